This is an optimization exercise on Yosys and OpenROAD, whose aim is small area, not a production implementation. Only simulation tests tie the RTL to the original design; equivalence was not proved. Runs are listed by start time; runs that overlapped did not see each other's results, and the first one shown may already differ from the original design. The series may have gaps, and a smaller design here may also do less where the tests do not look. Power is estimated from default activity; no workload was simulated.

`design/flow/run.sh`:
```
#!/bin/bash
# synth_recipe.tcl (not shown) runs the flow's synth.tcl, then flattens the netlist and writes it again
# the make line also repeats each setting of config.mk as NAME=value (left out here)
make -C /OpenROAD-flow-scripts/flow DESIGN_CONFIG=/design/flow/config.mk WORK_HOME=/design/flow/orfs CLKGATE_MAP_FILE= SYNTH_SCRIPT=/design/flow/synth_recipe.tcl finish
```
`design/flow/constraint.sdc`:
```
create_clock -name core_clock -period 18.0 [get_ports {clk}]
set_input_delay 3.6000 -clock core_clock [delete_from_list [all_inputs] [get_ports {clk}]]
set_output_delay 3.6000 -clock core_clock [all_outputs]
set_load 0.01 [all_outputs]
```
`design/flow/config.mk`:
```
export PLATFORM = sky130hd
export DESIGN_NAME = Num24
export DESIGN_NICKNAME = Num24
export VERILOG_FILES = /design/flow/design.v
export SDC_FILE = /design/flow/constraint.sdc
export NUM_CORES = 4
export LEC_CHECK = 0
export CAP_MARGIN = 20
export CORE_MARGIN = 2
export CORE_UTILIZATION = 40
export SLEW_MARGIN = 20
```
`design/flow/design.v`:
```
`timescale 1ns / 1ps
module clock_gen(
        clk_in,
        rst,
        clk_debounce
    );
    input clk_in;
    input rst;
    output clk_debounce;  
    reg clk_div;
    localparam debounce = 32'd99_999;
    reg [31:0] counter_debounce;
    assign clk_debounce = (counter_debounce == debounce) && !clk_div;
    always @(posedge clk_in) begin
        if (rst) begin
            counter_debounce <= 0;
            clk_div <= 1'b0;
        end
        else if (counter_debounce == debounce) begin
            counter_debounce <= 0;
            clk_div <= ~clk_div;
        end
        else
            counter_debounce <= counter_debounce + 1'b1;
    end
endmodule
module clock_gen_display(clk, rst, clk_pix);
    input clk;
    input rst;
    output clk_pix;  
    reg clk_display;
    reg [1:0] counter;
    always @(posedge clk) begin
        if (rst) begin
            counter <= 0;
            clk_display <= 1'b0;
        end else begin
            counter <= counter + 1;
            if (counter == 1) begin
                counter <= 0;
                clk_display <= ~clk_display;
            end
        end
    end
    assign clk_pix = (counter == 1) && !clk_display;
endmodule
module debouncer(clk_in, rst, en, but, but_out);
    input wire clk_in;
    input wire rst;
    input wire en;
    input wire but;
    output wire but_out;
    reg but_ff;
    always @ (posedge clk_in) begin
        if (rst)
            but_ff <= 0;
        else if (!en) begin
        end
        else if (but == 0)
            but_ff <= 0;
        else
            but_ff <= 1;
    end
    assign but_out = but_ff;
endmodule
`timescale 1ns / 1ps
module Decoder(
        clk,
        rst,
        Row,
        Col,
        DecodeOut
    );
    input clk;						 
    input rst;
    input [3:0] Row;				 
    output [3:0] Col;			 
    output [3:0] DecodeOut;	 
    reg [3:0] Col;
    reg [3:0] DecodeOut;
    reg [19:0] sclk;
    always @(posedge clk) begin
        if (rst) begin
            Col <= 4'b1111;
            DecodeOut <= 4'b0000;
            sclk <= 20'b00000000000000000000;
        end
        else if (sclk == 20'b00011000011010100000) begin
            Col <= 4'b0111;
            sclk <= sclk + 1'b1;
        end
        else if(sclk == 20'b00011000011010101000) begin
            if (Row == 4'b0111) begin
                DecodeOut <= 4'b0001;		 
            end
            else if(Row == 4'b1011) begin
                DecodeOut <= 4'b0100; 		 
            end
            else if(Row == 4'b1101) begin
                DecodeOut <= 4'b0111; 		 
            end
            else if(Row == 4'b1110) begin
                DecodeOut <= 4'b0000; 		 
            end
            sclk <= sclk + 1'b1;
        end
        else if(sclk == 20'b00110000110101000000) begin
            Col<= 4'b1011;
            sclk <= sclk + 1'b1;
        end
        else if(sclk == 20'b00110000110101001000) begin
            if (Row == 4'b0111) begin
                DecodeOut <= 4'b0010; 		 
            end
            else if(Row == 4'b1011) begin
                DecodeOut <= 4'b0101; 		 
            end
            else if(Row == 4'b1101) begin
                DecodeOut <= 4'b1000; 		 
            end
            else if(Row == 4'b1110) begin
                DecodeOut <= 4'b1111; 		 
            end
            sclk <= sclk + 1'b1;
        end
        else if(sclk == 20'b01001001001111100000) begin
            Col<= 4'b1101;
            sclk <= sclk + 1'b1;
        end
        else if(sclk == 20'b01001001001111101000) begin
            if(Row == 4'b0111) begin
                DecodeOut <= 4'b0011; 		 
            end
            else if(Row == 4'b1011) begin
                DecodeOut <= 4'b0110; 		 
            end
            else if(Row == 4'b1101) begin
                DecodeOut <= 4'b1001; 		 
            end
            else if(Row == 4'b1110) begin
                DecodeOut <= 4'b1110; 		 
            end
            sclk <= sclk + 1'b1;
        end
        else if(sclk == 20'b01100001101010000000) begin
            Col<= 4'b1110;
            sclk <= sclk + 1'b1;
        end
        else if(sclk == 20'b01100001101010001000) begin
            if(Row == 4'b0111) begin
                DecodeOut <= 4'b1010;  
            end
            else if(Row == 4'b1011) begin
                DecodeOut <= 4'b1011;  
            end
            else if(Row == 4'b1101) begin
                DecodeOut <= 4'b1100;  
            end
            else if(Row == 4'b1110) begin
                DecodeOut <= 4'b1101;  
            end
            sclk <= 20'b00000000000000000000;
        end
        else begin
            sclk <= sclk + 1'b1;
        end
    end
endmodule
`timescale 1ns / 1ps
module PmodKYPD( clk, rst, JA_row, JA_col, Decode);
    input clk;					 
    input rst;
    input [3:0] JA_row;			 
    output [3:0] JA_col;		 
    output wire [3:0] Decode;
    Decoder C0(
                .clk(clk),
                .rst(rst),
                .Row(JA_row),
                .Col(JA_col),
                .DecodeOut(Decode)
            );
endmodule
`timescale 1ns / 1ps
module psuedo_rand(clk, rst, enable, out);
    input clk, rst;
    input enable;
    output [3:0] out;
    reg enabled;
    reg [3:0] register;
    assign out=register;
    always @(posedge clk) begin
        if (rst) begin
            register <= 4'b1010;
            enabled <= 1'b0;
        end
        if (enable && !enabled) begin  
            register <= {register[2:0], ~(register[3] ^ register[2])};
            enabled <= 1'b1;
        end else if (enable == 0) begin
            enabled <= 1'b0;
        end else begin
        end
    end
endmodule
`timescale 1ns / 1ps
module valid_sets(index, num1, num2, num3, num4);
    input wire [3:0] index;
    output reg [9:0] num1;
    output reg [9:0]	num2;
    output reg [9:0] num3;
    output reg [9:0] num4;
    always @(index) begin
        case(index)
            4'b0000: begin
                num1 = 2; num2 = 4; num3 = 8; num4 = 10;
            end
            4'b0001: begin
                num1 = 2; num2 = 6; num3 = 12; num4 = 13;
            end
            4'b0010: begin
                num1 = 3; num2 = 5; num3 = 7; num4 = 13;
            end
            4'b0011: begin
                num1 = 3; num2 = 6; num3 = 6; num4 = 11;
            end
            4'b0100: begin
                num1 = 1; num2 = 3; num3 = 7; num4 = 12;
            end
            4'b0101: begin
                num1 = 7; num2 = 8; num3 = 9; num4 = 10;
            end
            4'b0110: begin
                num1 = 2; num2 = 6; num3 = 11; num4 = 12;
            end
            4'b0111: begin
                num1 = 3; num2 = 4; num3 = 8; num4 = 13;
            end
            4'b1000: begin
                num1 = 3; num2 = 6; num3 = 10; num4 = 10;
            end
            4'b1001: begin
                num1 = 4; num2 = 4; num3 = 9; num4 = 12;
            end
            4'b1010: begin
                num1 = 4; num2 = 6; num3 = 7; num4 = 9;
            end
            4'b1011: begin
                num1 = 5; num2 = 6; num3 = 11; num4 = 13;
            end
            4'b1100: begin
                num1 = 8; num2 = 8; num3 = 11; num4 = 12;
            end
            4'b1101: begin
                num1 = 11; num2 = 12; num3 = 12; num4 = 13;
            end
            4'b1111: begin
                num1 = 7; num2 = 8; num3 = 10; num4 = 13;
            end
            default: begin  
                num1 = 7; num2 = 8; num3 = 10; num4 = 13;
            end
        endcase
    end
endmodule
module FSM(clk, rst, START, RESTART, decode, m1, m2, m3, m4, num1, num2, num3, num4, valid_output, s1, s2, win, lose);
    input clk, START, RESTART;  
    input rst;	 
    input [3:0] decode;
    input [9:0] m1, m2, m3, m4;
    output [9:0] num1, num2, num3, num4;
    output [3:0] valid_output;
    output [2:0] s1, s2;
    assign s1 = {valid[select_1] && state[2] == 1, select_1};
    assign s2 = {valid[select_2] && state[1] == 1, select_2};
    wire [3:0] index;
    reg [9:0] num[0:3];
    reg [3:0] valid;
    reg [9:0] num1_old, num2_old, num3_old, num4_old;
    wire [5:0] signal;
    reg [5:0] last_signal;
    reg [2:0] state;
    reg [3:0] last_state;
    reg [1:0] select_1;  
    reg [1:0] select_2;
    wire [1:0] select_smaller;
    wire [1:0] select_larger;
    reg [1:0] op;
    wire [9:0] cal_num1, cal_num2;
    wire [9:0] result_add, result_sub, result_mul, result_div;
    wire [9:0] result;
    output wire win;
    output wire lose;
    assign win = (valid == 4'b0001 && num[0] == 24) ? 1 : 0;
    assign lose = (valid == 4'b0001 && num[0] != 24) ? 1 : 0;
    assign num1=num[0];
    assign num2=num[1];
    assign num3=num[2];
    assign num4=num[3];
    assign valid_output=valid;
    assign signal={START, RESTART, decode};
    assign select_smaller = select_1 < select_2 ? select_1 : select_2;
    assign select_larger = select_1 > select_2 ? select_1 : select_2;
    assign cal_num1 = num[select_1];
    assign cal_num2 = num[select_2];
    assign result_add=cal_num1+cal_num2;
    assign result_sub=cal_num1-cal_num2;
    assign result_mul=cal_num1*cal_num2;
    assign result_div=(cal_num2 == 10'd0) ? 10'h3FF : cal_num1/cal_num2;
    assign result=(op==2'b00 ? result_add : (op==2'b01 ? result_sub : (op==2'b10 ? result_mul : result_div)));
    always @(posedge clk) begin
        last_signal<=signal;
        if(rst) begin
            state <= 3'b000;
            num[0] <= 10'd0;
            num[1] <= 10'd0;
            num[2] <= 10'd0;
            num[3] <= 10'd0;
            num1_old <= 10'd0;
            num2_old <= 10'd0;
            num3_old <= 10'd0;
            num4_old <= 10'd0;
            valid <= 4'b1111;
            select_1 <= 2'b00;
            select_2 <= 2'b00;
            op <= 2'b00;
            last_signal <= 6'd0;
        end else
        if(last_signal==signal) begin
        end else
        begin
            if(START==1) begin
                state <= 3'b000;
                num[0] <= m1;
                num[1] <= m2;
                num[2] <= m3;
                num[3] <= m4;
                num1_old[9:0] <= m1[9:0];
                num2_old[9:0] <= m2[9:0];
                num3_old[9:0] <= m3[9:0];
                num4_old[9:0] <= m4[9:0];
                valid <= 4'b1111;
            end else
            begin
                if(RESTART==1) begin  
                    state <= 3'b000;
                    num[0][9:0] <= num1_old[9:0];
                    num[1][9:0] <= num2_old[9:0];
                    num[2][9:0] <= num3_old[9:0];
                    num[3][9:0] <= num4_old[9:0];
                    valid <= 4'b1111;
                end else begin
                    case(state)  
                        3'b000: begin
                            if (decode>=4'b0001 && decode<=4'b0100 && (valid[decode - 1] == 1'b1)) begin
                                select_1 <= decode - 1;
                                state<=3'b100;
                            end else begin
                                if(decode >= 4'b1010&& decode <= 4'b1101) begin
                                    op <= decode - 4'b1010;
                                    state<=3'b001;
                                end else begin
                                end
                            end
                        end
                        3'b001: begin
                            if(decode>=4'b0001 && decode<=4'b0100 && (valid[decode - 1] == 1'b1)) begin
                                select_1 <= decode - 1;
                                state<=3'b101;
                            end else begin if(decode>=4'b1010&& decode<=4'b1101) begin
                                    op <= decode - 4'b1010;
                                    state<=3'b001;
                                end else begin
                                end
                            end
                        end
                        3'b100: begin
                            if(decode>=4'b0001 && decode<=4'b0100 && (valid[decode - 1] == 1'b1)) begin
                                select_2 <= decode - 1;
                                state<=3'b110;
                            end else begin if(decode>=4'b1010&& decode<=4'b1101) begin
                                    op <= decode - 4'b1010;
                                    state<=3'b101;
                                end else begin
                                end
                            end
                        end
                        3'b101: begin
                            if(decode>=4'b0001 && decode<=4'b0100 && (valid[decode - 1] == 1'b1)) begin
                                select_2 <= decode - 1;
                                state<=3'b111;
                            end else begin
                                if(decode>=4'b1010&& decode<=4'b1101) begin  
                                    op <= decode - 4'b1010;
                                    state<=3'b101;
                                end else begin
                                end
                            end
                        end
                        3'b110: begin
                            if(decode>=4'b0001 && decode<=4'b0100 && (valid[decode - 1] == 1'b1)) begin  
                                select_1 <= decode - 1;
                                state<=3'b100;
                            end else begin if(decode>=4'b1010&& decode<=4'b1101) begin
                                    op <= decode - 4'b1010;
                                    state<=3'b111;
                                end else begin
                                end
                            end
                        end
                        3'b111: begin  
                            num[select_smaller] <= result;
                            valid[select_larger] <= 1'b0;
                            state <= 3'b000;
                        end
                        default: begin  
                            state <= 3'b000;
                        end
                    endcase
                end
            end
        end
    end
endmodule
`timescale 1ns / 1ps
module number_converter(num1, num2, num3, num4, valid, numbers);
    input [9:0] num1; input [9:0] num2; input [9:0] num3; input [9:0] num4;
    input [3:0] valid;
    output wire [47:0] numbers;
    wire [3:0] num1_d1;		 
    wire [3:0] num1_d2;
    wire [3:0] num1_d3;
    wire [3:0] num1_d4;
    wire [3:0] num2_d1;
    wire [3:0] num2_d2;
    wire [3:0] num2_d3;
    wire [3:0] num2_d4;
    wire [3:0] num3_d1;
    wire [3:0] num3_d2;
    wire [3:0] num3_d3;
    wire [3:0] num3_d4;
    wire [3:0] num4_d1;
    wire [3:0] num4_d2;
    wire [3:0] num4_d3;
    wire [3:0] num4_d4;
    assign num1_d1 = num1/100;	 
    assign num1_d2 = (num1/10)%10;
    assign num1_d3 = (num1)%10;
    assign num2_d1 = num2/100;
    assign num2_d2 = (num2/10)%10;
    assign num2_d3 = (num2)%10;
    assign num3_d1 = num3/100;
    assign num3_d2 = (num3/10)%10;
    assign num3_d3 = (num3)%10;
    assign num4_d1 = num4/100;
    assign num4_d2 = (num4/10)%10;
    assign num4_d3 = (num4)%10;
    assign numbers[47:36] = (valid[0] == 1) ?
           {num1_d1, num1_d2, num1_d3}
           : {12{1'b1}};
    assign numbers[35:24] = (valid[1] == 1) ?
           {num2_d1, num2_d2, num2_d3}
           : {12{1'b1}};
    assign numbers[23:12] = (valid[2] == 1) ?
           {num3_d1, num3_d2, num3_d3}
           : {12{1'b1}};
    assign numbers[11:0] = (valid[3] == 1) ?
           {num4_d1, num4_d2, num4_d3}
           : {12{1'b1}};
endmodule
module seven_segment_sim(sx_offset, sy_offset, number, if_display);
    input [9:0] sx_offset, sy_offset;
    input [3:0] number;
    output if_display;
    wire if_a, if_b, if_c, if_d, if_e, if_f, if_g;
    assign if_a = (sx_offset >= 0 && sx_offset < 80 && sy_offset >= 0 && sy_offset < 20);
    assign if_b = {sx_offset >= 60 && sx_offset < 80 && sy_offset >= 0 && sy_offset < 80};
    assign if_c = {sx_offset >= 60 && sx_offset < 80 && sy_offset >= 60 && sy_offset < 140};
    assign if_d = {sx_offset >= 0 && sx_offset < 80 && sy_offset >= 120 && sy_offset < 140};
    assign if_e = {sx_offset >= 0 && sx_offset < 20 && sy_offset >= 60 && sy_offset < 140};
    assign if_f = {sx_offset >= 0 && sx_offset < 20 && sy_offset >= 0 && sy_offset < 80};
    assign if_g = {sx_offset >= 0 && sx_offset < 80 && sy_offset >= 60 && sy_offset < 80};
    wire if_FAIL, if_SUCCESS;
    wire if_0, if_1, if_2, if_3, if_4, if_5, if_6, if_7, if_8, if_9;
    assign if_0 = if_a || if_b || if_c || if_d || if_e || if_f;
    assign if_1 = if_b || if_c;
    assign if_2 = if_a || if_b || if_g || if_e || if_d;
    assign if_3 = if_a || if_b || if_g || if_c || if_d;
    assign if_4 = if_f || if_g || if_b || if_c;
    assign if_5 = if_a || if_f || if_g || if_c || if_d;
    assign if_6 = if_a || if_f || if_g || if_c || if_d || if_e;
    assign if_7 = if_a || if_b || if_c;
    assign if_8 = if_a || if_b || if_c || if_d || if_e || if_f || if_g;
    assign if_9 = if_a || if_b || if_c || if_d || if_f || if_g;
    assign if_FAIL = if_a || if_f || if_g || if_e;
    assign if_SUCCESS = if_5;
    assign if_display = (number == 0 && if_0) || (number == 1 && if_1) || (number == 2 && if_2)
           || (number == 3 && if_3) || (number == 4 && if_4) || (number == 5 && if_5)
           || (number == 6 && if_6) || (number == 7 && if_7) || (number == 8 && if_8)
           || (number == 9 && if_9)
           || (number == 10 && if_FAIL) || (number == 11 && if_SUCCESS);
endmodule
module screen(sx, sy, numbers_concat, vga_r, vga_g, vga_b, s1, s2, win, lose);  
    input [9:0] sx, sy;
    input [2:0] s1, s2;
    input win , lose;
    input [47:0] numbers_concat;  
    output [2:0] vga_r;   
    output [2:0] vga_g;   
    output [1:0] vga_b;    
    wire [3:0] number;
    wire [1:0] num_pos;  
    wire [9:0] sx_offset, sy_offset;
    number_to_display number_to_display_INS(.numbers_concat(numbers_concat), .sx(sx), .sy(sy), .number(number), .sx_offset(sx_offset), .sy_offset(sy_offset), .num_pos(num_pos)
                                            , .win(win), .lose(lose));
    wire if_display;
    seven_segment_sim seven_segment_sim_INS(.sx_offset(sx_offset), .sy_offset(sy_offset), .number(number), .if_display(if_display));
    assign vga_r = if_display ? (((num_pos == s1[1:0] && s1[2] == 1) || (num_pos==s2[1:0] && s2[2] == 1)) ? 3'b111 :3'b111) : 3'b0;
    assign vga_g = if_display ? (((num_pos == s1[1:0] && s1[2] == 1) || (num_pos==s2[1:0] && s2[2] == 1)) ? 3'b000 :3'b111) : 3'b0;
    assign vga_b = if_display ? (((num_pos == s1[1:0] && s1[2] == 1) || (num_pos==s2[1:0] && s2[2] == 1)) ? 2'b00 : 2'b11) : 2'b0;
endmodule
module number_to_display(numbers_concat, sx, sy, number, sx_offset, sy_offset, num_pos, win, lose);
    input [47:0] numbers_concat;  
    input [9:0] sx, sy;
    input win , lose;
    output [9:0] sx_offset, sy_offset;
    output [3:0] number;
    reg [3:0] the_number;  
    output reg [1:0] num_pos;  
    reg [9:0] sx_offset_reg, sy_offset_reg;
    always @(*) begin
        case (1)
            (sx>=20 && sx<100 && sy>=20 && sy<160) : begin
                the_number[3:0] <= numbers_concat[47:44];
                sx_offset_reg <= sx - 20;
                sy_offset_reg <= sy - 20;
                num_pos <= 3'b000;
            end
            (sx>=120 && sx<200 && sy>=20 && sy<160) : begin
                the_number[3:0] <= numbers_concat[43:40];
                sx_offset_reg <= sx - 120;
                sy_offset_reg <= sy - 20;
                num_pos <= 3'b000;
            end
            (sx>=220 && sx<300 && sy>=20 && sy<160) : begin
                the_number[3:0] <= numbers_concat[39:36];
                sx_offset_reg <= sx - 220;
                sy_offset_reg <= sy - 20;
                num_pos <= 3'b000;
            end
            (sx>=340 && sx<420 && sy>=20 && sy<160) : begin
                the_number[3:0] <= numbers_concat[35:32];
                sx_offset_reg <= sx - 340;
                sy_offset_reg <= sy - 20;
                num_pos <= 3'b001;
            end
            (sx>=440 && sx<520 && sy>=20 && sy<160) : begin
                the_number[3:0] <= numbers_concat[31:28];
                sx_offset_reg <= sx - 440;
                sy_offset_reg <= sy - 20;
                num_pos <= 3'b001;
            end
            (sx>=540 && sx<620 && sy>=20 && sy<160) : begin
                the_number[3:0] <= numbers_concat[27:24];
                sx_offset_reg <= sx - 540;
                sy_offset_reg <= sy - 20;
                num_pos <= 3'b001;
            end
            (sx>=20 && sx<100 && sy>=200 && sy<340) : begin
                the_number[3:0] <= numbers_concat[23:20];
                sx_offset_reg <= sx - 20;
                sy_offset_reg <= sy - 200;
                num_pos <= 3'b010;
            end
            (sx>=120 && sx<200 && sy>=200 && sy<340) : begin
                the_number[3:0] <= numbers_concat[19:16];
                sx_offset_reg <= sx - 120;
                sy_offset_reg <= sy - 200;
                num_pos <= 3'b010;
            end
            (sx>=220 && sx<300 && sy>=200 && sy<340) : begin
                the_number[3:0] <= numbers_concat[15:12];
                sx_offset_reg <= sx - 220;
                sy_offset_reg <= sy - 200;
                num_pos <= 3'b010;
            end
            (sx>=340 && sx<420 && sy>=200 && sy<340) : begin
                the_number[3:0] <= numbers_concat[11:8];
                sx_offset_reg <= sx - 340;
                sy_offset_reg <= sy - 200;
                num_pos <= 3'b011;
            end
            (sx>=440 && sx<520 && sy>=200 && sy<340) : begin
                the_number[3:0] <= numbers_concat[7:4];
                sx_offset_reg <= sx - 440;
                sy_offset_reg <= sy - 200;
                num_pos <= 3'b011;
            end
            (sx>=540 && sx<620 && sy>=200 && sy<340) : begin
                the_number[3:0] <= numbers_concat[3:0];
                sx_offset_reg <= sx - 540;
                sy_offset_reg <= sy - 200;
                num_pos <= 3'b011;
            end
            (sx>=120 && sx<200 && sy >= 340 && sy < 480) : begin
                the_number[3:0] <= (win) ? 11 : ((lose) ? 10 : 15);
                sx_offset_reg <= sx - 120;
                sy_offset_reg <= sy - 340;
                num_pos <= 3'b100;
            end
            default : begin
                the_number[3:0] <= 4'b1111;   
                sx_offset_reg <= 0;
                sy_offset_reg <= 0;
                num_pos <= 3'b000;
            end
        endcase
    end
    assign number = the_number;
    assign sx_offset = sx_offset_reg;
    assign sy_offset = sy_offset_reg;
endmodule
module simple_480p (clk, clk_pix, rst, sx, sy, hsync, vsync, de);
    input  clk;        
    input  clk_pix;    
    input  rst;        
    output [9:0] sx;   
    output [9:0] sy;   
    output hsync;      
    output vsync;      
    output de;          
    reg [9:0] sx_cnt;
    reg [9:0] sy_cnt;
    localparam HA_END = 639;            
    localparam HS_STA = HA_END + 16;    
    localparam HS_END = HS_STA + 96;    
    localparam LINE   = 799;            
    localparam VA_END = 479;            
    localparam VS_STA = VA_END + 10;    
    localparam VS_END = VS_STA + 2;     
    localparam SCREEN = 524;            
    assign hsync = ~(sx >= HS_STA && sx < HS_END);   
    assign vsync = ~(sy >= VS_STA && sy < VS_END);   
    assign de = (sx <= HA_END && sy <= VA_END);
    always @(posedge clk) begin
        if(rst) begin
            sx_cnt <= 10'b0;
            sy_cnt <= 10'b0;
        end else if (clk_pix) begin
            if (sx_cnt == LINE) begin   
                sx_cnt <= 10'b0;
                sy_cnt <= (sy_cnt == SCREEN) ? 10'b0 : sy_cnt + 1'b1;   
            end else begin
                sx_cnt <= sx_cnt + 1'b1;
            end
        end
    end
    assign sx=sx_cnt;
    assign sy=sy_cnt;
endmodule
module vga (clk_100m, rst, numbers_concat, vga_hsync, vga_vsync, vga_r, vga_g, vga_b, s1, s2, win, lose);
    input  clk_100m;      
    input  rst;       
    input [47:0] numbers_concat;
    input [2:0] s1, s2;
    input win, lose;  
    output reg vga_hsync;     
    output reg vga_vsync;     
    output reg [2:0] vga_r;   
    output reg [2:0] vga_g;   
    output reg [1:0] vga_b;   
    wire clk_pix;
    clock_gen_display clock_pix_inst (
                          .clk(clk_100m),
                          .rst(rst),
                          .clk_pix(clk_pix)
                      );
    wire [9:0] sx, sy;
    wire hsync, vsync, de;
    simple_480p display_inst (
                    .clk(clk_100m),
                    .clk_pix(clk_pix),
                    .rst(rst),   
                    .sx(sx),
                    .sy(sy),
                    .hsync(hsync),
                    .vsync(vsync),
                    .de(de)
                );
    wire [2:0] vga_r_wire;
    wire [2:0] vga_g_wire;
    wire [1:0] vga_b_wire;
    screen screen_INS(.sx(sx), .sy(sy), .numbers_concat(numbers_concat), .vga_r(vga_r_wire), .vga_g(vga_g_wire), .vga_b(vga_b_wire), .s1(s1), .s2(s2)
                      , .win(win), .lose(lose));
    always @(posedge clk_100m) begin
        if (rst) begin
            vga_hsync <= 1'b1;
            vga_vsync <= 1'b1;
            vga_r <= 3'b0;
            vga_g <= 3'b0;
            vga_b <= 2'b0;
        end else if (clk_pix) begin
        vga_hsync <= hsync;
        vga_vsync <= vsync;
        vga_r <= vga_r_wire;
        vga_g <= vga_g_wire;
        vga_b <= vga_b_wire;
        end
    end
endmodule
`timescale 1ns / 1ps
module Num24(clk, rst, JA_row, JA_col, START, RESTART, red, green, blue, hsync, vsync);
    input clk;
    input rst;
    input [3:0] JA_row;   
    output [3:0] JA_col;  
    input START, RESTART;
    output [2:0] red;
    output [2:0] green;
    output [1:0] blue;
    output hsync, vsync;
    wire clk_debounce;
    clock_gen clock_gen_INS(
                  .clk_in(clk),
                  .rst(rst),
                  .clk_debounce(clk_debounce)
              );
    wire [3:0] decode;  
    PmodKYPD num_pad(.clk(clk), .rst(rst), .JA_row(JA_row), .JA_col(JA_col), .Decode(decode));
    wire START_d;
    debouncer debounce_START(.clk_in(clk), .rst(rst), .en(clk_debounce), .but(START),
                             .but_out(START_d));
    wire RESTART_d;
    debouncer debounce_RESTART(.clk_in(clk), .rst(rst), .en(clk_debounce), .but(RESTART),
                               .but_out(RESTART_d));
    wire enable;
    assign enable = START_d;
    wire [3:0] index;
    wire [9:0] m1, m2, m3, m4;
    psuedo_rand rand_index(.clk(clk), .rst(rst), .enable(enable), .out(index));
    valid_sets valid_set(.index(index), .num1(m1), .num2(m2), .num3(m3), .num4(m4));
    wire [9:0] num1, num2, num3, num4;
    wire [3:0] valid;
    wire [2:0] sel1;
    wire [2:0] sel2;
    wire w, l;
    FSM FSM_INS(.clk(clk), .rst(rst), .START(START_d), .RESTART(RESTART_d), .decode(decode), .m1(m1), .m2(m2), .m3(m3), .m4(m4), .num1(num1), .num2(num2), .num3(num3), .num4(num4), .valid_output(valid)
                , .s1(sel1), .s2(sel2), .win(w), .lose(l));
    wire [47:0] numbers;
    number_converter number_converter_INS(.num1(num1), .num2(num2), .num3(num3), .num4(num4), .valid(valid), .numbers(numbers));
    vga vga_INS(.clk_100m(clk), .rst(rst), .numbers_concat(numbers), .vga_hsync(hsync), .vga_vsync(vsync), .vga_r(red), .vga_g(green), .vga_b(blue)
                , .s1(sel1), .s2(sel2), .win(w), .lose(l));
endmodule
```
==> out/qor.yml, run 1 <==
num_vias: 26500
synth_compound_area_share_pct: 29.0
hold_viol: 0
yosys.area.top_type: "dfxtp_1"
ys_seq_elements: 189
antenna_found_initial: 0
cts_hold_repair.buffers: 0
max_freq_mhz: 59.6
h-tree-depth: 4
ios: 22
tns_ns: 0
synth-xor-area-share_pct: 6.07
tightest_slew_ns: 1.05
required_ns: 18.16
status: "no timing/DRC/antenna violations"
drv_slew: 0
drt-initial-drc-count: 2330
netlist_area_um2: 26100
worstSetupEndpointType: "flip-flop"
ys_seq_area_share_pct: 16.2
ys_top_cells_by_area: "dfxtp_1 (11%), ha_1 (8.6%), nor2_1 (5.8%)"
clock_latency_ns: 0.46
drtAntennaViolNets: 0
dr.pass1.iters: 8
r2r_cells: 89
r2r_end: "FSM_INS.num[3][0]$_DFFE_PP_"
ir_worst_vdd_uv: 70.4
min_period_ns: 16.79
period_share_pct: 93.3
critPathMostFrequentCell: "o21a_1"
setup_viol: 0
synth_fa_ha_area_share_pct: 10.8
vias_per_cell: 6.11
synth_simple_gate_area_share_pct: 26.4
grt_pass1_vias: 23900
start_kind: "flip-flop"
io_buffers: 21
grtUsageTotal_pct: 23.0
fp.coreArea_um2: 64500
die_area_um2: 67300
synth_top_area_share_pct: 11.1
diodes: 0
cp_max_fo: 16
r2r_slack_ns: 1.21
syn_nets: 3795
cts_buffers: 17
worstSetupPathType: "flip-flop to flip-flop"
arrival_ns: 16.95
p_per_area_nw_per_um2: 53.5
seq_area_um2: 4230
yosysMostFrequentCell: "nor2_1"
synth_top_family_by_area: "compound AO/OA/AOI/OAI gates"
num_rows: 93
clock_skew_ns: 0.0187
synthMuxAreaShare_pct: 5.09
numClockSinks: 189
avgRoutedWirePerCell_um: 18.3
clockBufferDepth: 2
grt_remaining_overflow: 0
synth_edf_count: 44
syn_inst: 3584
synth_flop_cell: "dfxtp_1"
path_clk_slew_ns: 0.08
crit_end: "FSM_INS.num[3][0]$_DFFE_PP_"
dp_hpwl_um: 60400
grt_pass1_wl_um: 129000
max_slew_margin_pct: 29.6
drcViolationCount: 0
syn_to_final_growth_pct: 5.75
die_w_um: 259
gp_congestion: 0.933
cts_tree: "built"
ys_types: 134
wl_um: 79600
power_mw: 1.48
async_reset_ff_share_pct: 0
synth_warnings: 10
grt_max_degree: 41
die_y_um: 259
hp-class: "flip-flop to flip-flop"
multi_input_area_um2: 20300
fillers: 6769
cts-root-buf: "clkbuf_16"
cap_violations: 0
fin_nets: 3683
start_util_pct: 40.5
drive_gt1_share_pct: 7.80
synth_commonest_cells: "nor2_1 (402), nand2_1 (373), a21oi_1 (234)"
avgSynthCellArea_um2: 7.28
slowest_delay_ns: 0.57
p_leak_nw: 10.2
crit_path_top_delay_cell: "mux4_2"
worst min path at each step:
stage	end	cells past startpoint	slack, ns	start
final	vga_INS.clock_pix_inst.counter[0]$_SDFF_PP0_	1	0.44	vga_INS.clock_pix_inst.counter[0]$_SDFF_PP0_
after global routing	FSM_INS.num4_old[2]$_SDFFE_PP0P_	2	0.46	FSM_INS.num4_old[2]$_SDFFE_PP0P_
after CTS	vga_INS.clock_pix_inst.counter[0]$_SDFF_PP0_	1	0.44	vga_INS.clock_pix_inst.counter[0]$_SDFF_PP0_
after detailed placement	vga_INS.clock_pix_inst.counter[0]$_SDFF_PP0_	1	0.42	vga_INS.clock_pix_inst.counter[0]$_SDFF_PP0_
after global placement	vga_INS.clock_pix_inst.counter[0]$_SDFF_PP0_	1	0.42	vga_INS.clock_pix_inst.counter[0]$_SDFF_PP0_
after floorplan	vga_INS.clock_pix_inst.counter[0]$_SDFF_PP0_	1	0.40	vga_INS.clock_pix_inst.counter[0]$_SDFF_PP0_
layout make-up:
type | count | area share [%]
Inverter | 185 | 2.55
Timing Repair Buffer | 84 | 2.47
Tap cell | 855 | 3.88
Clock buffer | 18 | 1.63
Sequential cell | 189 | 15.3
Clock inverter | 14 | 0.730
Multi-Input combinational cell | 2995 | 73.4
where the power goes:
group | switching, mW | internal, mW | total [mW]
Sequential | 0.00684 | 0.440 | 0.447
Clock | 0.215 | 0.203 | 0.418
Combinational | 0.375 | 0.236 | 0.611
Total | 0.597 | 0.879 | 1.48
per-layer routing:
metal / vias up / GRT usage (%) / wire, µm
met1: 12500 / 33.0 / 37600
met3: 107 / 2.27 / 4810
met2: 928 / 37.1 / 35800
met4: 0 / 5.36 / 1510
met5: - / 0 / 0
li1: 13000 / - / -
registers in the layout, summed over array words and instances, names as in the netlist, 6 cells and up, named ones only:
| name | flops |
|---|---|
| FSM_INS.last_signal | 6 |
| clock_gen_INS.counter_debounce | 32 |
| vga_INS.display_inst.sx_cnt | 10 |
| num_pad.C0.sclk | 20 |
| FSM_INS.num | 40 |
| vga_INS.display_inst.sy_cnt | 10 |
critical path, delay by kind of cell (launching register included):
family,cells,cell delay (ns)
compound gates,58,9.88
buf+inv,4,0.69
fa+ha+maj,9,2.56
simple gates,14,1.71
flops,1,0.40
mux,4,1.27
cells in the final DEF (no fill, tap or decap), types with 49 or more instances in the layout:
cell	netlist	final
nand3_1	103	103
o211ai_1	49	49
buf_4	14	62
dfxtp_1	145	144
xor2_1	61	61
o21ai_0	209	205
nor2_1	402	400
o21a_1	51	51
nor3_1	138	137
inv_1	169	169
xnor2_1	118	118
a31oi_1	56	56
nand2_1	373	373
a21oi_1	234	231
ha_1	179	179
repair_timing:
action / 4_1_cts / 5_1_grt
endpoints found under the hold margin: 0 / 0
setup endpoints to repair: 0 / 4
setup buffers: 0 / 7
resized for setup: 0 / 21
kinds of logic after synthesis:
group	Yosys count
buffers and inverters	400
multiplexers	95
AO/OA/AOI/OAI	1091
XOR/XNOR	180
adder cells (fa/ha/maj)	212
flip-flops	189
AND/OR/NAND/NOR	1417
through the flow:
step	cells	utilization (%)	instance area (µm²)	hold slack (ns)	setup WS [ns]
final	4340	42.8	27600	0.438	1.21
after global placement	4301	41.6	26800	0.417	0.512
after detailed placement	4301	41.6	26800	0.424	0.206
after CTS	4333	42.6	27500	0.437	0.143
after floorplan	3584	-	26100	0.404	0.834
after global routing	4340	42.8	27600	0.460	-0.0417
==> inputs of run 2 (changes only) <==
==> design/flow/design.v (replaced) <==
module Num24(clk, rst, JA_row, JA_col, START, RESTART, red, green, blue, hsync, vsync);
    input clk;
    input rst;
    input [3:0] JA_row;
    output [3:0] JA_col;
    input START, RESTART;
    output [2:0] red;
    output [2:0] green;
    output [1:0] blue;
    output hsync, vsync;
    reg [1:0] ph;
    reg [4:0] rx;
    reg [5:0] cx;
    reg [4:0] ry;
    reg [4:0] cy;
    reg [6:0] ln;
    wire pix = (ph == 2'd1);
    wire rx_end = (rx == 5'd19);
    wire x_end = rx_end && (cx == 6'd39);
    always @(posedge clk) begin
        if (rst) begin
            ph <= 2'd0;
            rx <= 5'd0;
            cx <= 6'd0;
            ry <= 5'd0;
            cy <= 5'd0;
            ln <= 7'd0;
        end else begin
            ph <= ph + 2'd1;
            if (pix) begin
                if (rx_end) begin
                    rx <= 5'd0;
                    cx <= (cx == 6'd39) ? 6'd0 : cx + 6'd1;
                end else
                    rx <= rx + 5'd1;
                if (x_end) begin
                    ln <= (ln == 7'd124) ? 7'd0 : ln + 7'd1;
                    if (cy == 5'd26 && ry == 5'd4) begin
                        ry <= 5'd0;
                        cy <= 5'd0;
                    end else if (ry == 5'd19) begin
                        ry <= 5'd0;
                        cy <= cy + 5'd1;
                    end else
                        ry <= ry + 5'd1;
                end
            end
        end
    end
    wire en = (ph == 2'd3) && (rx == 5'd0) &&
         ((ln == 7'd31 && cx == 6'd10) || (ln == 7'd93 && cx == 6'd30));
    reg [16:0] kr;
    reg [1:0] kc;
    reg kfirst;
    reg [3:0] dk;
    wire kwrap = (kc == 2'd3) ? (kr == 17'd100008) : (kr == 17'd99999);
    wire ksamp = (kr == 17'd7);
    reg khit;
    reg [3:0] kkey;
    always @(*) begin
        khit = 1'b1;
        kkey = 4'd0;
        case (JA_row)
            4'b0111: case (kc) 2'd0: kkey = 4'h1; 2'd1: kkey = 4'h2; 2'd2: kkey = 4'h3; default: kkey = 4'hA; endcase
            4'b1011: case (kc) 2'd0: kkey = 4'h4; 2'd1: kkey = 4'h5; 2'd2: kkey = 4'h6; default: kkey = 4'hB; endcase
            4'b1101: case (kc) 2'd0: kkey = 4'h7; 2'd1: kkey = 4'h8; 2'd2: kkey = 4'h9; default: kkey = 4'hC; endcase
            4'b1110: case (kc) 2'd0: kkey = 4'h0; 2'd1: kkey = 4'hF; 2'd2: kkey = 4'hE; default: kkey = 4'hD; endcase
            default: khit = 1'b0;
        endcase
    end
    wire [3:0] dk_next = (ksamp && khit) ? kkey : dk;
    always @(posedge clk) begin
        if (rst) begin
            kr <= 17'd8;
            kc <= 2'd3;
            kfirst <= 1'b1;
            dk <= 4'd0;
        end else begin
            if (kwrap) begin
                kr <= 17'd0;
                kc <= kc + 2'd1;
                kfirst <= 1'b0;
            end else
                kr <= kr + 17'd1;
            dk <= dk_next;
        end
    end
    assign JA_col = kfirst ? 4'b1111 : ~(4'b1000 >> kc);
    reg sd, rd;
    always @(posedge clk) begin
        if (rst) begin
            sd <= 1'b0;
            rd <= 1'b0;
        end else if (en) begin
            sd <= START;
            rd <= RESTART;
        end
    end
    reg enabled;
    reg [3:0] lfsr;
    always @(posedge clk) begin
        if (sd && !enabled) begin
            lfsr <= {lfsr[2:0], ~(lfsr[3] ^ lfsr[2])};
            enabled <= 1'b1;
        end else if (rst) begin
            lfsr <= 4'b1010;
            enabled <= 1'b0;
        end else if (!sd)
            enabled <= 1'b0;
    end
    reg chg;
    always @(posedge clk)
        chg <= !rst && ((en && ((START ^ sd) || (RESTART ^ rd))) || (dk_next != dk));
    reg [9:0] n0, n1, n2, n3;
    reg [3:0] valid;
    reg [2:0] st;
    reg [1:0] s1r, s2r, op;
    reg [3:0] oidx;    
    wire [3:0] ri = sd ? lfsr : oidx;
    reg [15:0] rom;
    always @(*) begin
        case (ri)
            4'd0:  rom = {4'd2, 4'd4, 4'd8, 4'd10};
            4'd1:  rom = {4'd2, 4'd6, 4'd12, 4'd13};
            4'd2:  rom = {4'd3, 4'd5, 4'd7, 4'd13};
            4'd3:  rom = {4'd3, 4'd6, 4'd6, 4'd11};
            4'd4:  rom = {4'd1, 4'd3, 4'd7, 4'd12};
            4'd5:  rom = {4'd7, 4'd8, 4'd9, 4'd10};
            4'd6:  rom = {4'd2, 4'd6, 4'd11, 4'd12};
            4'd7:  rom = {4'd3, 4'd4, 4'd8, 4'd13};
            4'd8:  rom = {4'd3, 4'd6, 4'd10, 4'd10};
            4'd9:  rom = {4'd4, 4'd4, 4'd9, 4'd12};
            4'd10: rom = {4'd4, 4'd6, 4'd7, 4'd9};
            4'd11: rom = {4'd5, 4'd6, 4'd11, 4'd13};
            4'd12: rom = {4'd8, 4'd8, 4'd11, 4'd12};
            4'd13: rom = {4'd11, 4'd12, 4'd12, 4'd13};
            4'd14: rom = {4'd7, 4'd8, 4'd10, 4'd13};
            default: rom = sd ? {4'd7, 4'd8, 4'd10, 4'd13} : 16'd0;
        endcase
    end
    wire dnum = (dk >= 4'd1) && (dk <= 4'd4);
    wire [1:0] dsel = dk[1:0] - 2'd1;
    wire isnum = dnum && valid[dsel];
    wire isop = (dk >= 4'd10) && (dk <= 4'd13);
    wire [1:0] dop = dk[1:0] - 2'd2;
    reg [9:0] a, b;
    always @(*) begin
        case (s1r) 2'd0: a = n0; 2'd1: a = n1; 2'd2: a = n2; default: a = n3; endcase
        case (s2r) 2'd0: b = n0; 2'd1: b = n1; 2'd2: b = n2; default: b = n3; endcase
    end
    wire [9:0] r_add = a + b;
    wire [9:0] r_sub = a - b;
    wire [9:0] r_mul = a * b;
    wire [9:0] r_div = (b == 10'd0) ? 10'h3FF : a / b;
    reg [9:0] res;
    always @(*) begin
        case (op) 2'd0: res = r_add; 2'd1: res = r_sub; 2'd2: res = r_mul; default: res = r_div; endcase
    end
    wire [1:0] ssm = (s1r < s2r) ? s1r : s2r;
    wire [1:0] slg = (s1r > s2r) ? s1r : s2r;
    always @(posedge clk) begin
        if (rst) begin
            st <= 3'd0;
            n0 <= 10'd0;
            n1 <= 10'd0;
            n2 <= 10'd0;
            n3 <= 10'd0;
            valid <= 4'hF;
            oidx <= 4'hF;
        end else if (chg) begin
            if (sd || rd) begin
                st <= 3'd0;
                n0 <= {6'd0, rom[15:12]};
                n1 <= {6'd0, rom[11:8]};
                n2 <= {6'd0, rom[7:4]};
                n3 <= {6'd0, rom[3:0]};
                valid <= 4'hF;
                if (sd)
                    oidx <= (lfsr == 4'hF) ? 4'hE : lfsr;
            end else begin
                case (st)
                    3'b000, 3'b001: begin
                        if (isnum) begin
                            s1r <= dsel;
                            st <= {1'b1, 1'b0, st[0]};
                        end else if (isop) begin
                            op <= dop;
                            st <= 3'b001;
                        end
                    end
                    3'b100, 3'b101: begin
                        if (isnum) begin
                            s2r <= dsel;
                            st <= {2'b11, st[0]};
                        end else if (isop) begin
                            op <= dop;
                            st <= 3'b101;
                        end
                    end
                    3'b110: begin
                        if (isnum) begin
                            s1r <= dsel;
                            st <= 3'b100;
                        end else if (isop) begin
                            op <= dop;
                            st <= 3'b111;
                        end
                    end
                    3'b111: begin
                        case (ssm)
                            2'd0: n0 <= res;
                            2'd1: n1 <= res;
                            2'd2: n2 <= res;
                            default: n3 <= res;
                        endcase
                        valid[slg] <= 1'b0;
                        st <= 3'b000;
                    end
                    default: st <= 3'b000;
                endcase
            end
        end
    end
    wire one_left = (valid == 4'b0001);
    wire is24 = (n0 == 10'd24);
    wire win = one_left && is24;
    wire lose = one_left && !is24;
    wire hl1 = valid[s1r] && st[2];
    wire hl2 = valid[s2r] && st[1];
    reg xin;           
    reg xright;        
    reg [1:0] xdig;    
    reg [1:0] ix;
    always @(*) begin
        xin = 1'b1;
        xright = 1'b0;
        xdig = 2'd0;
        ix = 2'd0;
        if (cx >= 6'd1 && cx <= 6'd4) begin xdig = 2'd0; ix = cx - 6'd1; end
        else if (cx >= 6'd6 && cx <= 6'd9) begin xdig = 2'd1; ix = cx - 6'd6; end
        else if (cx >= 6'd11 && cx <= 6'd14) begin xdig = 2'd2; ix = cx - 6'd11; end
        else if (cx >= 6'd17 && cx <= 6'd20) begin xright = 1'b1; xdig = 2'd0; ix = cx - 6'd17; end
        else if (cx >= 6'd22 && cx <= 6'd25) begin xright = 1'b1; xdig = 2'd1; ix = cx - 6'd22; end
        else if (cx >= 6'd27 && cx <= 6'd30) begin xright = 1'b1; xdig = 2'd2; ix = cx - 6'd27; end
        else xin = 1'b0;
    end
    reg yrow0, yrow1, ybox;
    reg [2:0] iy;
    always @(*) begin
        yrow0 = 1'b0;
        yrow1 = 1'b0;
        ybox = 1'b0;
        iy = 3'd0;
        if (cy >= 5'd1 && cy <= 5'd7) begin yrow0 = 1'b1; iy = cy - 5'd1; end
        else if (cy >= 5'd10 && cy <= 5'd16) begin yrow1 = 1'b1; iy = cy - 5'd10; end
        else if (cy >= 5'd17 && cy <= 5'd23) begin ybox = 1'b1; iy = cy - 5'd17; end
    end
    wire innum = xin && (yrow0 || yrow1);
    wire inbox = ybox && (cx >= 6'd6) && (cx <= 6'd9);
    wire [1:0] pos = innum ? {yrow1, xright} : 2'd0;
    reg [9:0] nsel;
    always @(*) begin
        case (pos) 2'd0: nsel = n0; 2'd1: nsel = n1; 2'd2: nsel = n2; default: nsel = n3; endcase
    end
    wire [3:0] d_h = nsel / 10'd100;
    wire [3:0] d_t = (nsel / 10'd10) % 10'd10;
    wire [3:0] d_o = nsel % 10'd10;
    reg [3:0] code;
    always @(*) begin
        code = 4'hF;
        if (innum) begin
            if (valid[pos])
                case (xdig) 2'd0: code = d_h; 2'd1: code = d_t; default: code = d_o; endcase
        end else if (inbox)
            code = win ? 4'd11 : (lose ? 4'd10 : 4'd15);
    end
    wire ix0 = (ix == 2'd0);
    wire ix3 = (ix == 2'd3);
    wire sa = (iy == 3'd0);
    wire sb = ix3 && (iy <= 3'd3);
    wire sc = ix3 && (iy >= 3'd3);
    wire sd_ = (iy == 3'd6);
    wire se = ix0 && (iy >= 3'd3);
    wire sf = ix0 && (iy <= 3'd3);
    wire sg = (iy == 3'd3);
    reg disp;
    always @(*) begin
        case (code)
            4'd0: disp = sa | sb | sc | sd_ | se | sf;
            4'd1: disp = sb | sc;
            4'd2: disp = sa | sb | sg | se | sd_;
            4'd3: disp = sa | sb | sg | sc | sd_;
            4'd4: disp = sf | sg | sb | sc;
            4'd5, 4'd11: disp = sa | sf | sg | sc | sd_;
            4'd6: disp = sa | sf | sg | sc | sd_ | se;
            4'd7: disp = sa | sb | sc;
            4'd8: disp = sa | sb | sc | sd_ | se | sf | sg;
            4'd9: disp = sa | sb | sc | sd_ | sf | sg;
            4'd10: disp = sa | sf | sg | se;
            default: disp = 1'b0;
        endcase
    end
    wire hl = (hl1 && pos == s1r) || (hl2 && pos == s2r);
    reg px_r, px_gb;
    always @(posedge clk) begin
        if (rst) begin
            px_r <= 1'b0;
            px_gb <= 1'b0;
        end else if (pix) begin
            px_r <= disp;
            px_gb <= disp && !hl;
        end
    end
    assign red = {3{px_r}};
    assign green = {3{px_gb}};
    assign blue = {2{px_gb}};
    assign hsync = !((cx == 6'd32 && rx >= 5'd16) || (cx >= 6'd33 && cx <= 6'd36) ||
                     (cx == 6'd37 && rx <= 5'd11));
    wire sx0 = (cx == 6'd0) && (rx == 5'd0);
    assign vsync = !((cy == 5'd24) && (sx0 ? (ry == 5'd10 || ry == 5'd11) : (ry == 5'd9 || ry == 5'd10)));
endmodule
--- a/design/flow/config.mk
+++ b/design/flow/config.mk
@@ -5,6 +5,7 @@
 export SDC_FILE = /design/flow/constraint.sdc
 export NUM_CORES = 4
 export LEC_CHECK = 0
+export ABC_AREA = 1
 export CAP_MARGIN = 20
 export CORE_MARGIN = 2
 export CORE_UTILIZATION = 40
==> run 2 against run 1 <==
Net effect: still clean on timing, DRC and antenna; register-to-register slack improved by 0.27 ns; sequential share of layout area increased by 1.4 points; hold slack got worse by 0.0090 ns.
==> out/qor.yml, run 2 <==
antenna_found_initial: 0  # unchanged
clock_latency_ns: 0.43  # -0.03 ns
cts_buffers: 17  # unchanged
clock_skew_ns: 0.00823  # -0.0105 ns
setup_viol: 0  # unchanged
layout_common_cells: "nand2_1 (375), inv_1 (314), nor2_1 (231)"
synth_commonest_cells: "nand2_1 (378), inv_1 (315), nor2_1 (231)"
ios: 22  # unchanged
fp.coreArea_um2: 33400  # -48%
cts_hold_repair.buffers: 0  # unchanged
critPathMostFrequentCell: "nand2_1"
worstSetupPathType: "flip-flop to flip-flop"
yosysMostFrequentCell: "nand2_1"
ys_types: 63  # -53%
largest_register_ffs: 17  # -57%
netlist_area_um2: 13500  # -48%
slowest_delay_ns: 0.50  # -0.07 ns
regMostFlops: "kr"
grtUsageTotal_pct: 22.5  # -0.53 points
cts-root-buf: "clkbuf_16"
layout_commonest_cell: "nand2_1"
syn_to_final_growth_pct: 11.1
drtAntennaViolNets: 0  # unchanged
wl_um: 39100  # -51%
ys_top_cells_by_area: "dfxtp_1 (16%), ha_1 (12%), nand2_1 (10%)"
grt_max_degree: 56  # +37%
fillers: 3507  # -48%
start_kind: "flip-flop"
multi_input_area_um2: 9590  # -53%
fin_nets: 2288  # -38%
synth_edf_count: 10  # -77%
syn_nets: 2247  # -41%
grt_remaining_overflow: 0  # unchanged
status: "no timing/DRC/antenna violations"
arrival_ns: 16.80  # -0.15 ns
drcViolationCount: 0  # unchanged
drt-initial-drc-count: 913  # -61%
ys_seq_area_share_pct: 18.6  # +2.4 points
grt_pass1_wl_um: 65000  # -50%
path_clk_slew_ns: 0.06  # -0.02 ns
async_reset_ff_share_pct: 0  # unchanged
cts_tree: "built"
synth_flop_cell: "dfxtp_1"
min_period_ns: 16.51  # -0.271 ns
grt_pass1_vias: 13100  # -45%
avgSynthCellArea_um2: 6.50  # -11%
max_freq_mhz: 60.6  # +1.6%
avgRoutedWirePerCell_um: 15.1  # -17%
hp-class: "flip-flop to flip-flop"
io_buffers: 21  # unchanged
die_area_um2: 35300  # -47%
required_ns: 18.29  # +0.13 ns
cap_violations: 0  # unchanged
start_util_pct: 40.5  # about the same
yosys.area.top_type: "dfxtp_1"
h-tree-depth: 4  # unchanged
syn_inst: 2083  # -42%
synth_warnings: 1  # -9
hold_viol: 0  # unchanged
clockBufferDepth: 2  # unchanged
dr.pass1.iters: 8  # unchanged
numClockSinks: 121  # -36%
tightest_slew_ns: 0.862  # -0.189 ns
drive_gt1_share_pct: 8.75  # +0.95 points
max_slew_margin_pct: 42.0  # +12 points
ys_seq_elements: 121  # -36%
die_y_um: 188  # -28%
cp_max_fo: 12  # -4
num_rows: 67  # -28%
worstSetupEndpointType: "flip-flop"
crit_path_top_delay_cell: "edfxtp_1"
vias_per_cell: 5.35  # -12%
num_vias: 13800  # -48%
drv_slew: 0  # unchanged
diodes: 0  # unchanged
fin_util_pct: 45.0  # +2.2 points
period_share_pct: 91.7  # -1.5 points
synth_top_area_share_pct: 16.4  # +5.3 points
seq_area_um2: 2520  # -40%
gp_congestion: 0.934  # about the same
die_w_um: 188  # -28%
dp_hpwl_um: 30700  # -49%
==> run 2: changes by cell type after synthesis, sizes merged, moves of 48 or more <==
| cell | delta |
|---|---|
| a21oi | -106 |
| nor3 | -109 |
| inv | +153 |
| nor2 | -164 |
| mux2i | -48 |
| xnor2 | -88 |
| clkbuf | -129 |
| buf | -48 |
==> run 2: final timing paths <==
check                                          start                   end  slack [ns]  cells past startpoint
worst max-delay path                s2r[1]$_DFFE_PP_    n1[0]$_SDFFE_PP0P_        1.49                    106
worst min-delay path            enabled$_SDFFE_PP1P_  enabled$_SDFFE_PP1P_        0.43                      1
worst max register to register      s2r[1]$_DFFE_PP_    n1[0]$_SDFFE_PP0P_        1.49                    106
worst min register to register  enabled$_SDFFE_PP1P_  enabled$_SDFFE_PP1P_        0.43                      1
==> run 2: cell families after synthesis <==
| logic type | after synthesis | synth area share, % |
|---|---|---|
| simple gates | 869 | 28.8 |
| mux | 2 | 0.157 |
| compound gates | 477 | 20.5 |
| flops | 121 | 18.6 |
| buf+inv | 375 | 10.8 |
| xor+xnor | 83 | 5.43 |
| fa+ha+maj | 156 | 15.7 |
==> run 2: metrics by stage <==
step	cell area, µm²	setup WS [ns]	cells	TNS (ns)	hold slack (ns)
after floorplan	13500	0.825	2083	0	0.409
after global placement	14300	0.449	2541	0	0.418
after detailed placement	14300	-0.220	2541	-0.857	0.424
after CTS	14900	0.133	2573	0	0.431
after global routing	15000	-0.0739	2585	-0.208	0.469
final	15000	1.49	2585	0	0.429
==> run 2: repair_timing <==
item | 4_1_cts | 5_1_grt
setup buffers | 0 | 12
cloned | 0 | 0
gates resized for setup | 3 | 15
pin swaps | 0 | 1
setup endpoints to repair | 4 | 8
==> run 2: cell type report <==
class | count | area share [%]
clock inverters | 14 | 1.14
well taps | 448 | 3.73
clock buffers | 18 | 2.85
repair buffers | 60 | 3.33
inverters | 337 | 8.42
multi-input cells | 1587 | 63.8
flip-flops and latches | 121 | 16.8
==> run 2: worst max-delay path, delay by kind of cell (launching register included) <==
family / cells / cell delay (ns)
AO/OA/AOI/OAI: 52 / 7.69
AND/OR/NAND/NOR: 27 / 3.52
adder cells (fa/ha/maj): 9 / 2.58
buffers and inverters: 17 / 1.69
flip-flops: 1 / 0.50
multiplexers: 1 / 0.36
==> run 2: per-layer routing <==
layer  GRT usage (%)  share of wire [%]
met1            29.7                 46
met2            37.5                 46
met3            3.31                5.7
met4            7.51                2.7
met5               0                  0
Power of run 2 is not shown: the default activity estimate is doubtful for this run.
==> inputs of run 3 (changes only) <==
--- a/design/flow/design.v
+++ b/design/flow/design.v
@@ -1,60 +1,141 @@
-module Num24(clk, rst, JA_row, JA_col, START, RESTART, red, green, blue, hsync, vsync);
-    input clk;
-    input rst;
-    input [3:0] JA_row;
-    output [3:0] JA_col;
-    input START, RESTART;
-    output [2:0] red;
-    output [2:0] green;
-    output [1:0] blue;
+module timebase(clk, rst, pix, en, rx, cx, ry, cy, hsync, vsync);
+    input clk, rst;
+    output pix, en;
+    output reg [4:0] rx;
+    output reg [5:0] cx;
+    output reg [4:0] ry;
+    output reg [4:0] cy;
     output hsync, vsync;
+    localparam [5:0] CX_0 = 6'b000100;
+    localparam [5:0] CX_10 = 6'b010100;
+    localparam [5:0] CX_30 = 6'b110011;
+    localparam [5:0] CX_32 = 6'b111001;
+    localparam [5:0] CX_37 = 6'b111110;
+    localparam [5:0] CX_39 = 6'b011000;
+    localparam [4:0] CY_0 = 5'b11011;
+    localparam [4:0] CY_24 = 5'b11000;
+    localparam [4:0] CY_26 = 5'b11010;
+    localparam [6:0] L_0 = 7'h01;
+    localparam [6:0] L_31 = 7'h0B;
+    localparam [6:0] L_93 = 7'h69;
+    localparam [6:0] L_124 = 7'h70;
     reg [1:0] ph;
-    reg [4:0] rx;
-    reg [5:0] cx;
-    reg [4:0] ry;
-    reg [4:0] cy;
     reg [6:0] ln;
-    wire pix = (ph == 2'd1);
+    function [4:0] inc5;
+        input [4:0] x;
+        integer i;
+        reg c;
+        begin
+            c = 1'b1;
+            for (i = 0; i < 5; i = i + 1) begin
+                inc5[i] = x[i] ^ c;
+                c = c & x[i];
+            end
+        end
+    endfunction
+    wire [1:0] cxd = cx[4:3];
+    wire [1:0] cxk = cx[1:0];
+    wire [1:0] cxk_inc = {cxk[1] ^ cxk[0], ~cxk[0]};
+    wire [1:0] cxd_inc = {cxd[0], ~cxd[1] & ~cxd[0]};    
+    reg [5:0] cx_inc;
+    always @(*) begin
+        if (cxd == 2'd3) begin
+            if (!cx[5])
+                cx_inc = CX_0;
+            else if (cx[2:0] == 3'd7)
+                cx_inc = CX_39;
+            else
+                cx_inc = {3'b111, cx[2] ^ (cx[1] & cx[0]), cxk_inc};
+        end else if (!cx[2]) begin
+            if (cxk != 2'd3)
+                cx_inc = {cx[5:2], cxk_inc};
+            else if (cxd == 2'd2)
+                cx_inc = cx[5] ? {3'b111, 3'b000} : 6'b100100;
+            else
+                cx_inc = {cx[5], cxd_inc, 3'b100};
+        end else begin
+            if (cx[5] && cxd == 2'd0 && cxk == 2'd0)
+                cx_inc = 6'b100101;
+            else
+                cx_inc = {cx[5:3], 3'b000};
+        end
+    end
+    wire [2:0] cyi = cy[2:0];
+    wire [2:0] cyi_inc = {cyi[2] ^ (cyi[1] & cyi[0]), cyi[1] ^ cyi[0], ~cyi[0]};
+    reg [4:0] cy_inc;
+    always @(*) begin
+        if (cy[4:3] == 2'd3) begin
+            if (cyi == 3'd3)
+                cy_inc = 5'b00000;
+            else if (cyi == 3'd5)
+                cy_inc = 5'b01000;
+            else
+                cy_inc = {2'b11, cyi_inc};
+        end else if (cyi == 3'd6) begin
+            case (cy[4:3])
+                2'd0: cy_inc = 5'b11100;
+                2'd1: cy_inc = 5'b10000;
+                default: cy_inc = 5'b11000;
+            endcase
+        end else
+            cy_inc = {cy[4:3], cyi_inc};
+    end
+    assign pix = (ph == 2'd1);
     wire rx_end = (rx == 5'd19);
-    wire x_end = rx_end && (cx == 6'd39);
+    wire x_end = rx_end && (cx == CX_39);
+    wire y_step = (ry == 5'd19) || (cy == CY_26 && ry == 5'd4);
     always @(posedge clk) begin
         if (rst) begin
             ph <= 2'd0;
             rx <= 5'd0;
-            cx <= 6'd0;
+            cx <= CX_0;
             ry <= 5'd0;
-            cy <= 5'd0;
-            ln <= 7'd0;
+            cy <= CY_0;
+            ln <= L_0;
         end else begin
-            ph <= ph + 2'd1;
+            ph <= {ph[1] ^ ph[0], ~ph[0]};
             if (pix) begin
                 if (rx_end) begin
                     rx <= 5'd0;
-                    cx <= (cx == 6'd39) ? 6'd0 : cx + 6'd1;
+                    cx <= cx_inc;
                 end else
-                    rx <= rx + 5'd1;
+                    rx <= inc5(rx);
                 if (x_end) begin
-                    ln <= (ln == 7'd124) ? 7'd0 : ln + 7'd1;
-                    if (cy == 5'd26 && ry == 5'd4) begin
-                        ry <= 5'd0;
-                        cy <= 5'd0;
-                    end else if (ry == 5'd19) begin
+                    ln <= (ln == L_124) ? L_0 : {ln[5:0], ln[6] ^ ln[5]};
+                    if (y_step) begin
                         ry <= 5'd0;
-                        cy <= cy + 5'd1;
+                        cy <= cy_inc;
                     end else
-                        ry <= ry + 5'd1;
+                        ry <= inc5(ry);
                 end
             end
         end
     end
-    wire en = (ph == 2'd3) && (rx == 5'd0) &&
-         ((ln == 7'd31 && cx == 6'd10) || (ln == 7'd93 && cx == 6'd30));
+    assign en = (ph == 2'd3) && (rx == 5'd0) &&
+         ((ln == L_31 && cx == CX_10) || (ln == L_93 && cx == CX_30));
+    wire hs_lo = (cx == CX_32 && rx[4]) ||                           
+                 (cx[5:3] == 3'b111 && (cx[2] ^ cx[1])) ||            
+                 (cx == CX_37 && !(rx[4] || (rx[3] && rx[2])));       
+    assign hsync = !hs_lo;
+    wire sx0 = (cx == CX_0) && (rx == 5'd0);
+    assign vsync = !((cy == CY_24) && (sx0 ? (ry == 5'd10 || ry == 5'd11) : (ry == 5'd9 || ry == 5'd10)));
+endmodule
+module keypad(clk, rst, JA_row, JA_col, dk, dk_chg);
+    input clk, rst;
+    input [3:0] JA_row;
+    output [3:0] JA_col;
+    output reg [3:0] dk;
+    output dk_chg;       
     reg [16:0] kr;
     reg [1:0] kc;
     reg kfirst;
-    reg [3:0] dk;
-    wire kwrap = (kc == 2'd3) ? (kr == 17'd100008) : (kr == 17'd99999);
-    wire ksamp = (kr == 17'd7);
+    localparam [16:0] S_0 = 17'h00001;
+    localparam [16:0] S_7 = 17'h00080;
+    localparam [16:0] S_8 = 17'h00100;
+    localparam [16:0] S_99999 = 17'h0FCBC;
+    localparam [16:0] S_100008 = 17'h17919;
+    wire kwrap = (kc == 2'd3) ? (kr == S_100008) : (kr == S_99999);
+    wire ksamp = (kr == S_7);
     reg khit;
     reg [3:0] kkey;
     always @(*) begin
@@ -68,24 +149,35 @@
             default: khit = 1'b0;
         endcase
     end
-    wire [3:0] dk_next = (ksamp && khit) ? kkey : dk;
+    wire load = ksamp && khit;
+    assign dk_chg = load && (kkey != dk);
     always @(posedge clk) begin
         if (rst) begin
-            kr <= 17'd8;
+            kr <= S_8;
             kc <= 2'd3;
             kfirst <= 1'b1;
             dk <= 4'd0;
         end else begin
             if (kwrap) begin
-                kr <= 17'd0;
-                kc <= kc + 2'd1;
+                kr <= S_0;
+                kc <= {kc[1] ^ kc[0], ~kc[0]};
                 kfirst <= 1'b0;
             end else
-                kr <= kr + 17'd1;
-            dk <= dk_next;
+                kr <= {kr[15:0], kr[16] ^ kr[13]};
+            if (load)
+                dk <= kkey;
         end
     end
     assign JA_col = kfirst ? 4'b1111 : ~(4'b1000 >> kc);
+endmodule
+module game(clk, rst, en, START, RESTART, dk, dk_chg, n0, n1, n2, n3, valid, st, s1r, s2r);
+    input clk, rst, en, START, RESTART;
+    input [3:0] dk;
+    input dk_chg;
+    output reg [9:0] n0, n1, n2, n3;
+    output reg [3:0] valid;
+    output reg [2:0] st;
+    output reg [1:0] s1r, s2r;
     reg sd, rd;
     always @(posedge clk) begin
         if (rst) begin
@@ -110,11 +202,8 @@
     end
     reg chg;
     always @(posedge clk)
-        chg <= !rst && ((en && ((START ^ sd) || (RESTART ^ rd))) || (dk_next != dk));
-    reg [9:0] n0, n1, n2, n3;
-    reg [3:0] valid;
-    reg [2:0] st;
-    reg [1:0] s1r, s2r, op;
+        chg <= !rst && ((en && ((START ^ sd) || (RESTART ^ rd))) || dk_chg);
+    reg [1:0] op;
     reg [3:0] oidx;    
     wire [3:0] ri = sd ? lfsr : oidx;
     reg [15:0] rom;
@@ -148,14 +237,8 @@
         case (s1r) 2'd0: a = n0; 2'd1: a = n1; 2'd2: a = n2; default: a = n3; endcase
         case (s2r) 2'd0: b = n0; 2'd1: b = n1; 2'd2: b = n2; default: b = n3; endcase
     end
-    wire [9:0] r_add = a + b;
-    wire [9:0] r_sub = a - b;
-    wire [9:0] r_mul = a * b;
-    wire [9:0] r_div = (b == 10'd0) ? 10'h3FF : a / b;
-    reg [9:0] res;
-    always @(*) begin
-        case (op) 2'd0: res = r_add; 2'd1: res = r_sub; 2'd2: res = r_mul; default: res = r_div; endcase
-    end
+    wire [9:0] res;
+    alu alu_i(.a(a), .b(b), .op(op), .y(res));
     wire [1:0] ssm = (s1r < s2r) ? s1r : s2r;
     wire [1:0] slg = (s1r > s2r) ? s1r : s2r;
     always @(posedge clk) begin
@@ -221,50 +304,130 @@
             end
         end
     end
+endmodule
+module alu(a, b, op, y);
+    input [9:0] a, b;
+    input [1:0] op;
+    output reg [9:0] y;
+    wire sub = op[0];
+    wire [10:0] ac;
+    wire [9:0] as;
+    assign ac[0] = sub;
+    genvar i, j, k;
+    generate
+        for (j = 0; j < 10; j = j + 1) begin : g_add
+            wire bb = b[j] ^ sub;
+            assign as[j] = a[j] ^ bb ^ ac[j];
+            assign ac[j+1] = (a[j] & bb) | (a[j] & ac[j]) | (bb & ac[j]);
+        end
+    endgenerate
+    wire [9:0] ms [0:9];
+    wire [9:0] mc [0:9];
+    wire [9:0] mp;
+    generate
+        for (j = 0; j < 10; j = j + 1) begin : g_m0
+            assign ms[0][j] = a[j] & b[0];
+            assign mc[0][j] = 1'b0;
+        end
+        for (i = 1; i < 10; i = i + 1) begin : g_mr
+            for (j = 0; j < 10; j = j + 1) begin : g_mc
+                if (j < i) begin : g_pass
+                    assign ms[i][j] = ms[i-1][j];
+                    assign mc[i][j] = 1'b0;
+                end else begin : g_fa
+                    wire pp = a[j-i] & b[i];
+                    wire x = ms[i-1][j];
+                    wire ci = (j > 0) ? mc[i-1][j-1] : 1'b0;
+                    assign ms[i][j] = x ^ pp ^ ci;
+                    assign mc[i][j] = (x & pp) | (x & ci) | (pp & ci);
+                end
+            end
+        end
+    endgenerate
+    wire [10:0] mr;
+    assign mr[0] = 1'b0;
+    generate
+        for (j = 0; j < 10; j = j + 1) begin : g_mf
+            wire cc = (j > 0) ? mc[9][j-1] : 1'b0;
+            assign mp[j] = ms[9][j] ^ cc ^ mr[j];
+            assign mr[j+1] = (ms[9][j] & cc) | (ms[9][j] & mr[j]) | (cc & mr[j]);
+        end
+    endgenerate
+    wire [9:0] dq = (b == 10'd0) ? 10'h3FF : a / b;
+    always @(*) begin
+        case (op)
+            2'd0, 2'd1: y = as;
+            2'd2: y = mp;
+            default: y = dq;
+        endcase
+    end
+endmodule
+module bin2dec(n, h, t, o);
+    input [9:0] n;
+    output [3:0] h, t, o;
+    function [3:0] a3;
+        input [3:0] x;
+        case (x)
+            4'd0: a3 = 4'd0;
+            4'd1: a3 = 4'd1;
+            4'd2: a3 = 4'd2;
+            4'd3: a3 = 4'd3;
+            4'd4: a3 = 4'd4;
+            4'd5: a3 = 4'd8;
+            4'd6: a3 = 4'd9;
+            4'd7: a3 = 4'd10;
+            4'd8: a3 = 4'd11;
+            4'd9: a3 = 4'd12;
+            default: a3 = 4'bxxxx;
+        endcase
+    endfunction
+    integer i;
+    reg [25:0] s;
+    always @(*) begin
+        s = {16'd0, n};
+        for (i = 0; i < 10; i = i + 1) begin
+            s[13:10] = a3(s[13:10]);
+            s[17:14] = a3(s[17:14]);
+            s[21:18] = a3(s[21:18]);
+            s = s << 1;
+        end
+    end
+    assign h = s[22] ? 4'd10 : s[21:18];
+    assign t = s[17:14];
+    assign o = s[13:10];
+endmodule
+module display(clk, rst, pix, cx, cy, n0, n1, n2, n3, valid, st, s1r, s2r, px_r, px_gb);
+    input clk, rst, pix;
+    input [5:0] cx;
+    input [4:0] cy;
+    input [9:0] n0, n1, n2, n3;
+    input [3:0] valid;
+    input [2:0] st;
+    input [1:0] s1r, s2r;
+    output reg px_r, px_gb;
     wire one_left = (valid == 4'b0001);
     wire is24 = (n0 == 10'd24);
     wire win = one_left && is24;
     wire lose = one_left && !is24;
     wire hl1 = valid[s1r] && st[2];
     wire hl2 = valid[s2r] && st[1];
-    reg xin;           
-    reg xright;        
-    reg [1:0] xdig;    
-    reg [1:0] ix;
-    always @(*) begin
-        xin = 1'b1;
-        xright = 1'b0;
-        xdig = 2'd0;
-        ix = 2'd0;
-        if (cx >= 6'd1 && cx <= 6'd4) begin xdig = 2'd0; ix = cx - 6'd1; end
-        else if (cx >= 6'd6 && cx <= 6'd9) begin xdig = 2'd1; ix = cx - 6'd6; end
-        else if (cx >= 6'd11 && cx <= 6'd14) begin xdig = 2'd2; ix = cx - 6'd11; end
-        else if (cx >= 6'd17 && cx <= 6'd20) begin xright = 1'b1; xdig = 2'd0; ix = cx - 6'd17; end
-        else if (cx >= 6'd22 && cx <= 6'd25) begin xright = 1'b1; xdig = 2'd1; ix = cx - 6'd22; end
-        else if (cx >= 6'd27 && cx <= 6'd30) begin xright = 1'b1; xdig = 2'd2; ix = cx - 6'd27; end
-        else xin = 1'b0;
-    end
-    reg yrow0, yrow1, ybox;
-    reg [2:0] iy;
-    always @(*) begin
-        yrow0 = 1'b0;
-        yrow1 = 1'b0;
-        ybox = 1'b0;
-        iy = 3'd0;
-        if (cy >= 5'd1 && cy <= 5'd7) begin yrow0 = 1'b1; iy = cy - 5'd1; end
-        else if (cy >= 5'd10 && cy <= 5'd16) begin yrow1 = 1'b1; iy = cy - 5'd10; end
-        else if (cy >= 5'd17 && cy <= 5'd23) begin ybox = 1'b1; iy = cy - 5'd17; end
-    end
+    wire xin = !cx[2] && (cx[4:3] != 2'd3);    
+    wire xright = cx[5];                       
+    wire [1:0] xdig = cx[4:3];                 
+    wire [1:0] ix = cx[1:0];
+    wire yrow0 = (cy[4:3] == 2'd0);
+    wire yrow1 = (cy[4:3] == 2'd1);
+    wire ybox = (cy[4:3] == 2'd2);
+    wire [2:0] iy = cy[2:0];
     wire innum = xin && (yrow0 || yrow1);
-    wire inbox = ybox && (cx >= 6'd6) && (cx <= 6'd9);
+    wire inbox = ybox && (cx[5:2] == 4'b0010);    
     wire [1:0] pos = innum ? {yrow1, xright} : 2'd0;
     reg [9:0] nsel;
     always @(*) begin
         case (pos) 2'd0: nsel = n0; 2'd1: nsel = n1; 2'd2: nsel = n2; default: nsel = n3; endcase
     end
-    wire [3:0] d_h = nsel / 10'd100;
-    wire [3:0] d_t = (nsel / 10'd10) % 10'd10;
-    wire [3:0] d_o = nsel % 10'd10;
+    wire [3:0] d_h, d_t, d_o;
+    bin2dec bin2dec_i(.n(nsel), .h(d_h), .t(d_t), .o(d_o));
     reg [3:0] code;
     always @(*) begin
         code = 4'hF;
@@ -277,11 +440,13 @@
     wire ix0 = (ix == 2'd0);
     wire ix3 = (ix == 2'd3);
     wire sa = (iy == 3'd0);
-    wire sb = ix3 && (iy <= 3'd3);
-    wire sc = ix3 && (iy >= 3'd3);
+    wire iy_le3 = !iy[2];
+    wire iy_ge3 = iy[2] || (iy[1] && iy[0]);
+    wire sb = ix3 && iy_le3;
+    wire sc = ix3 && iy_ge3;
     wire sd_ = (iy == 3'd6);
-    wire se = ix0 && (iy >= 3'd3);
-    wire sf = ix0 && (iy <= 3'd3);
+    wire se = ix0 && iy_ge3;
+    wire sf = ix0 && iy_le3;
     wire sg = (iy == 3'd3);
     reg disp;
     always @(*) begin
@@ -301,7 +466,6 @@
         endcase
     end
     wire hl = (hl1 && pos == s1r) || (hl2 && pos == s2r);
-    reg px_r, px_gb;
     always @(posedge clk) begin
         if (rst) begin
             px_r <= 1'b0;
@@ -311,11 +475,35 @@
             px_gb <= disp && !hl;
         end
     end
+endmodule
+module Num24(clk, rst, JA_row, JA_col, START, RESTART, red, green, blue, hsync, vsync);
+    input clk;
+    input rst;
+    input [3:0] JA_row;   
+    output [3:0] JA_col;  
+    input START, RESTART;
+    output [2:0] red;
+    output [2:0] green;
+    output [1:0] blue;
+    output hsync, vsync;
+    wire pix, en;
+    wire [4:0] rx, ry, cy;
+    wire [5:0] cx;
+    timebase timebase_i(.clk(clk), .rst(rst), .pix(pix), .en(en), .rx(rx), .cx(cx), .ry(ry), .cy(cy),
+                        .hsync(hsync), .vsync(vsync));
+    wire [3:0] dk;
+    wire dk_chg;
+    keypad keypad_i(.clk(clk), .rst(rst), .JA_row(JA_row), .JA_col(JA_col), .dk(dk), .dk_chg(dk_chg));
+    wire [9:0] n0, n1, n2, n3;
+    wire [3:0] valid;
+    wire [2:0] st;
+    wire [1:0] s1r, s2r;
+    game game_i(.clk(clk), .rst(rst), .en(en), .START(START), .RESTART(RESTART), .dk(dk), .dk_chg(dk_chg),
+                .n0(n0), .n1(n1), .n2(n2), .n3(n3), .valid(valid), .st(st), .s1r(s1r), .s2r(s2r));
+    wire px_r, px_gb;
+    display display_i(.clk(clk), .rst(rst), .pix(pix), .cx(cx), .cy(cy), .n0(n0), .n1(n1), .n2(n2), .n3(n3),
+                      .valid(valid), .st(st), .s1r(s1r), .s2r(s2r), .px_r(px_r), .px_gb(px_gb));
     assign red = {3{px_r}};
     assign green = {3{px_gb}};
     assign blue = {2{px_gb}};
-    assign hsync = !((cx == 6'd32 && rx >= 5'd16) || (cx >= 6'd33 && cx <= 6'd36) ||
-                     (cx == 6'd37 && rx <= 5'd11));
-    wire sx0 = (cx == 6'd0) && (rx == 5'd0);
-    assign vsync = !((cy == 5'd24) && (sx0 ? (ry == 5'd10 || ry == 5'd11) : (ry == 5'd9 || ry == 5'd10)));
 endmodule
--- a/design/flow/config.mk
+++ b/design/flow/config.mk
@@ -8,5 +8,6 @@
 export ABC_AREA = 1
 export CAP_MARGIN = 20
 export CORE_MARGIN = 2
-export CORE_UTILIZATION = 40
+export CORE_UTILIZATION = 70
+export CTS_BUF_LIST = sky130_fd_sc_hd__clkbuf_8
 export SLEW_MARGIN = 20
==> run 3 against run 2 <==
Net effect: cell count fell by 23%; sequential share of layout area rose by 2.8 points; still clean on timing, DRC and antenna; critical path type unchanged; highest routed layer unchanged; synthesized cell count fell by 17%; synthesized area fell by 12%; count of clock-buffer cells in the layout did not move.
==> out/qor.yml, run 3 <==
fin_nets: 1905  # -17%
period_share_pct: 94.0  # +2.2 points
arrival_ns: 17.22  # +0.42 ns
cp_max_fo: 14  # +2
layout_common_cells: "nand2_1 (304), inv_1 (225), nor2_1 (180)"
avgSynthCellArea_um2: 6.86  # +5.5%
drv_slew: 0  # unchanged
synth_top_area_share_pct: 18.7  # +2.3 points
max_freq_mhz: 59.1  # -2.4%
avgRoutedWirePerCell_um: 16.2  # +6.9%
grt_pass1_vias: 10900  # -16%
place_ws_ns: -0.152  # +0.0687 ns
clockBufferDepth: 2  # unchanged
dr.pass1.iters: 7  # -1
numClockSinks: 121  # unchanged
die_w_um: 134  # -29%
grt_pass1_wl_um: 51700  # -20%
die_area_um2: 18000  # -49%
critPathMostFrequentCell: "nand2_1"
worstSetupPathType: "flip-flop to flip-flop"
ys_top_cells_by_area: "dfxtp_1 (19%), ha_1 (10%), nand2_1 (9.7%)"
slowest_delay_ns: 0.50  # about the same
largest_register_ffs: 17  # unchanged
tns_ns: 0  # unchanged
hp-class: "flip-flop to flip-flop"
layout_commonest_cell: "nand2_1"
dp_hpwl_um: 24300  # -21%
drive_gt1_share_pct: 10.1  # +1.4 points
ys_seq_elements: 121  # unchanged
ys_types: 62  # -1.6%
syn_nets: 1876  # -17%
drtAntennaViolNets: 0  # unchanged
die_y_um: 134  # -29%
setup_viol: 0  # unchanged
fillers: 1299  # -63%
ios: 22  # unchanged
grtUsageTotal_pct: 35.3  # +13 points
syn_to_final_growth_pct: 8.67
grt_remaining_overflow: 0  # unchanged
tightest_slew_ns: 1.10  # +0.240 ns
h-tree-depth: 4  # unchanged
stdcell_count: 1994  # -23%
wl_um: 32300  # -18%
async_reset_ff_share_pct: 0  # unchanged
synth_edf_count: 10  # unchanged
clock_skew_ns: 0.0146  # +0.00634 ns
r2r_start: "game_i.s2r[0]$_DFFE_PP_"
cts_tree: "built"
io_buffers: 21  # unchanged
crit_path_top_delay_cell: "edfxtp_1"
cts_buffers: 17  # unchanged
hp-start: "keypad_i.kr[14]$_SDFF_PP0_"
start_util_pct: 71.6  # +31 points
yosys.area.top_type: "dfxtp_1"
dp.cells: 1941  # -24%
syn_inst: 1733  # -17%
cts-root-buf: "clkbuf_8"
cap_violations: 0  # unchanged
cts_hold_repair.buffers: 0  # unchanged
required_ns: 18.30  # about the same
max_slew_margin_pct: 26.3  # -16 points
place_area_um2: 12300  # -14%
synth_warnings: 6  # +5
num_rows: 47  # -30%
drcViolationCount: 0  # unchanged
gp_congestion: 0.989  # +5.9%
fin_ws_ns: 1.08  # -0.405 ns
antenna_found_initial: 0  # unchanged
start_kind: "flip-flop"
yosysMostFrequentCell: "nand2_1"
synth_commonest_cells: "nand2_1 (306), inv_1 (230), nor2_1 (183)"
vias_per_cell: 6.05  # +13%
regMostFlops: "keypad_i.kr"
clock_latency_ns: 0.45  # +0.02 ns
grt_max_degree: 59  # +5.4%
num_vias: 12100  # -13%
status: "no timing/DRC/antenna violations"
fin_area_um2: 12900  # -14%
diodes: 0  # unchanged
worstSetupStartpoint: "game_i.s2r[0]$_DFFE_PP_"
synth_flop_cell: "dfxtp_1"
drt-initial-drc-count: 1045  # +14%
fp.coreArea_um2: 16600  # -50%
netlist_area_um2: 11900  # -12%
path_clk_slew_ns: 0.08  # +0.02 ns
ys_seq_area_share_pct: 21.2  # +2.6 points
worstSetupEndpointType: "flip-flop"
min_period_ns: 16.92  # +0.405 ns
hold_viol: 0  # unchanged
## run 3: changes by cell type after synthesis, sizes merged, moves of 27 or more
cell,before,now
a21oi,131,104
ha,133,99
inv,330,249
nand2,416,327
nand3,120,82
nor2,241,194
o21ai,209,177
## run 3: final timing paths
kind	end	slack, ns	depth (start not counted)
max	game_i.n3[0]$_SDFFE_PP0P_	1.08	105
min	keypad_i.kr[15]$_SDFF_PP0_	0.45	2
max reg2reg	game_i.n3[0]$_SDFFE_PP0P_	1.08	105
min reg2reg	keypad_i.kr[15]$_SDFF_PP0_	0.45	2
## run 3: what timing repair did
| action | in CTS | in global routing |
|---|---|---|
| pin swaps | 0 | 6 |
| setup buffers | 0 | 22 |
| endpoints found under the setup margin | 4 | 8 |
| resized for setup | 2 | 27 |
## run 3: cell families after synthesis
family	Yosys count	synth area share [%]
DFF	121	21.2
xor gates and xnor gates	68	5.01
buffers and inverters	305	10.1
and+or+nand+nor	673	25.5
adders and majority gates	135	16.5
muxes	1	0.0948
AOI/OAI and AO/OA	430	21.7
## run 3: layout make-up
type | instances | area [µm²] | share of cell area [%]
Clock buffer | 18 | 248 | 1.92
Tap cell | 220 | 275 | 2.13
Multi-Input combinational cell | 1307 | 8250 | 63.9
Timing Repair Buffer | 60 | 515 | 3.99
Inverter | 255 | 966 | 7.48
Clock inverter | 13 | 130 | 1.01
Sequential cell | 121 | 2520 | 19.5
## run 3: per-stage QoR
step / hold WS, ns / util, %
3_3_place_gp: 0.431 / 74.0
5_1_grt: 0.472 / 77.9
3_5_place_dp: 0.439 / 74.0
4_1_cts: 0.450 / 76.3
2_1_floorplan: 0.421 / -
6_report: 0.452 / 77.9
## run 3: critical path, delay by kind of cell, from the launching register on
family,cells,cell delay [ns]
flops,1,0.50
buf+inv,12,1.24
simple gates,30,3.92
mux,1,0.34
compound gates,53,8.02
fa+ha+maj,9,2.77
## run 3: per-layer routing
layer	vias up	part of all wire [%]	GRT usage [%]
met4	0	1.8	10.1
met5	-	0	0
met1	5572	43	47.9
met3	62	9.5	8.35
met2	551	45	56.2
li1	5871	-	-
Power of run 3 is not shown: the default activity estimate is doubtful for this run.
==> run 4: too many edits to list; what changed since run 3 <==
design/flow/design.v: 509 -> 4658 lines; modules unchanged: 0
  Num24: edited, 31 -> 4658 lines, shown in part
  removed: timebase, keypad, game, alu, bin2dec, display
==> module Num24, changes in run 4, first 57 of 4688 lines <==
@@ -1,31 +1,4658 @@
 module Num24(clk, rst, JA_row, JA_col, START, RESTART, red, green, blue, hsync, vsync);
-    input clk;
-    input rst;
-    input [3:0] JA_row;   
-    output [3:0] JA_col;  
-    input START, RESTART;
-    output [2:0] red;
-    output [2:0] green;
-    output [1:0] blue;
-    output hsync, vsync;
-    wire pix, en;
-    wire [4:0] rx, ry, cy;
-    wire [5:0] cx;
-    timebase timebase_i(.clk(clk), .rst(rst), .pix(pix), .en(en), .rx(rx), .cx(cx), .ry(ry), .cy(cy),
-                        .hsync(hsync), .vsync(vsync));
-    wire [3:0] dk;
-    wire dk_chg;
-    keypad keypad_i(.clk(clk), .rst(rst), .JA_row(JA_row), .JA_col(JA_col), .dk(dk), .dk_chg(dk_chg));
-    wire [9:0] n0, n1, n2, n3;
-    wire [3:0] valid;
-    wire [2:0] st;
-    wire [1:0] s1r, s2r;
-    game game_i(.clk(clk), .rst(rst), .en(en), .START(START), .RESTART(RESTART), .dk(dk), .dk_chg(dk_chg),
-                .n0(n0), .n1(n1), .n2(n2), .n3(n3), .valid(valid), .st(st), .s1r(s1r), .s2r(s2r));
-    wire px_r, px_gb;
-    display display_i(.clk(clk), .rst(rst), .pix(pix), .cx(cx), .cy(cy), .n0(n0), .n1(n1), .n2(n2), .n3(n3),
-                      .valid(valid), .st(st), .s1r(s1r), .s2r(s2r), .px_r(px_r), .px_gb(px_gb));
-    assign red = {3{px_r}};
-    assign green = {3{px_gb}};
-    assign blue = {2{px_gb}};
+  input clk;
+  wire clk;
+  input rst;
+  wire rst;
+  input [3:0] JA_row;
+  wire [3:0] JA_row;
+  output [3:0] JA_col;
+  wire [3:0] JA_col;
+  input START;
+  wire START;
+  input RESTART;
+  wire RESTART;
+  output [2:0] red;
+  wire [2:0] red;
+  output [2:0] green;
+  wire [2:0] green;
+  output [1:0] blue;
+  wire [1:0] blue;
+  output hsync;
+  wire hsync;
+  output vsync;
+  wire vsync;
+  wire _0000_;
+  wire _0001_;
+  wire _0002_;
+  wire _0003_;
==> run 4 against run 3 <==
Net effect: still clean on timing, DRC and antenna; clock skew up 0.0075 ns; sequential share of layout area up 0.56 points; routed wire length up 3.7%; global-route usage up 3.9 points; synthesized cell count down 1.0%; count of clock-buffer cells in the layout up 2; critical endpoint is now display_i_n3[0]$_SDFF_PN0_; largest cell class unchanged.
==> out/qor.yml, run 4 <==
syn_inst: 1715  # -1.0%
layout_common_cells: "inv_1 (297), nand2_1 (295), nor2_1 (184)"
io_buffers: 21  # unchanged
hp-class: "flip-flop to flip-flop"
ys_seq_area_share_pct: 21.6  # +0.34 points
setup_viol: 0  # unchanged
start_kind: "flip-flop"
fin_nets: 1832  # -3.8%
grt_pass1_vias: 10800  # -0.80%
clock_skew_ns: 0.0221  # +0.00754 ns
num_rows: 46  # -2.1%
cts_buffers: 17  # unchanged
cp_max_fo: 18  # +4
ys_types: 66  # +6.5%
clock_latency_ns: 0.45  # about the same
synth_flop_cell: "dfxtp_1"
fillers: 1315  # +1.2%
die_area_um2: 17100  # -5.3%
avgRoutedWirePerCell_um: 17.1  # +5.9%
max_slew_margin_pct: 33.8  # +7.5 points
path_delay_family: "compound AO/OA/AOI/OAI gates"
period_share_pct: 90.9  # -3.1 points
synth_warnings: 1  # -5
num_vias: 11800  # -1.8%
fin_util_pct: 76.5  # -1.3 points
netlist_area_um2: 11200  # -5.5%
syn_nets: 1822  # -2.9%
tightest_slew_ns: 0.989  # -0.112 ns
gp_congestion: 1.05  # +6.1%
grtUsageTotal_pct: 39.2  # +3.9 points
numClockSinks: 121  # unchanged
cap_violations: 0  # unchanged
path_clk_slew_ns: 0.08  # about the same
dp_hpwl_um: 25000  # +2.9%
slowest_delay_ns: 0.61  # +0.11 ns
drv_slew: 0  # unchanged
die_w_um: 131  # -2.7%
avgSynthCellArea_um2: 6.55  # -4.5%
worstSetupPathType: "flip-flop to flip-flop"
largest_register_ffs: 17  # unchanged
critical_path_buf_inv_count: 26  # +14
status: "no timing/DRC/antenna violations"
worstSetupEndpointType: "flip-flop"
drt-initial-drc-count: 1381  # +32%
use_met2_pct: 63.6  # +7.4 points
regMostFlops: "keypad_i_kr"
diodes: 0  # unchanged
ys_seq_elements: 121  # unchanged
hold_viol: 0  # unchanged
wl_um: 33500  # +3.7%
start_util_pct: 71.2  # -0.42 points
drtAntennaViolNets: 0  # unchanged
use_met1_pct: 48.3  # +0.36 points
drcViolationCount: 0  # unchanged
drive_gt1_share_pct: 8.69  # -1.5 points
yosysMostFrequentCell: "inv_1"
max_freq_mhz: 61.1  # +3.4%
min_period_ns: 16.37  # -0.551 ns
syn_to_final_growth_pct: 7.47
async_reset_ff_share_pct: 0  # unchanged
crit_path_top_delay_cell: "dfxtp_2"
layout_commonest_cell: "inv_1"
clockBufferDepth: 2  # unchanged
met3_usage_pct: 8.47  # +0.12 points
synth_commonest_cells: "inv_1 (298), nand2_1 (296), nor2_1 (184)"
yosys.area.top_type: "dfxtp_1"
dr.pass1.iters: 7  # unchanged
synth_edf_count: 0  # -10
critPathMostFrequentCell: "nand2_1"
die_y_um: 131  # -2.7%
arrival_ns: 16.74  # -0.48 ns
grt_remaining_overflow: 0  # unchanged
grt_max_degree: 54  # -8.5%
required_ns: 18.37  # +0.07 ns
cts_tree: "built"
ios: 22  # unchanged
ys_top_cells_by_area: "dfxtp_1 (22%), inv_1 (10%), nand2_1 (9.9%)"
grt_pass1_wl_um: 52800  # +2.1%
fp.coreArea_um2: 15800  # -4.9%
synth_top_area_share_pct: 21.6  # +2.9 points
vias_per_cell: 6.06  # +0.21%
h-tree-depth: 4  # unchanged
cts-root-buf: "clkbuf_8"
busiest_layer: "met2"
antenna_found_initial: 0  # unchanged
==> run 4: cell count changes after synthesis, moves of 10 or more <==
cell      before  now
xnor2_1       29   17
nand2_1      306  296
nand4_1       18   34
a21o_1        14    1
inv_1        230  298
edfxtp_1      10    0
ha_1          99   71
dfxtp_1      111  121
o221ai_1       5   20
a31oi_1       17    7
==> run 4: final timing paths <==
| check | startpoint | end | slack (ns) | depth (start not counted) |
|---|---|---|---|---|
| setup / recovery | display_i_s2r[0]$_SDFFE_PP1P_ | display_i_n3[0]$_SDFF_PN0_ | 1.63 | 122 |
| hold / removal | keypad_i_kr[6]$_SDFF_PN0_ | keypad_i_kr[7]$_SDFF_PN0_ | 0.43 | 2 |
| setup reg to reg | display_i_s2r[0]$_SDFFE_PP1P_ | display_i_n3[0]$_SDFF_PN0_ | 1.63 | 122 |
| hold reg to reg | keypad_i_kr[6]$_SDFF_PN0_ | keypad_i_kr[7]$_SDFF_PN0_ | 0.43 | 2 |
==> run 4: worst reg2reg max path, delay by kind of cell, from the launching register on <==
kind,cells,cell delay [ns]
compound gates,27,4.63
simple gates,45,4.50
flops,1,0.61
buf+inv,26,2.08
fa+ha+maj,19,3.65
xor+xnor,5,0.84
==> run 4: cell families (layout without fill, tap and decap cells) <==
group	after synthesis	in the layout	share of synthesized area (%)
buf+inv	374	397	13.2
mux	1	1	0.0891
simple gates	672	672	27.0
flops	121	121	21.6
fa+ha+maj	99	99	12.9
xor+xnor	61	61	4.76
compound gates	387	387	20.5
==> run 4: per-stage QoR <==
stage	hold WS, ns	area, µm²	setup TNS, ns	instances	setup slack, ns
after floorplan	0.406	11200	0	1715	4.11
after global placement	0.416	11500	0	1908	1.95
after detailed placement	0.423	11500	0	1908	1.13
after CTS	0.436	11900	0	1940	1.07
after global routing	0.455	12100	-0.147	1954	-0.0578
final	0.433	12100	0	1954	1.63
==> run 4: layout make-up <==
class	count	area, µm²	share of cell area (%)
tap	216	270	2.24
sequential	121	2430	20.1
inverter	323	1220	10.1
clock buffer	20	275	2.28
multi-input combinational	1220	7350	60.9
clock inverter	12	161	1.34
timing repair buffer	42	368	3.05
==> run 4: repair_timing <==
item / 4_1_cts / 5_1_grt
hold buffers: 0 / 0
setup endpoints to repair: 0 / 8
resized for setup: 0 / 12
buffers inserted: 0 / 14
==> run 4: metal layers <==
layer / wire length, µm / vias up
met3: 3550 / 173
met5: 0 / -
met1: 13100 / 5320
li1: - / 5623
met2: 14900 / 723
met4: 1920 / 0
Power of run 4 is not shown: the default activity estimate is doubtful for this run.
==> inputs of run 5 (changes only) <==
==> design/flow/design.v: back to that of run 3 <==
--- a/design/flow/config.mk
+++ b/design/flow/config.mk
@@ -10,4 +10,6 @@
 export CORE_MARGIN = 2
 export CORE_UTILIZATION = 70
 export CTS_BUF_LIST = sky130_fd_sc_hd__clkbuf_8
+export CTS_CLUSTER_DIAMETER = 100
+export CTS_CLUSTER_SIZE = 30
 export SLEW_MARGIN = 20
==> run 5 against run 4 <==
Net effect: global-route usage down 3.9 points; still clean; non-clock buffer count up 18; routed wire length down 3.6%; final area up 7.0%; highest routed layer unchanged; register-to-register slack worse by 0.55 ns; fmax down 3.3%; synthesized area up 5.8%; synthesized cell count up 1.0%; critical path type unchanged; setup slack worse by 0.55 ns; count of clock-buffer cells in the layout down 2; largest cell class unchanged; cell count up 2.0%.
==> out/qor.yml, run 5 <==
r2r_cells: 105  # -14%
setup_viol: 0  # unchanged
wl_um: 32300  # -3.6%
arrival_ns: 17.22  # +0.48 ns
grt_pass1_wl_um: 51700  # -2.1%
die_w_um: 134  # +2.8%
regMostFlops: "keypad_i.kr"
syn_to_final_growth_pct: 8.67
num_vias: 12100  # +1.8%
clock_skew_ns: 0.0146  # -0.00754 ns
min_period_ns: 16.92  # +0.551 ns
largest_register_ffs: 17  # unchanged
r2r_end: "game_i.n3[0]$_SDFFE_PP0P_"
synth_edf_count: 10  # +10
seq_area_um2: 2520  # +4.0%
vias_per_cell: 6.05  # -0.21%
ios: 22  # unchanged
synth_warnings: 6  # +5
tns_ns: 0  # unchanged
stdcell_count: 1994  # +2.0%
start_util_pct: 71.6  # +0.42 points
path_clk_slew_ns: 0.08  # about the same
grt_max_degree: 59  # +9.3%
multi_input_area_um2: 8250  # +12%
cap_violations: 0  # unchanged
hp-class: "flip-flop to flip-flop"
avgRoutedWirePerCell_um: 16.2  # -5.5%
dr.pass1.iters: 7  # unchanged
gp_congestion: 0.989  # -5.7%
max_freq_mhz: 59.1  # -3.3%
required_ns: 18.30  # -0.07 ns
grt_pass1_vias: 10900  # +0.81%
ys_seq_elements: 121  # unchanged
fillers: 1299  # -1.2%
syn_nets: 1876  # +3.0%
slowest_delay_ns: 0.50  # -0.11 ns
antenna_found_initial: 0  # unchanged
cts_hold_repair.buffers: 0  # unchanged
diodes: 0  # unchanged
ys_top_cells_by_area: "dfxtp_1 (19%), ha_1 (10%), nand2_1 (9.7%)"
syn_inst: 1733  # +1.0%
h-tree-depth: 4  # unchanged
r2r_start: "game_i.s2r[0]$_DFFE_PP_"
worstSetupEndpointType: "flip-flop"
max_slew_margin_pct: 26.3  # -7.5 points
synth_top_area_share_pct: 18.7  # -2.9 points
layout_common_cells: "nand2_1 (304), inv_1 (225), nor2_1 (180)"
synth_commonest_cells: "nand2_1 (306), inv_1 (230), nor2_1 (183)"
status: "no timing/DRC/antenna violations"
tightest_slew_ns: 1.10  # +0.112 ns
synth_flop_cell: "dfxtp_1"
yosys.area.top_type: "dfxtp_1"
die_area_um2: 18000  # +5.6%
num_rows: 47  # +2.2%
clockBufferDepth: 2  # unchanged
dp_hpwl_um: 24300  # -2.8%
grtUsageTotal_pct: 35.3  # -3.9 points
cts_buffers: 17  # unchanged
numClockSinks: 121  # unchanged
hold_viol: 0  # unchanged
cts_tree: "built"
fin_nets: 1905  # +4.0%
hold_depth: 2  # unchanged
crit_path_top_delay_cell: "edfxtp_1"
drt-initial-drc-count: 1045  # -24%
layout_commonest_cell: "nand2_1"
period_share_pct: 94.0  # +3.1 points
avgSynthCellArea_um2: 6.86  # +4.7%
drcViolationCount: 0  # unchanged
hp-start: "keypad_i.kr[14]$_SDFF_PP0_"
r2r_slack_ns: 1.08  # -0.55 ns
fp.coreArea_um2: 16600  # +5.2%
clock_latency_ns: 0.45  # about the same
ys_seq_area_share_pct: 21.2  # -0.34 points
netlist_area_um2: 11900  # +5.8%
min_delay_worst_endpoint: "keypad_i.kr[15]$_SDFF_PP0_"
critPathMostFrequentCell: "nand2_1"
worstSetupPathType: "flip-flop to flip-flop"
ys_types: 62  # -6.1%
dp.cells: 1941  # +1.7%
cts-root-buf: "clkbuf_8"
async_reset_ff_share_pct: 0  # unchanged
yosysMostFrequentCell: "nand2_1"
place_ws_ns: -0.152  # -1.28 ns
grt_remaining_overflow: 0  # unchanged
drv_slew: 0  # unchanged
drtAntennaViolNets: 0  # unchanged
cp_max_fo: 14  # -4
start_kind: "flip-flop"
io_buffers: 21  # unchanged
die_y_um: 134  # +2.8%
drive_gt1_share_pct: 10.1  # +1.5 points
fin_ws_ns: 1.08  # -0.551 ns
-- run 5: cell types whose count changed in the layout (fill, tap and decap cells not counted), moves of 8 or more --
cell | previous run | this run
fa_1 | 28 | 36
a21o_1 | 1 | 14
o221ai_1 | 20 | 5
nand4_1 | 34 | 18
buf_4 | 21 | 38
inv_1 | 297 | 225
edfxtp_1 | 0 | 10
nand2_1 | 295 | 304
xnor2_1 | 17 | 29
ha_1 | 71 | 99
a31oi_1 | 7 | 17
-- run 5: worst max-delay path by stage --
stage / from / endpoint / slack, ns / cells after the start
floorplan: game_i.s2r[0]$_DFFE_PP_ / game_i.n3[0]$_SDFFE_PP0P_ / 1.34 / 102
global placement: game_i.s2r[1]$_DFFE_PP_ / game_i.n3[0]$_SDFFE_PP0P_ / 0.86 / 104
detailed placement: game_i.s2r[1]$_DFFE_PP_ / game_i.n3[0]$_SDFFE_PP0P_ / -0.15 / 104
CTS: game_i.s2r[1]$_DFFE_PP_ / game_i.n3[0]$_SDFFE_PP0P_ / 0.06 / 104
global route: game_i.s2r[0]$_DFFE_PP_ / game_i.n0[0]$_SDFFE_PP0P_ / -0.24 / 106
finish: game_i.s2r[0]$_DFFE_PP_ / game_i.n3[0]$_SDFFE_PP0P_ / 1.08 / 105
-- run 5: final cells by class --
cell class              count  share of cell area (%)
repair buffers             60                    3.99
multi-input cells        1307                    63.9
clock inverters            13                    1.01
inverters                 255                    7.48
flip-flops and latches    121                    19.5
clock buffers              18                    1.92
well taps                 220                    2.13
-- run 5: layer usage --
layer | wire length [µm] | part of all wire, % | global-route usage [%]
met1 | 13900 | 43 | 47.9
met2 | 14700 | 45 | 56.2
met3 | 3070 | 9.5 | 8.35
met4 | 593 | 1.8 | 10.1
met5 | 0 | 0 | 0
-- run 5: stage by stage --
stage	util [%]	hold WS, ns	instance area (µm²)
after floorplan	-	0.421	11900
after global placement	74.0	0.431	12300
after detailed placement	74.0	0.439	12300
after CTS	76.3	0.450	12700
after global routing	77.9	0.472	12900
final	77.9	0.452	12900
-- run 5: what timing repair did --
action,4_1_cts,5_1_grt
resized for setup,2,27
cloned,0,0
pin swaps,0,6
setup buffers,0,22
setup endpoints to repair,4,8
-- run 5: kinds of logic (layout without fill, tap and decap cells) --
family | after synthesis | count (layout) | synth area share (%)
mux | 1 | 1 | 0.0948
simple gates | 673 | 673 | 25.5
fa+ha+maj | 135 | 135 | 16.5
buf+inv | 305 | 346 | 10.1
compound gates | 430 | 430 | 21.7
xor+xnor | 68 | 68 | 5.01
flops | 121 | 121 | 21.2
-- run 5: worst max-delay path, delay by kind of cell, from the launching register on --
family                   cells  cell delay [ns]
adder cells (fa/ha/maj)      9             2.77
flip-flops                   1             0.50
buffers and inverters       12             1.24
AO/OA/AOI/OAI               53             8.02
AND/OR/NAND/NOR             30             3.92
multiplexers                 1             0.34
Power of run 5 is not shown: the default activity estimate is doubtful for this run.
==> inputs of run 6 (changes only) <==
==> design/flow/design.v: back to that of run 4 <==
==> design/flow/flow/run.sh (new file) <==
#!/bin/bash
# The standard layout (standard.sh: standard synthesis, floorplan, place,
# CTS, route), with one change: clock tree synthesis inserts no dummy loads
# (the H-tree balancing cells that drive nothing). Output of the ORFS run goes
# to standard_flow.log; ORFS's per-step logs stay under orfs/logs/.
set -euo pipefail
export CTS_ARGS="-sink_clustering_enable -repair_clock_nets -buf_list sky130_fd_sc_hd__clkbuf_8 -dont_use_dummy_load"
bash standard.sh finish > standard_flow.log 2>&1
==> design/flow/standard.sh (new file) <==
#!/bin/bash
# synth_recipe.tcl (not shown) runs the flow's synth.tcl, then flattens the netlist and writes it again
# the make line also repeats each setting of config.mk as NAME=value (left out here)
make -C /OpenROAD-flow-scripts/flow DESIGN_CONFIG=/design/flow/config.mk WORK_HOME=/design/flow/orfs CLKGATE_MAP_FILE= SYNTH_SCRIPT=/design/flow/synth_recipe.tcl "${@:-finish}"
--- a/design/flow/config.mk
+++ b/design/flow/config.mk
@@ -10,6 +10,4 @@
 export CORE_MARGIN = 2
 export CORE_UTILIZATION = 70
 export CTS_BUF_LIST = sky130_fd_sc_hd__clkbuf_8
-export CTS_CLUSTER_DIAMETER = 100
-export CTS_CLUSTER_SIZE = 30
 export SLEW_MARGIN = 20
removed: design/flow/run.sh
==> run 6 against run 5 <==
Net effect: first-iteration DRC count grew 11%; highest routed layer unchanged; routed wire length grew 3.2%; synthesized area fell by 5.5%; flip-flop and latch count did not move; sequential share of layout area rose by 0.88 points.
==> out/qor.yml, run 6 <==
status: "no timing/DRC/antenna violations"
crit_path_top_delay_cell: "dfxtp_1"
dr.pass1.iters: 7  # unchanged
die_y_um: 131  # -2.7%
r2r_start: "display_i_s1r[0]$_SDFFE_PP1P_"
critical_path_buf_inv_count: 27  # +15
netlist_area_um2: 11200  # -5.5%
h-tree-depth: 4  # unchanged
min_delay_worst_endpoint: "keypad_i_kr[15]$_SDFF_PN0_"
busiest_layer: "met2"
r2r_slack_ns: 1.63  # +0.55 ns
avgSynthCellArea_um2: 6.55  # -4.5%
grt_remaining_overflow: 0  # unchanged
hp-start: "keypad_i_kr[14]$_SDFF_PN0_"
layout_commonest_cell: "inv_1"
grt_pass1_wl_um: 52600  # +1.7%
hp-class: "flip-flop to flip-flop"
die_area_um2: 17100  # -5.3%
path_clk_slew_ns: 0.08  # about the same
grtUsageTotal_pct: 39.1  # +3.8 points
cts-root-buf: "clkbuf_8"
path_delay_family: "compound AO/OA/AOI/OAI gates"
avgRoutedWirePerCell_um: 17.2  # +6.0%
vias_per_cell: 6.06  # +0.18%
syn_to_final_growth_pct: 5.78
cp_max_fo: 18  # +4
arrival_ns: 16.71  # -0.51 ns
drt-initial-drc-count: 1155  # +11%
yosys.area.top_type: "dfxtp_1"
setup_viol: 0  # unchanged
drv_slew: 0  # unchanged
yosysMostFrequentCell: "inv_1"
timing.hold.ws_ns: 0.422  # -0.0300 ns
grt_pass1_vias: 10800  # -1.6%
worstSetupEndpointType: "flip-flop"
dp_hpwl_um: 25000  # +2.9%
gp_congestion: 1.05  # +6.1%
grt_max_degree: 54  # -8.5%
start_kind: "flip-flop"
cts_tree: "built"
clock_latency_ns: 0.43  # -0.02 ns
regMostFlops: "keypad_i_kr"
met3_usage_pct: 8.27  # -0.087 points
die_w_um: 131  # -2.7%
use_met2_pct: 63.8  # +7.6 points
clockBufferDepth: 2  # unchanged
drcViolationCount: 0  # unchanged
drtAntennaViolNets: 0  # unchanged
synth_top_area_share_pct: 21.6  # +2.9 points
diodes: 0  # unchanged
wl_um: 33300  # +3.2%
worstSetupStartpoint: "display_i_s1r[0]$_SDFFE_PP1P_"
r2r_cells: 118  # +12%
largest_register_ffs: 17  # unchanged
r2r_end: "display_i_n3[0]$_SDFF_PN0_"
numClockSinks: 121  # unchanged
num_rows: 46  # -2.1%
use_met1_pct: 48.5  # +0.59 points
ios: 22  # unchanged
ys_seq_elements: 121  # unchanged
synth_warnings: 1  # -5
antenna_found_initial: 0  # unchanged
fp.coreArea_um2: 15800  # -4.9%
critPathMostFrequentCell: "inv_1"
start_util_pct: 71.2  # -0.42 points
ys_types: 66  # +6.5%
max_freq_mhz: 61.1  # +3.4%
drive_gt1_share_pct: 7.94  # -2.2 points
worstSetupPathType: "flip-flop to flip-flop"
fin_nets: 1834  # -3.7%
required_ns: 18.34  # +0.04 ns
synth_flop_cell: "dfxtp_1"
hold_viol: 0  # unchanged
slowest_delay_ns: 0.75  # +0.25 ns
syn_inst: 1715  # -1.0%
synth_commonest_cells: "inv_1 (298), nand2_1 (296), nor2_1 (184)"
clock_skew_ns: 0.0320  # +0.0175 ns
async_reset_ff_share_pct: 0  # unchanged
hold_depth: 2  # unchanged
synth_edf_count: 0  # -10
cts_buffers: 17  # unchanged
syn_nets: 1822  # -2.9%
min_period_ns: 16.37  # -0.552 ns
ys_top_cells_by_area: "dfxtp_1 (22%), inv_1 (10%), nand2_1 (9.9%)"
tightest_slew_ns: 0.967  # -0.135 ns
ys_seq_area_share_pct: 21.6  # +0.34 points
layout_common_cells: "inv_1 (297), nand2_1 (296), nor2_1 (184)"
num_vias: 11800  # -2.5%
period_share_pct: 90.9  # -3.1 points
io_buffers: 21  # unchanged
fillers: 1357  # +4.5%
max_slew_margin_pct: 35.1  # +8.8 points
cap_violations: 0  # unchanged
==> run 6: layout make-up <==
cell class,instances,area (µm²),share of cell area (%)
tap,216,270,2.27
sequential,121,2430,20.4
multi-input combinational,1220,7350,61.9
timing repair buffer,44,383,3.22
clock buffer,17,234,1.97
inverter,323,1220,10.3
==> run 6: kinds of logic (layout without fill, tap and decap cells) <==
family	Yosys count	count (layout)	share of synthesized area (%)
and+or+nand+nor	672	672	27.0
buffers and inverters	374	384	13.2
DFF	121	121	21.6
muxes	1	1	0.0891
xor gates and xnor gates	61	61	4.76
AOI/OAI and AO/OA	387	387	20.5
adders and majority gates	99	99	12.9
==> run 6: worst max-delay path by stage <==
| stage | endpoint | slack (ns) | depth (start not counted) |
|---|---|---|---|
| 2_1_floorplan | display_i_n2[0]$_SDFF_PN0_ | 4.11 | 122 |
| 3_3_place_gp | display_i_n2[0]$_SDFF_PN0_ | 1.95 | 123 |
| 3_5_place_dp | display_i_n3[0]$_SDFF_PN0_ | 1.13 | 121 |
| 4_1_cts | display_i_n3[0]$_SDFF_PN0_ | 1.06 | 121 |
| 5_1_grt | display_i_n3[0]$_SDFF_PN0_ | -0.13 | 118 |
| 6_report | display_i_n3[0]$_SDFF_PN0_ | 1.63 | 118 |
==> run 6: through the flow <==
step | setup TNS (ns) | std cells | cell area, µm² | setup slack (ns) | utilization, %
2_1_floorplan | 0 | 1715 | 11200 | 4.11 | -
3_3_place_gp | 0 | 1908 | 11500 | 1.95 | 72.9
3_5_place_dp | 0 | 1908 | 11500 | 1.13 | 72.9
4_1_cts | 0 | 1925 | 11700 | 1.06 | 74.4
5_1_grt | -0.438 | 1941 | 11900 | -0.134 | 75.3
6_report | 0 | 1941 | 11900 | 1.63 | 75.3
==> run 6: what timing repair did <==
action,CTS,global route
hold buffers,0,0
setup buffers,0,16
setup endpoints to repair,0,8
resized for setup,0,11
hold endpoints to repair,0,0
==> run 6: metal layers <==
metal  up-vias  share of wire [%]  wire (µm)
met5         -                  0          0
met4         0                5.2       1720
met3       145                 10       3310
met2       683                 45      15000
met1      5324                 40      13300
li1       5605                  -          -
==> run 6: worst register-to-register path: cells and delay by family (launching register included) <==
| family | cells | cell delay [ns] |
|---|---|---|
| xor+xnor | 6 | 1.19 |
| simple gates | 39 | 4.13 |
| flops | 1 | 0.75 |
| compound gates | 27 | 4.91 |
| buf+inv | 27 | 1.83 |
| fa+ha+maj | 19 | 3.49 |
Power of run 6 is not shown: the default activity estimate is doubtful for this run.
==> inputs of run 7 (changes only) <==
==> design/flow/flow/run.sh (replaced) <==
#!/bin/bash
# The standard layout (standard.sh: standard synthesis, floorplan, place,
# CTS, route), with two changes:
# - every input and output port still gets a buffer, but a
#   sky130_fd_sc_hd__buf_1 rather than the default delay buffer;
# - clock tree synthesis inserts no dummy loads (the H-tree balancing cells
#   that drive nothing).
# Output of the ORFS run goes to standard_flow.log; ORFS's per-step logs stay
# under orfs/logs/.
set -euo pipefail
export BUFFER_PORTS_ARGS="-buffer_cell sky130_fd_sc_hd__buf_1"
export CTS_ARGS="-sink_clustering_enable -repair_clock_nets -buf_list sky130_fd_sc_hd__clkbuf_8 -dont_use_dummy_load"
bash standard.sh finish > standard_flow.log 2>&1
==> run 7 against run 6 <==
Net effect: hold slack improved by 0.011 ns; first-iteration DRC count decreased by 3.5%; global-route usage fell by 0.27 points; routed wire length shrank 0.96%; critical path type unchanged.
==> out/qor.yml, run 7 <==
die_y_um: 131  # unchanged
busiest_layer: "met2"
worstSetupEndpointType: "flip-flop"
arrival_ns: 16.42  # -0.29 ns
tightest_slew_ns: 0.925  # -0.0420 ns
tns_ns: 0  # unchanged
drive_gt1_share_pct: 8.13  # +0.18 points
cts_buffers: 17  # unchanged
clock_latency_ns: 0.45  # +0.02 ns
fin_area_um2: 11800  # -1.1%
start_util_pct: 71.2  # unchanged
grt_pass1_wl_um: 51700  # -1.7%
clock_skew_ns: 0.0244  # -0.00766 ns
start_kind: "flip-flop"
setup_viol: 0  # unchanged
critPathMostFrequentCell: "nand2_1"
synth_flop_cell: "dfxtp_1"
use_met1_pct: 47.1  # -1.5 points
cp_max_fo: 18  # unchanged
fin_nets: 1832  # -0.11%
ys_types: 66  # unchanged
num_vias: 11700  # -0.90%
synth_top_area_share_pct: 21.6  # unchanged
synth_edf_count: 0  # unchanged
cts-root-buf: "clkbuf_8"
fp.coreArea_um2: 15800  # unchanged
slowest_delay_ns: 0.49  # -0.26 ns
wl_um: 33000  # -0.96%
period_share_pct: 89.1  # -1.8 points
largest_register_ffs: 17  # unchanged
ys_top_cells_by_area: "dfxtp_1 (22%), inv_1 (10%), nand2_1 (9.9%)"
drt-initial-drc-count: 1115  # -3.5%
gp_congestion: 1.04  # -0.45%
cts_tree: "built"
rsz0062_at_grt: "false"
fillers: 1364  # +0.52%
syn_nets: 1822  # unchanged
worstSetupPathType: "flip-flop to flip-flop"
netlist_area_um2: 11200  # unchanged
syn_inst: 1715  # unchanged
crit_path_top_delay_cell: "dfxtp_4"
diodes: 0  # unchanged
num_rows: 46  # unchanged
use_met2_pct: 63.1  # -0.70 points
grt_max_degree: 56  # +3.7%
status: "no timing/DRC/antenna violations"
min_period_ns: 16.05  # -0.321 ns
cts_hold_repair.buffers: 0  # unchanged
path_clk_slew_ns: 0.08  # about the same
required_ns: 18.37  # +0.03 ns
clockBufferDepth: 2  # unchanged
ys_seq_elements: 121  # unchanged
yosysMostFrequentCell: "inv_1"
dr.pass1.iters: 6  # -1
syn_to_final_growth_pct: 4.67
antenna_found_initial: 0  # unchanged
synth_commonest_cells: "inv_1 (298), nand2_1 (296), nor2_1 (184)"
synth_warnings: 1  # unchanged
layout_commonest_cell: "inv_1"
max_slew_margin_pct: 37.7  # +2.6 points
layout_common_cells: "inv_1 (297), nand2_1 (295), nor2_1 (184)"
drcViolationCount: 0  # unchanged
regMostFlops: "keypad_i_kr"
vias_per_cell: 6.01  # -0.80%
max_freq_mhz: 62.3  # +2.0%
avgRoutedWirePerCell_um: 17.0  # -0.86%
numClockSinks: 121  # unchanged
die_area_um2: 17100  # unchanged
hp-class: "flip-flop to flip-flop"
met3_usage_pct: 9.77  # +1.5 points
drtAntennaViolNets: 0  # unchanged
place_area_um2: 11400  # -0.94%
yosys.area.top_type: "dfxtp_1"
grtUsageTotal_pct: 38.8  # -0.27 points
async_reset_ff_share_pct: 0  # unchanged
grt_pass1_vias: 10600  # -1.3%
cap_violations: 0  # unchanged
avgSynthCellArea_um2: 6.55  # unchanged
drv_slew: 0  # unchanged
io_buffers: 21  # unchanged
ios: 22  # unchanged
r2r_slack_ns: 1.95  # +0.32 ns
ys_seq_area_share_pct: 21.6  # unchanged
grt_remaining_overflow: 0  # unchanged
h-tree-depth: 4  # unchanged
dp_hpwl_um: 24900  # -0.18%
hold_viol: 0  # unchanged
die_w_um: 131  # unchanged
-- run 7: kinds of logic (layout without fill, tap and decap cells) --
logic type / after synthesis / after routing / synth area share, %
AND/OR/NAND/NOR: 672 / 672 / 27.0
AO/OA/AOI/OAI: 387 / 387 / 20.5
buffers and inverters: 374 / 382 / 13.2
flip-flops: 121 / 121 / 21.6
adder cells (fa/ha/maj): 99 / 99 / 12.9
XOR/XNOR: 61 / 61 / 4.76
multiplexers: 1 / 1 / 0.0891
-- run 7: per-stage QoR --
stage          utilization [%]  hold WS, ns  worst slack (ns)  std cells
6_report                  74.5        0.433              1.95       1939
5_1_grt                   74.5        0.449            0.0120       1939
4_1_cts                   73.7        0.434              1.27       1928
3_5_place_dp              72.2        0.421              1.33       1911
3_3_place_gp              72.2        0.418              2.07       1911
2_1_floorplan                -        0.406              4.11       1715
-- run 7: final timing paths --
kind                                      start                         end  cells past startpoint
setup reg to reg  display_i_s2r[0]$_SDFFE_PP1P_  display_i_n2[0]$_SDFF_PN0_                    124
hold reg to reg       keypad_i_kr[9]$_SDFF_PN0_  keypad_i_kr[10]$_SDFF_PN0_                      2
setup / recovery  display_i_s2r[0]$_SDFFE_PP1P_  display_i_n2[0]$_SDFF_PN0_                    124
hold / removal        keypad_i_kr[9]$_SDFF_PN0_  keypad_i_kr[10]$_SDFF_PN0_                      2
-- run 7: layout make-up --
type / count / area, µm² / share of cell area, %
Clock buffer: 17 / 234 / 1.99
Inverter: 323 / 1220 / 10.4
Multi-Input combinational cell: 1220 / 7360 / 62.6
Sequential cell: 121 / 2430 / 20.7
Tap cell: 216 / 270 / 2.30
Timing Repair Buffer: 42 / 238 / 2.02
-- run 7: worst max-delay path: cells and delay by family, from the launching register on --
family          cells  cell delay, ns
simple gates       46            4.43
xor+xnor            4            0.67
compound gates     28            4.65
buf+inv            27            2.06
fa+ha+maj          19            3.62
flops               1            0.49
-- run 7: layer usage --
| metal | routed length [µm] | share of wire, % |
|---|---|---|
| met2 | 15000 | 46 |
| met5 | 0 | 0 |
| met4 | 1750 | 5.3 |
| met1 | 13100 | 40 |
| met3 | 3100 | 9.4 |
-- run 7: timing repair --
item / CTS / global route
gates resized for setup: 0 / 18
buffers inserted: 0 / 11
endpoints found under the setup margin: 0 / 8
Power of run 7 is not shown: the default activity estimate is doubtful for this run.

[afterwards: timing with drivers on the ports]
Ports are ideal in the flow. The routed layouts listed here were re-timed in OpenROAD. Step 1 (the two cells are an assumption about what drives the block):
set clk [get_ports {clk}]
set_driving_cell -lib_cell sky130_fd_sc_hd__clkbuf_16 $clk
set_driving_cell -lib_cell sky130_fd_sc_hd__buf_2 [delete_from_list [all_inputs] $clk]
Step 2 times the ports against the registers' clock, not the clock port: input delays grow and output delays shrink by t, the midpoint of the rising clock arrivals with the driver on. Three values: ideal, step 1, step 2; two values: the first two.
run | t (ns) | setup WS [ns] | worst setup path after step 2 | worst register clock-pin slew, ns | pins driven straight from the clock port
run 1 | 0.507 | 1.215 / 1.215 / 1.215 | register to register | 0.10 / 0.10 | 1
run 2 | 0.479 | 1.486 / 1.486 / 1.486 | register to register | 0.06 / 0.06 | 1
run 3 | 0.477 | 1.081 / 1.081 / 1.081 | register to register | 0.08 / 0.08 | 1
run 4 | 0.482 | 1.632 / 1.632 / 1.632 | register to register | 0.09 / 0.09 | 1
run 5 | 0.477 | 1.081 / 1.081 / 1.081 | register to register | 0.08 / 0.08 | 1
run 6 | 0.463 | 1.633 / 1.633 / 1.633 | register to register | 0.08 / 0.08 | 1
run 7 | 0.482 | 1.954 / 1.954 / 1.954 | register to register | 0.08 / 0.08 | 1
After both steps every run listed still meets setup and hold.
